From an optimization exercise on the open Yosys and OpenROAD flow, aimed at small area; shortcuts taken in it are not production practice. Where RTL was checked, it was by simulation tests only, not by an equivalence proof against the original. The runs stand in the order in which they began. Some may have run side by side, so a run need not build on the results above it, and the first need not be the original design. The series may have gaps, and a smaller design here may also do less where the tests do not look. No functional check of the RTL was part of runs 1 to 5. Power and IR drop assume default switching activity.

==> flow/design.v <==
`timescale 1ns / 1ps
module cache_controller (
    input clk,
    input reset,
    input read_en,
    input write_en,
    input [7:0] address,
    input [7:0] write_data,
    output [7:0] read_data,
    output reg hit,
    output reg mem_read_en,
    output reg mem_write_en,
    output reg [7:0] mem_address,
    output [7:0] mem_write_data,
    input      [7:0] mem_read_data
);
    reg [7:0] data0 [0:3];
    reg [7:0] data1 [0:3];
    reg [3:0] tag0  [0:3];
    reg [3:0] tag1  [0:3];
    reg [3:0] lru;    
    reg [3:0] v1;     
    wire [1:0] index = address[3:2];
    wire [3:0] tag   = address[7:4];
    wire active = read_en | write_en;
    wire lru_s = lru[index];
    wire v1_s  = v1[index];
    wire m0 = (lru_s | v1_s) & (tag0[index] == tag);
    wire m1 = v1_s & (tag1[index] == tag);
    wire any_hit = m0 | m1;
    wire way = m1 | (~m0 & lru_s);
    wire data_we = active & ~(read_en & any_hit);
    wire [7:0] wdata = read_en ? mem_read_data : write_data;
    integer s;
    always @(posedge clk) begin
        for (s = 0; s < 4; s = s + 1) begin
            if (reset) begin
                lru[s] <= 1'b0;
                v1[s]  <= 1'b0;
            end else if (active && index == s) begin
                lru[s] <= ~way;
                if (way) v1[s] <= 1'b1;
            end
            if (index == s && data_we) begin
                if (way) begin
                    data1[s] <= wdata;
                    tag1[s]  <= tag;
                end else begin
                    data0[s] <= wdata;
                    tag0[s]  <= tag;
                end
            end
        end
    end
    always @(posedge clk) begin
        hit          <= ~reset & active & any_hit;
        mem_read_en  <= read_en & ~any_hit;
        mem_write_en <= ~read_en & write_en;
        mem_address  <= address;
    end
    wire [1:0] oidx = mem_address[3:2];
    wire oway = ~lru[oidx];
    wire [7:0] line = oway ? data1[oidx] : data0[oidx];
    assign read_data      = line;
    assign mem_write_data = line;
endmodule
==> flow/run.sh <==
#!/bin/bash
# synth_recipe.tcl (not shown) runs the flow's synth.tcl, then flattens the netlist and writes it again
# the make line also repeats each setting of config.mk as NAME=value (left out here)
make -C /OpenROAD-flow-scripts/flow DESIGN_CONFIG=/design/flow/config.mk WORK_HOME=/design/flow/orfs CLKGATE_MAP_FILE= SYNTH_SCRIPT=/design/flow/synth_recipe.tcl finish
==> flow/config.mk <==
export PLATFORM = sky130hd
export DESIGN_NAME = cache_controller
export DESIGN_NICKNAME = cache_controller
export VERILOG_FILES = /design/flow/design.v
export SDC_FILE = /design/flow/constraint.sdc
export NUM_CORES = 4
export LEC_CHECK = 0
export CAP_MARGIN = 20
export CORE_MARGIN = 2
export CORE_UTILIZATION = 40
export SLEW_MARGIN = 20
==> flow/constraint.sdc <==
create_clock -name core_clock -period 5.0 [get_ports {clk}]
set_input_delay 1.0000 -clock core_clock [delete_from_list [all_inputs] [get_ports {clk}]]
set_output_delay 1.0000 -clock core_clock [all_outputs]
set_load 0.01 [all_outputs]
==> flow_summary.yaml, run 1 <==
timing:
  finalCritPeriodShare_pct: 75.9
  fin_worst_skew_ns: 0.00686
  maxSlewViolCount: 0
  setup_tns_ns: 0
  max_slew_margin_pct: 55.9
  setup_violations: 0
  rsz0062_at_grt: "no"
  hold_viol: 0
  fin_ws_ns: 1.20
  min_period_ns: 3.80
  worst_slew_pin_slew_ns: 0.662
  clock.fmax_ghz: 0.263
  worst_hold_slack_ns: 0.483
synthesis:
  avgSynthCellArea_um2: 19.4
  netlist_instances: 236
  yosys-top-cells-area: "edfxtp_1 (63%), mux4_2 (12%), dfxtp_1 (8.3%), mux2_2 (3.9%), xnor2_1 (1.5%)"
  ys_warn_count: 5
  ys_seq_elements: 115
  synth_top_area_cell: "edfxtp_1"
  syn-cell-area_um2: 4570
  synth_top_area_share_pct: 63.1
  synth_cell_types: 31
  ys_seq_area_share_pct: 71.4
place:
  dp_slack_ns: 0.770
  dp_hpwl_mm: 5.58
  place_inst: 428
  port_buffers: 54
  gp_congestion: 0.801
floorplan:
  start_util_pct: 40.6
  core_region_area_um2: 11300
  die_area_um2: 12300
  die_h_um: 111
  io_pins: 55
  num_rows: 39
  die_w_um: 111
global_route:
  grt_pass1_wl_mm: 13.5
  antenna_found_initial: 0
  grt_overflow: 0
  grt_start_max_net_pins: 19
  track_usage_pct: 14.8
  grt_pass1_vias: 2417
clocking:
  root_buffer: "clkbuf_16"
  insertion_delay_ns: 0.40
  cts_made_buffers: 17
  clkSinkCount: 115
  holdBufCountCts: 0
  h-tree-depth: 4
  clk_pin_slew_ns: 0.05
  clock_path_buffers: 2
  postCtsSetupBuffers: 0
  cts_resized: 0
  cts_tree: "yes"
pwr:
  ir_drop_v: 0.000243
  total_leakage_power_uw: 0.00203
  p_total_uw: 2580
  cellPowerDensity_nw_per_um2: 437
worst_setup_path:
  reg2regPathDepth: 7
  cp-start-kind: "input pin"
  crit_type: "in -> reg"
  critPathMaxFanout: 13
  end_kind: "flip-flop"
  cp_data_arrival_time_ns: 3.82
  cp.required_ns: 5.02
final_layout:
  fin_cells: 460
  drive_gt1_share_pct: 28.7
  area_growth_pct: 29.1
  num_antenna_cells: 0
  nNetsFinal: 332
hold_path:
  hold_class: "reg -> reg"
  holdPathStages: 1
routing:
  firstDrtPassIters: 4
  wirelength_mm: 8.47
  vias: 2345
  ant_nets: 0
  viasPerCell: 5.10
  post-route-drc-count: 0
  wl_per_cell_um: 18.4
  drt_iter0_markers: 146
run_status:
  status: "complete, no violations"
flow_run:
  maxCapViolCount: 0
==> critical path, cell delays in order <==
cell	delay, ns
clkdlybuf4s50_1	0.82
mux2i_1	0.33
xnor2_1	0.09
or3_1	0.34
a21oi_1	0.25
a21o_1	0.17
buf_4	0.23
and3b_1	0.59
==> area by class of cell <==
type                       count  area (um2)
fill                         910        5370
tap                          143         179
sequential                   115        3260
timing repair buffer          69         653
clock buffer                  21         450
inverter                       1        3.75
multi-input combinational    100        1170
clock inverter                11         183
==> kinds of logic after synthesis <==
kind of cell | synth area share [%]
AND/OR/NAND/NOR | 4.21
multiplexers | 17.1
flip-flops | 71.4
buffers and inverters | 2.98
XOR/XNOR | 1.92
AO/OA/AOI/OAI | 2.38
==> sequential cells by signal, indices dropped and copies added (netlist names) <==
register and cells:
v1 4, mem_read_en 1, data1 32, data0 32, lru 4, hit 1
mem_address 8, tag0 16, mem_write_en 1, tag1 16
==> power breakdown <==
| group | leakage (uW) | switching, uW | internal, uW |
|---|---|---|---|
| Combinational | 0.000688 | 99.7 | 111 |
| Clock | 0.000311 | 385 | 891 |
| Sequential | 0.00103 | 8.92 | 1080 |
| Total | 0.00203 | 494 | 2090 |
==> stage by stage <==
| stage | util [%] | instance area (um2) |
|---|---|---|
| after global placement | 46.8 | 5270 |
| final | 52.4 | 5900 |
| after floorplan | - | 4570 |
| after detailed placement | 46.8 | 5270 |
| after CTS | 52.4 | 5900 |
| after global routing | 52.4 | 5900 |
==> layout by cell type (no fill, tap or decap), drive strengths merged, types with 5 or more instances in the layout <==
cell           Yosys  routed
buf               17      15
bufinv             0       5
clkbuf             3      21
clkdlybuf4s50      0      54
clkinv             0       5
dfxtp             19      19
edfxtp            96      96
mux2              16      16
mux4              25      25
nand3              6       6
nor2              10      10
nor3               5       5
xnor2              8       8
==> path summary, 6_finish.rpt <==
| kind | startpoint | to | slack, ns |
|---|---|---|---|
| setup / recovery | address[3] | data1[2][7] | 1.20 |
| hold / removal | v1[3] | v1[3] | 0.48 |
| setup reg to reg | tag1[3][0] | data1[2][7] | 2.32 |
| hold reg to reg | v1[3] | v1[3] | 0.48 |
==> layer usage <==
metal  part of all wire [%]  global-route usage (%)
met2                     49                    22.9
met3                    4.2                    4.37
met1                     45                    19.6
met5                      0                       0
met4                    1.3                    6.75
==> synthesized netlist by cell type <==
master    count
nor3_2        4
o31ai_4       1
inv_1         1
buf_2         4
nor2_1       10
o31ai_2       1
a22o_1        4
nor3_1        1
o31ai_1       2
nand4_1       1
buf_4         8
a21o_1        1
dfxtp_1      19
nand2_1       2
and2_1        2
buf_1         2
a21oi_1       1
mux2_2       16
nand3_1       6
xor2_1        2
xnor2_1       8
buf_6         3
mux4_2       25
or3_1         2
edfxtp_1     96
nor2b_1       1
clkbuf_1      3
mux2i_1       4
and3b_1       4
o21ai_0       1
o211ai_1      1
==> run 2, diff against run 1 <==
==> flow/flow/run.sh (new file) <==
#!/bin/bash
# Standard ORFS layout (standard synthesis unchanged) with smaller port
# buffers and a clock tree built from small clock buffers without dummy loads.
set -euo pipefail
bash standard.sh \
  GPL_TIMING_DRIVEN=0 \
  BUFFER_PORTS_ARGS="-buffer_cell sky130_fd_sc_hd__buf_1" \
  CTS_ARGS="-sink_clustering_enable -repair_clock_nets -dont_use_dummy_load -buf_list {sky130_fd_sc_hd__clkbuf_4 sky130_fd_sc_hd__clkbuf_8} -sink_clustering_size 30" \
  finish > flow.log 2>&1
==> flow/standard.sh (new file) <==
#!/bin/bash
# synth_recipe.tcl (not shown) runs the flow's synth.tcl, then flattens the netlist and writes it again
# the make line also repeats each setting of config.mk as NAME=value (left out here)
make -C /OpenROAD-flow-scripts/flow DESIGN_CONFIG=/design/flow/config.mk WORK_HOME=/design/flow/orfs CLKGATE_MAP_FILE= SYNTH_SCRIPT=/design/flow/synth_recipe.tcl "${@:-finish}"
removed: flow/run.sh
==> flow_summary.yaml, run 2 <==
place:
  dp_hpwl_mm: 5.26
  port_buffers: 53
  dp_slack_ns: 1.14
  gp_congestion: 0.747
routing:
  firstDrtPassIters: 4
  ant_nets: 0
  viasPerCell: 5.10
  wirelength_mm: 8.36
  drt_iter0_markers: 113
  post-route-drc-count: 0
  vias: 2291
  wl_per_cell_um: 18.6
synthesis:
  ys_seq_elements: 115
  synth_top_area_share_pct: 63.1
  yosys-top-cells-area: "edfxtp_1 (63%), mux4_2 (12%), dfxtp_1 (8.3%), mux2_2 (3.9%), xnor2_1 (1.5%)"
  synth_common_cells: "edfxtp_1 (96), mux4_2 (25), dfxtp_1 (19), mux2_2 (16), nor2_1 (10)"
  synthFlopType: "edfxtp_1"
  ys_seq_area_share_pct: 71.4
  syn-cell-area_um2: 4570
  netlist_instances: 236
  avgSynthCellArea_um2: 19.4
  synth_cell_types: 31
  synth_top_area_cell: "edfxtp_1"
  ys_warn_count: 5
  synth_edf_count: 96
  yosysMostFrequentCell: "edfxtp_1"
  ys_async_sr_fraction_pct: 0
clocking:
  clock_path_buffers: 2
  postCtsSetupBuffers: 0
  holdBufCountCts: 0
  insertion_delay_ns: 0.43
  clkSinkCount: 115
  h-tree-depth: 4
  cts_resized: 0
  cts_made_buffers: 17
  cts_tree: "yes"
  clk_pin_slew_ns: 0.06
  root_buffer: "clkbuf_8"
worst_setup_path:
  critPathMaxFanout: 10
  cp_data_arrival_time_ns: 2.90
  cp.required_ns: 4.00
  cp-start-kind: "flip-flop"
  end_kind: "output port"
  crit_type: "reg -> out"
pwr:
  ir_drop_v: 0.000167
  total_leakage_power_uw: 0.00169
  cellPowerDensity_nw_per_um2: 357
timing:
  finalCritPeriodShare_pct: 77.9
  setup_violations: 0
  fin_worst_skew_ns: 0.0359
  rsz0062_at_grt: "no"
  maxSlewViolCount: 0
  setup_tns_ns: 0
  max_slew_margin_pct: 47.7
  hold_viol: 0
  fin_ws_ns: 1.10
  clock.fmax_ghz: 0.257
  worst_slew_pin_slew_ns: 0.785
  min_period_ns: 3.90
global_route:
  grt_pass1_wl_mm: 13.0
  grt_pass1_vias: 2363
  antenna_found_initial: 0
  track_usage_pct: 14.5
  grt_start_max_net_pins: 17
  grt_overflow: 0
hold_path:
  hold_class: "reg -> reg"
floorplan:
  die_area_um2: 12300
  io_pins: 55
  num_rows: 39
  start_util_pct: 40.6
  core_region_area_um2: 11300
  die_h_um: 111
  die_w_um: 111
final_layout:
  final_common_cell: "edfxtp_1"
  nNetsFinal: 336
  largest_registers: "data0: 32 flops, data1: 32 flops"
  layout_common_cells: "edfxtp_1 (96), buf_1 (55), mux4_2 (25)"
  nFillCells: 997
  num_antenna_cells: 0
  area_growth_pct: 13.9
  seq_area_um2: 3260
  drive_gt1_share_pct: 25.8
  multi_input_area_um2: 1200
flow_run:
  maxCapViolCount: 0
run_status:
  status: "complete, no violations"
run 2: cell counts after synthesis:
No cell type changed its count.
run 2: path summary, 6_finish.rpt:
path	start	endpoint	slack, ns	cells past startpoint
min reg2reg	v1[3]	v1[3]	0.48	1
max	mem_address[2]	read_data[7]	1.10	6
max reg2reg	tag1[2][0]	data1[0][4]	2.25	6
min	v1[3]	v1[3]	0.48	1
run 2: cells by family (layout without fill, tap and decap cells):
family          Yosys count  after routing  synth area share [%]
flops                   115            115                  71.4
mux                      45             45                  17.1
xor+xnor                 10             10                  1.92
simple gates             33             33                  4.21
buf+inv                  21             91                  2.98
compound gates           12             12                  2.38
run 2: where the power goes:
part | internal (uW) | total [uW] | switching (uW)
clock | 297 | 586 | 289
combinational | 79.2 | 181 | 102
sequential | 1080 | 1090 | 8.47
total | 1460 | 1860 | 400
run 2: routing by layer:
layer	part of all wire, %	GRT usage, %	up-vias	wire [um]
li1	-	-	1066	-
met3	3.7	4.87	6	311
met4	0.59	4.75	0	49
met1	41	16.8	1169	3460
met5	0	0	-	0
met2	54	25.5	50	4540
run 2: metrics by stage:
stage | hold WS, ns | total power, uW | utilization (%) | instance area (um2) | std cells
floorplan | 0.444 | 1230 | - | 4570 | 236
global placement | 0.458 | 1290 | 43.9 | 4950 | 432
detailed placement | 0.463 | 1300 | 44.1 | 4970 | 432
CTS | 0.479 | 1880 | 46.2 | 5210 | 449
global route | 0.485 | 1940 | 46.2 | 5210 | 449
finish | 0.476 | 1860 | 46.2 | 5210 | 449
run 2: cell type report:
cell class / count / share of cell area [%]
tap: 143 / 3.44
inverter: 1 / 0.0721
sequential: 115 / 62.6
clock buffer: 17 / 4.49
multi-input combinational: 100 / 23.0
buffer: 20 / 2.55
timing repair buffer: 53 / 3.82
run 2: worst max-delay path, stage by stage, from the launching register on:
cell and delay (ns):
dfxtp_1 0.32, clkbuf_1 0.55, buf_2 0.49, mux4_2 0.55, mux2_2 0.31, buf_4 0.13
buf_1 0.11
==> run 3, diff against run 2 <==
==> flow/flow/run.sh (replaced) <==
#!/bin/bash
# Standard ORFS layout (standard synthesis unchanged) with: synthesis buffers
# removed and gates downsized at floorplan, smaller port buffers, and a clock
# tree of a few clock buffers without dummy loads.
set -euo pipefail
F=$(pwd)/flow
bash standard.sh \
  REMOVE_ABC_BUFFERS=1 \
  POST_FLOORPLAN_TCL=$F/downsize.tcl \
  GPL_TIMING_DRIVEN=0 \
  BUFFER_PORTS_ARGS="-buffer_cell sky130_fd_sc_hd__buf_1" \
  CTS_ARGS="-sink_clustering_enable -repair_clock_nets -dont_use_dummy_load -buf_list {sky130_fd_sc_hd__clkbuf_8 sky130_fd_sc_hd__clkbuf_16} -sink_clustering_size 30 -sink_clustering_max_diameter 200" \
  finish > flow.log 2>&1
==> flow/flow/downsize.tcl (new file) <==
# Swap every combinational cell for the smallest-area cell with the same
# function (timing is repaired later by the standard repair steps).
sta::make_equiv_cells [lindex [get_libs *] 0]
set n 0
foreach inst [get_cells *] {
  set lc [get_lib_cells -of_objects $inst]
  if {[get_property $lc is_sequential]} { continue }
  set best $lc
  set best_area [get_property $lc area]
  set equiv [sta::find_equiv_cells $lc]
  foreach c $equiv {
    set name [get_name $c]
    if {[string match "*probe*" $name] || [string match "*lpflow*" $name] || [string match "*dly*" $name]} { continue }
    set a [get_property $c area]
    if {$a < $best_area - 1e-6} { set best $c; set best_area $a }
  }
  if {$best ne $lc} {
    replace_cell $inst $best
    incr n
  }
}
puts "downsize: replaced $n cells"
==> flow_summary.yaml, run 3 <==
run_status:
  status: "aborted with a tool error"
  lastStage: "floorplan (2_1_floorplan)"
  error: "Error: floorplan.tcl, 161 liberty_cell objects do not have a is_sequential property."
synthesis:
  avgSynthCellArea_um2: 19.4
  ys_seq_elements: 115
  synthFlopType: "edfxtp_1"
  yosysMostFrequentCell: "edfxtp_1"
  syn-cell-area_um2: 4570
  synth_edf_count: 96
  netlist_instances: 236
  yosys-top-cells-area: "edfxtp_1 (63%), mux4_2 (12%), dfxtp_1 (8.3%), mux2_2 (3.9%), xnor2_1 (1.5%)"
  ys_seq_area_share_pct: 71.4
  synth_top_area_cell: "edfxtp_1"
  synth_cell_types: 31
  synth_top_area_share_pct: 63.1
  ys_async_sr_fraction_pct: 0
  ys_warn_count: 5
  synth_common_cells: "edfxtp_1 (96), mux4_2 (25), dfxtp_1 (19), mux2_2 (16), nor2_1 (10)"
floorplan:
  num_rows: 39
  start_util_pct: 40.6
  die_w_um: 111
  die_h_um: 111
==> run 3: cell families after synthesis <==
group | Yosys count | synth area share [%]
muxes | 45 | 17.1
AOI/OAI and AO/OA | 12 | 2.38
xor gates and xnor gates | 10 | 1.92
DFF | 115 | 71.4
and+or+nand+nor | 33 | 4.21
buffers and inverters | 21 | 2.98
==> run 4, diff against run 3 <==
--- a/flow/flow/downsize.tcl
+++ b/flow/flow/downsize.tcl
@@ -5,5 +5,6 @@
 foreach inst [get_cells *] {
   set lc [get_lib_cells -of_objects $inst]
-  if {[get_property $lc is_sequential]} { continue }
+  set lname [get_name $lc]
+  if {[regexp {__(.*df.*|dl.*|conb.*|tap.*|fill.*|decap.*)$} $lname]} { continue }
   set best $lc
   set best_area [get_property $lc area]
==> flow_summary.yaml, run 4 <==
final_layout:
  stdcell_area_um2: 5260
  nNetsFinal: 321
  fin_cells: 434
  largest_registers: "data0: 32 flops, data1: 32 flops"
  num_antenna_cells: 0
  layout_common_cells: "edfxtp_1 (96), buf_1 (54), mux4_2 (25)"
  drive_gt1_share_pct: 23.0
  final_common_cell: "edfxtp_1"
  area_growth_pct: 15.1
pwr:
  cellPowerDensity_nw_per_um2: 413
  p_total_uw: 2170
  total_leakage_power_uw: 0.00172
  ir_drop_v: 0.000258
global_route:
  grt_start_max_net_pins: 19
  antenna_found_initial: 0
  grt_pass1_wl_mm: 13.5
  track_usage_pct: 15.1
  grt_overflow: 0
  grt_pass1_vias: 2427
routing:
  ant_nets: 0
  viasPerCell: 5.19
  drt_iter0_markers: 154
  wirelength_mm: 8.60
  vias: 2254
  post-route-drc-count: 0
  wl_per_cell_um: 19.8
  firstDrtPassIters: 4
hold_path:
  holdPathStages: 1
  hold_class: "reg -> reg"
place:
  gp_congestion: 0.750
  place_inst: 417
  dpl_cell_area_um2: 4840
  port_buffers: 54
  dp_slack_ns: 0.389
  dp_hpwl_mm: 5.33
clocking:
  cts_resized: 0
  cts_tree: "yes"
  holdBufCountCts: 0
  cts_made_buffers: 17
  clk_pin_slew_ns: 0.04
  insertion_delay_ns: 0.40
  root_buffer: "clkbuf_16"
  clock_path_buffers: 2
  postCtsSetupBuffers: 0
  clkSinkCount: 115
  h-tree-depth: 4
timing:
  setup_violations: 0
  max_slew_margin_pct: 29.3
  finalCritPeriodShare_pct: 82.1
  setup_tns_ns: 0
  fin_worst_skew_ns: 0.0167
  min_period_ns: 4.10
  fin_ws_ns: 0.895
  rsz0062_at_grt: "no"
  worst_slew_pin_slew_ns: 1.06
  maxSlewViolCount: 0
  hold_viol: 0
  clock.fmax_ghz: 0.244
worst_setup_path:
  cp_data_arrival_time_ns: 4.11
  critPathMaxFanout: 16
  cp-start-kind: "input pin"
  crit_type: "in -> reg"
  cp.required_ns: 5.00
  end_kind: "flip-flop"
  reg2regPathDepth: 6
synthesis:
  syn-cell-area_um2: 4570
  netlist_instances: 236
  yosys-top-cells-area: "edfxtp_1 (63%), mux4_2 (12%), dfxtp_1 (8.3%), mux2_2 (3.9%), xnor2_1 (1.5%)"
  ys_seq_elements: 115
  avgSynthCellArea_um2: 19.4
  ys_async_sr_fraction_pct: 0
  synth_top_area_cell: "edfxtp_1"
  synth_edf_count: 96
  synth_common_cells: "edfxtp_1 (96), mux4_2 (25), dfxtp_1 (19), mux2_2 (16), nor2_1 (10)"
  synth_top_area_share_pct: 63.1
  ys_warn_count: 5
  synthFlopType: "edfxtp_1"
  yosysMostFrequentCell: "edfxtp_1"
  ys_seq_area_share_pct: 71.4
  synth_cell_types: 31
run_status:
  status: "complete, no violations"
floorplan:
  core_region_area_um2: 11300
  num_rows: 39
  die_area_um2: 12300
  io_pins: 55
  start_util_pct: 40.6
  die_w_um: 111
  die_h_um: 111
flow_run:
  maxCapViolCount: 0
-- run 4: per-layer routing --
metal	GRT usage, %	part of all wire, %	vias to the layer above
li1	-	-	1034
met1	19.8	44	1137
met2	23.8	50	76
met3	4.87	5.2	7
met4	5.17	1.0	0
met5	0	0	-
-- run 4: cells by family (layout without fill, tap and decap cells) --
| logic type | after synthesis | count (layout) | synth area share [%] |
|---|---|---|---|
| AO/OA/AOI/OAI | 12 | 12 | 2.38 |
| XOR/XNOR | 10 | 10 | 1.92 |
| AND/OR/NAND/NOR | 33 | 33 | 4.21 |
| flip-flops | 115 | 115 | 71.4 |
| buffers and inverters | 21 | 76 | 2.98 |
| multiplexers | 45 | 45 | 17.1 |
-- run 4: stage by stage --
step | utilization [%] | hold slack (ns)
after floorplan | - | 0.444
final | 46.7 | 0.487
after detailed placement | 42.9 | 0.468
after global routing | 46.7 | 0.510
after CTS | 46.7 | 0.482
after global placement | 42.4 | 0.457
-- run 4: worst paths after layout --
path	from	slack, ns	to
worst min-delay path	v1[2]	0.49	v1[2]
worst max-delay path	address[2]	0.90	data1[2][6]
worst max register to register	tag1[3][0]	1.99	data1[2][6]
worst min register to register	v1[2]	0.49	v1[2]
-- run 4: layout make-up --
type                    instances  area, um2
inverters                       1       3.75
multi-input cells             100       1150
well taps                     143        179
clock buffers                  17        425
fillers                       951       6010
flip-flops and latches        115       3260
repair buffers                 58        236
-- run 4: worst max-delay path, stage by stage --
cell     delay [ns]
buf_1          0.71
mux4_2         0.61
xnor2_1        0.20
nand3_1        0.10
a21oi_1        0.22
a21o_1         0.45
and3b_1        0.80
-- run 4: power by group --
| group | switching, uW | total, uW | internal (uW) |
|---|---|---|---|
| sequential | 16.0 | 1100 | 1080 |
| combinational | 89.9 | 157 | 66.8 |
| clock | 331 | 914 | 583 |
==> run 5, diff against run 4 <==
==> flow/flow/run.sh (replaced) <==
#!/bin/bash
# Standard ORFS layout (standard synthesis unchanged) with: synthesis buffers
# removed and gates downsized at floorplan, smaller port buffers, and a clock
# tree of small clock buffers without dummy loads.
set -euo pipefail
F=$(pwd)/flow
bash standard.sh \
  REMOVE_ABC_BUFFERS=1 \
  POST_FLOORPLAN_TCL=$F/downsize.tcl \
  GPL_TIMING_DRIVEN=0 \
  BUFFER_PORTS_ARGS="-buffer_cell sky130_fd_sc_hd__buf_1" \
  CTS_ARGS="-sink_clustering_enable -repair_clock_nets -dont_use_dummy_load -buf_list {sky130_fd_sc_hd__clkbuf_2 sky130_fd_sc_hd__clkbuf_4}" \
  finish > flow.log 2>&1
--- a/flow/config.mk
+++ b/flow/config.mk
@@ -6,6 +6,7 @@
 export NUM_CORES = 4
 export LEC_CHECK = 0
-export CAP_MARGIN = 20
+export CAP_MARGIN = 0
 export CORE_MARGIN = 2
-export CORE_UTILIZATION = 40
-export SLEW_MARGIN = 20
+export CORE_UTILIZATION = 65
+export PLACE_DENSITY = 0.75
+export SLEW_MARGIN = 0
==> flow_summary.yaml, run 5 <==
synthesis:
  synth_cell_types: 31
  synth_top_area_share_pct: 63.1
  yosys-top-cells-area: "edfxtp_1 (63%), mux4_2 (12%), dfxtp_1 (8.3%), mux2_2 (3.9%), xnor2_1 (1.5%)"
  synth_edf_count: 96
  ys_warn_count: 5
  syn-cell-area_um2: 4570
  netlist_instances: 236
  ys_async_sr_fraction_pct: 0
  synthFlopType: "edfxtp_1"
  ys_seq_elements: 115
  synth_top_area_cell: "edfxtp_1"
  ys_seq_area_share_pct: 71.4
  synth_common_cells: "edfxtp_1 (96), mux4_2 (25), dfxtp_1 (19), mux2_2 (16), nor2_1 (10)"
  yosysMostFrequentCell: "edfxtp_1"
  avgSynthCellArea_um2: 19.4
worst_setup_path:
  end_kind: "flip-flop"
  cp_num_buf_inv: 1
  slowest_stage: "and3b_1"
  crit_type: "in -> reg"
  cp_data_arrival_time_ns: 4.06
  r2r-end: "data1[1][5]"
  r2r-start: "tag1[3][0]"
  critPathMaxFanout: 16
  critical_path.top_delay_family: "simple AND/OR/NAND/NOR gates"
  crit_chain: "buf_1 > mux4_2 > xnor2_1 > nand3_1 > a21oi_1 > a21o_1 > and3b_1"
  cp.required_ns: 5.09
  reg2regPathDepth: 6
  cp-start-kind: "input pin"
  slowest_delay_ns: 0.79
  r2r_setup_slack_ns: 2.03
pwr:
  switching_share_pct: 21.9
  total_leakage_power_uw: 0.00160
  p_total_uw: 1670
  p_switching_uw: 364
  internal_power_uw: 1300
  cellPowerDensity_nw_per_um2: 339
  comb_power_share_pct: 9.4
  ir_drop_v: 0.000199
  seqPwrFrac_pct: 65.7
  p_clk_share_pct: 24.9
place:
  gp_congestion: 0.786
  place_inst: 370
  port_buffers: 54
  dp_hpwl_mm: 4.88
routing:
  wl_met3_um: 394
  wl_met1_mm: 3.20
  wl_per_cell_um: 20.1
  firstDrtPassIters: 4
  vias: 2248
  ant_nets: 0
  wl_met2_mm: 4.09
  top_layer: "met4"
  wirelength_mm: 7.77
  drt_iter0_markers: 137
  viasPerCell: 5.81
  post-route-drc-count: 0
floorplan:
  die_h_um: 87.9
  die_area_um2: 7720
  core_region_area_um2: 6790
  io_pins: 55
  die_w_um: 87.9
  start_util_pct: 67.3
  num_rows: 30
timing:
  worst_hold_slack_ns: 0.485
  rsz0062_at_grt: "no"
  worst_slew_pin_slew_ns: 1.17
  setup_violations: 0
  finalCritPeriodShare_pct: 79.6
  clock.fmax_ghz: 0.251
  hold_viol: 0
  max_slew_margin_pct: 21.7
  min_period_ns: 3.98
  maxSlewViolCount: 0
  fin_worst_skew_ns: 0.0388
  setup_tns_ns: 0
final_layout:
  nFillCells: 420
  num_antenna_cells: 0
  fin_cells: 387
  area_growth_pct: 7.53
  multi_input_area_um2: 1150
  layout_common_cells: "edfxtp_1 (96), buf_1 (54), mux4_2 (25)"
  seq_area_um2: 3260
  largest_registers: "data0: 32 flops, data1: 32 flops"
  drive_gt1_share_pct: 22.7
  final_common_cell: "edfxtp_1"
  nNetsFinal: 321
global_route:
  antenna_found_initial: 0
  grt_start_max_net_pins: 19
  grt_pass1_wl_mm: 11.8
  grt_pass1_vias: 2180
  track_usage_pct: 22.3
  grt_overflow: 0
clocking:
  root_buffer: "clkbuf_4"
  postCtsSetupBuffers: 0
  insertion_delay_ns: 0.49
  cts_tree: "yes"
  clock_path_buffers: 2
  cts_resized: 0
  clkSinkCount: 115
  h-tree-depth: 4
  holdBufCountCts: 0
  clk_pin_slew_ns: 0.08
  cts_made_buffers: 17
hold_path:
  hold_class: "reg -> reg"
  holdPathStages: 1
  hp-start: "v1[2]"
  hold_end: "v1[2]"
run_status:
  status: "complete, no violations"
flow_run:
  maxCapViolCount: 0
## run 5: layout make-up
class,instances,area share [%]
sequential,115,66.4
timing repair buffer,58,5.04
multi-input combinational,100,23.5
tap,96,2.44
clock buffer,17,2.60
inverter,1,0.0764
## run 5: worst max-delay path by stage
stage / from / to / slack, ns / cells past startpoint
floorplan: address[2] / data1[2][0] / 1.88 / 6
global placement: address[2] / data0[1][3] / -0.20 / 6
detailed placement: address[2] / data1[1][3] / 0.48 / 7
global route: address[2] / data1[1][5] / 0.77 / 7
finish: address[2] / data1[1][5] / 1.02 / 7
CTS: address[2] / data1[1][5] / 0.98 / 7
## run 5: power by group through the flow
stage	Combinational, uW	Sequential (uW)	Clock, uW
6_report	157	1090	415
5_1_grt	171	1100	473
4_1_cts	158	1100	428
3_5_place_dp	158	1120	0
3_3_place_gp	148	1120	0
2_1_floorplan	96.2	1110	0
## run 5: kinds of logic (layout without fill, tap and decap cells)
logic type	count (synthesis)	count (layout)	synth area share (%)
flops	115	115	71.4
mux	45	45	17.1
simple gates	33	33	4.21
buf+inv	21	76	2.98
compound gates	12	12	2.38
xor+xnor	10	10	1.92
## run 5: layer usage
layer,global-route usage [%],vias up
li1,-,1038
met1,28.4,1123
met2,37.1,80
met3,7.26,7
met4,7.13,0
met5,0,-
## run 5: stage by stage
step | util (%) | worst slack [ns] | instance area, um2
finish | 72.4 | 1.02 | 4920
global route | 72.4 | 0.770 | 4920
CTS | 72.4 | 0.984 | 4920
detailed placement | 70.5 | 0.478 | 4790
global placement | 69.5 | -0.196 | 4720
floorplan | - | 1.88 | 4440
==> run 6, diff against run 5 <==
--- a/flow/design.v
+++ b/flow/design.v
@@ -23,9 +23,17 @@
     wire [1:0] index = address[3:2];
     wire [3:0] tag   = address[7:4];
+    wire [3:0] dec   = 4'b0001 << index;
     wire active = read_en | write_en;
-    wire lru_s = lru[index];
-    wire v1_s  = v1[index];
-    wire m0 = (lru_s | v1_s) & (tag0[index] == tag);
-    wire m1 = v1_s & (tag1[index] == tag);
+    wire [3:0] t0, t1;
+    wire lru_s, v1_s;
+    cache_sel4 #(.W(10)) u_look (
+        .sel (dec),
+        .d0  ({tag1[0], tag0[0], v1[0], lru[0]}),
+        .d1  ({tag1[1], tag0[1], v1[1], lru[1]}),
+        .d2  ({tag1[2], tag0[2], v1[2], lru[2]}),
+        .d3  ({tag1[3], tag0[3], v1[3], lru[3]}),
+        .q   ({t1, t0, v1_s, lru_s}));
+    wire m0 = (lru_s | v1_s) & (t0 == tag);
+    wire m1 = v1_s & (t1 == tag);
     wire any_hit = m0 | m1;
     wire way = m1 | (~m0 & lru_s);
@@ -38,9 +46,9 @@
                 lru[s] <= 1'b0;
                 v1[s]  <= 1'b0;
-            end else if (active && index == s) begin
+            end else if (active && dec[s]) begin
                 lru[s] <= ~way;
                 if (way) v1[s] <= 1'b1;
             end
-            if (index == s && data_we) begin
+            if (dec[s] && data_we) begin
                 if (way) begin
                     data1[s] <= wdata;
@@ -59,8 +67,29 @@
         mem_address  <= address;
     end
-    wire [1:0] oidx = mem_address[3:2];
-    wire oway = ~lru[oidx];
-    wire [7:0] line = oway ? data1[oidx] : data0[oidx];
+    wire [3:0] odec  = 4'b0001 << mem_address[3:2];
+    wire [3:0] osel0 = odec & lru;      
+    wire [3:0] osel1 = odec & ~lru;
+    wire [7:0] line;
+    cache_sel8 u_out (
+        .sel ({osel1, osel0}),
+        .d0  (data0[0]), .d1 (data0[1]), .d2 (data0[2]), .d3 (data0[3]),
+        .d4  (data1[0]), .d5 (data1[1]), .d6 (data1[2]), .d7 (data1[3]),
+        .q   (line));
     assign read_data      = line;
     assign mem_write_data = line;
 endmodule
+module cache_sel4 #(parameter W = 8) (
+    input  [3:0]   sel,
+    input  [W-1:0] d0, d1, d2, d3,
+    output [W-1:0] q
+);
+    assign q = ({W{sel[0]}} & d0) | ({W{sel[1]}} & d1) | ({W{sel[2]}} & d2) | ({W{sel[3]}} & d3);
+endmodule
+module cache_sel8 (
+    input  [7:0] sel,
+    input  [7:0] d0, d1, d2, d3, d4, d5, d6, d7,
+    output [7:0] q
+);
+    assign q = ({8{sel[0]}} & d0) | ({8{sel[1]}} & d1) | ({8{sel[2]}} & d2) | ({8{sel[3]}} & d3)
+             | ({8{sel[4]}} & d4) | ({8{sel[5]}} & d5) | ({8{sel[6]}} & d6) | ({8{sel[7]}} & d7);
+endmodule
--- a/flow/flow/run.sh
+++ b/flow/flow/run.sh
@@ -10,4 +10,4 @@
   GPL_TIMING_DRIVEN=0 \
   BUFFER_PORTS_ARGS="-buffer_cell sky130_fd_sc_hd__buf_1" \
-  CTS_ARGS="-sink_clustering_enable -repair_clock_nets -dont_use_dummy_load -buf_list {sky130_fd_sc_hd__clkbuf_2 sky130_fd_sc_hd__clkbuf_4}" \
+  CTS_ARGS="-sink_clustering_enable -repair_clock_nets -dont_use_dummy_load -buf_list {sky130_fd_sc_hd__clkbuf_4}" \
   finish > flow.log 2>&1
--- a/flow/config.mk
+++ b/flow/config.mk
@@ -11,2 +11,4 @@
 export PLACE_DENSITY = 0.75
 export SLEW_MARGIN = 0
+export SYNTH_HIERARCHICAL = 1
+export SYNTH_MINIMUM_KEEP_SIZE = 0
==> flow_summary.yaml, run 6 <==
timing:
  hold_viol: 0
  finalCritPeriodShare_pct: 84.5
  setup_violations: 0
  min_period_ns: 4.23
  max_slew_margin_pct: 11.6
  clock.fmax_ghz: 0.237
  maxSlewViolCount: 0
  fin_worst_skew_ns: 0.0449
  rsz0062_at_grt: "no"
  worst_hold_slack_ns: 0.497
  setup_tns_ns: 0
  fin_ws_ns: 0.774
  worst_slew_pin_slew_ns: 1.32
worst_setup_path:
  cp-start-kind: "input pin"
  crit_type: "in -> reg"
  cp.required_ns: 5.16
  reg2regPathDepth: 7
  r2r_setup_slack_ns: 1.74
  r2r-start: "tag0[0][3]"
  cp_data_arrival_time_ns: 4.38
  critPathMaxFanout: 12
  end_kind: "flip-flop"
  r2r-end: "data0[2][0]"
  cp-startpoint: "address[3]"
final_layout:
  nNetsFinal: 371
  largest_registers: "data0: 32 flops, data1: 32 flops"
  layout_common_cells: "edfxtp_1 (96), buf_1 (54), a22oi_1 (52)"
  drive_gt1_share_pct: 10.9
  fin_cells: 421
  final_common_cell: "edfxtp_1"
  area_growth_pct: 6.36
  num_antenna_cells: 0
pwr:
  cellPowerDensity_nw_per_um2: 347
  ir_drop_v: 0.000224
  p_total_uw: 1660
  total_leakage_power_uw: 0.00155
synthesis:
  netlist_instances: 287
  synth_edf_count: 96
  ys_warn_count: 15
  ys_async_sr_fraction_pct: 0
  synthFlopType: "edfxtp_1"
  syn-cell-area_um2: 4500
  synth_cell_types: 35
  ys_seq_area_share_pct: 72.5
  synth_top_area_cell: "edfxtp_1"
  ys_seq_elements: 115
  synth_common_cells: "edfxtp_1 (96), a22oi_1 (47), dfxtp_1 (19), nand2_1 (14), nor2_1 (11)"
  yosysMostFrequentCell: "edfxtp_1"
  yosys-top-cells-area: "edfxtp_1 (64%), dfxtp_1 (8.4%), a22oi_1 (7.8%), buf_6 (2.3%), mux2_2 (2.0%)"
  avgSynthCellArea_um2: 15.7
  synth_top_area_share_pct: 64.0
clocking:
  cts_tree: "yes"
  insertion_delay_ns: 0.48
  cts_resized: 0
  root_buffer: "clkbuf_4"
  clk_pin_slew_ns: 0.08
  clkSinkCount: 115
  postCtsSetupBuffers: 0
  clock_path_buffers: 2
  cts_made_buffers: 17
  h-tree-depth: 4
  holdBufCountCts: 0
global_route:
  antenna_found_initial: 0
  grt_overflow: 0
  grt_busiest_layer: "met2"
  met3_usage_pct: 9.00
  grt_util_met2_pct: 37.9
  grt_start_max_net_pins: 17
  track_usage_pct: 25.1
  grt_pass1_wl_mm: 13.5
  use_met1_pct: 34.6
  grt_pass1_vias: 2511
hold_path:
  hold_class: "reg -> reg"
  hp-start: "v1[2]"
  holdPathStages: 1
  hold_end: "v1[2]"
routing:
  ant_nets: 0
  wl_per_cell_um: 20.9
  viasPerCell: 6.32
  drt_iter0_markers: 194
  wirelength_mm: 8.80
  post-route-drc-count: 0
  vias: 2661
  firstDrtPassIters: 5
place:
  gp_congestion: 0.777
  dp_hpwl_mm: 5.70
  place_inst: 404
  dp_slack_ns: 0.330
  port_buffers: 54
floorplan:
  num_rows: 30
  start_util_pct: 66.6
  io_pins: 55
  die_w_um: 87.2
  die_area_um2: 7610
  core_region_area_um2: 6760
  die_h_um: 87.2
flow_run:
  maxCapViolCount: 0
run_status:
  status: "complete, no violations"
-- run 6: per-module statistics from Yosys (local to each module, per instance), a selection --
module	copies in the design	area (um2)	cells
cache_controller	1	3880	205
cache_sel8	1	379	48
-- run 6: layout make-up --
cell class / instances / area (um2)
clock buffer: 17 / 128
fill: 462 / 1970
inverter: 4 / 15.0
multi-input combinational: 146 / 1030
sequential: 115 / 3260
tap: 80 / 100
timing repair buffer: 59 / 248
-- run 6: routing by layer --
metal,vias to the layer above,part of all wire (%)
li1,1234,-
met1,1301,42
met2,118,50
met3,8,7.4
met4,0,1.1
met5,-,0
-- run 6: cell families after synthesis --
family                 Yosys count  share of synthesized area [%]
flip-flops                     115                           72.5
AO/OA/AOI/OAI                   71                           12.6
multiplexers                     8                           2.00
buffers and inverters           26                           4.50
AND/OR/NAND/NOR                 59                           6.89
XOR/XNOR                         8                           1.56
-- run 6: metrics by stage --
step	utilization (%)	instance area, um2
after CTS	70.8	4780
after detailed placement	68.9	4660
after floorplan	-	4310
final	70.9	4790
after global placement	67.8	4580
after global routing	70.9	4790
-- run 6: power by group --
part,internal (uW),leakage [uW],switching (uW)
combinational,51.2,0.000435,105
sequential,1080,0.00103,12.4
clock,155,0.0000782,260
-- run 6: worst max-delay path, cell delays in order --
cell     delay (ns)
buf_1          0.12
nor2_1         0.74
a22oi_1        0.23
nand2_1        0.13
xnor2_1        0.17
a41o_1         0.26
o21ai_0        0.43
nor4_2         0.97
buf_4          0.32
-- run 6: worst max-delay path by stage --
stage,to,slack [ns]
floorplan,data0[1][0],1.16
global placement,data0[2][7],-0.83
detailed placement,data0[2][5],0.33
CTS,data0[2][0],0.82
global route,data0[2][0],0.52
finish,data0[2][0],0.77
==> run 7, diff against run 6 <==
--- a/flow/config.mk
+++ b/flow/config.mk
@@ -8,6 +8,6 @@
 export CAP_MARGIN = 0
 export CORE_MARGIN = 2
-export CORE_UTILIZATION = 65
-export PLACE_DENSITY = 0.75
+export CORE_UTILIZATION = 72
+export PLACE_DENSITY = 0.85
 export SLEW_MARGIN = 0
 export SYNTH_HIERARCHICAL = 1
==> flow_summary.yaml, run 7 <==
run_status:
  status: "complete, no violations"
worst_setup_path:
  cp-startpoint: "address[3]"
  r2r-start: "tag0[0][3]"
  crit_chain: "buf_1 > nor2_1 > a22oi_1 > nand2_1 > xnor2_1 > a41o_1 > o21ai_0 > nor4_2 > buf_6"
  slowest_delay_ns: 0.91
  reg2regPathDepth: 7
  cp-start-kind: "input pin"
  crit_type: "in -> reg"
  critical_path.top_delay_family: "simple AND/OR/NAND/NOR gates"
  slowest_stage: "nor4_2"
  cp.depth: 9
  critPathMaxFanout: 12
  cp_num_buf_inv: 2
  end_kind: "flip-flop"
  cp.required_ns: 5.18
  cp_data_arrival_time_ns: 4.33
  r2r-end: "data0[2][4]"
  crit_end: "data0[2][4]"
  r2r_setup_slack_ns: 1.82
clocking:
  clkSinkCount: 115
  clock_path_buffers: 2
  root_buffer: "clkbuf_4"
  postCtsSetupBuffers: 0
  holdBufCountCts: 0
  cts_made_buffers: 17
  clk_pin_slew_ns: 0.07
  cts_resized: 0
  cts_tree: "yes"
  insertion_delay_ns: 0.51
  h-tree-depth: 4
final_layout:
  nFillCells: 342
  fin_cells: 417
  layout_common_cells: "edfxtp_1 (96), buf_1 (54), a22oi_1 (52)"
  num_antenna_cells: 0
  drive_gt1_share_pct: 11.4
  final_util_pct: 80.2
  largest_registers: "data0: 32 flops, data1: 32 flops"
  final_common_cell: "edfxtp_1"
  area_growth_pct: 6.70
  nNetsFinal: 372
timing:
  hold_viol: 0
  finalCritPeriodShare_pct: 83.1
  worst_slew_pin_slew_ns: 1.36
  clock.fmax_ghz: 0.241
  min_period_ns: 4.16
  fin_worst_skew_ns: 0.0485
  setup_violations: 0
  rsz0062_at_grt: "no"
  fin_ws_ns: 0.843
  maxSlewViolCount: 0
  max_slew_margin_pct: 9.23
global_route:
  antenna_found_initial: 0
  grt_pass1_vias: 2746
  grt_pass1_wl_mm: 14.4
  grt_start_max_net_pins: 17
  grt_overflow: 0
  track_usage_pct: 28.2
routing:
  wirelength_mm: 9.23
  post-route-drc-count: 0
  vias: 2785
  wl_per_cell_um: 22.1
  ant_nets: 0
  viasPerCell: 6.68
  drt_iter0_markers: 339
  firstDrtPassIters: 6
floorplan:
  die_w_um: 83.1
  start_util_pct: 75.1
  die_h_um: 83.1
  io_pins: 55
  core_region_area_um2: 5990
  die_area_um2: 6900
  num_rows: 28
synthesis:
  synth_top_area_cell: "edfxtp_1"
  synth_edf_count: 96
  yosysMostFrequentCell: "edfxtp_1"
  ys_warn_count: 15
  synth_cell_types: 35
  ys_seq_elements: 115
  synth_top_area_share_pct: 64.0
  ys_seq_area_share_pct: 72.5
  synthFlopType: "edfxtp_1"
  ys_async_sr_fraction_pct: 0
  avgSynthCellArea_um2: 15.7
  yosys-top-cells-area: "edfxtp_1 (64%), dfxtp_1 (8.4%), a22oi_1 (7.8%), buf_6 (2.3%), mux2_2 (2.0%)"
  synth_common_cells: "edfxtp_1 (96), a22oi_1 (47), dfxtp_1 (19), nand2_1 (14), nor2_1 (11)"
  netlist_instances: 287
  syn-cell-area_um2: 4500
pwr:
  p_clk_share_pct: 24.9
  seqPwrFrac_pct: 65.5
  internal_power_uw: 1290
  ir_drop_v: 0.000234
  cellPowerDensity_nw_per_um2: 347
  p_switching_uw: 381
  switching_share_pct: 22.9
  comb_power_share_pct: 9.6
  total_leakage_power_uw: 0.00156
place:
  dp_slack_ns: 0.495
  port_buffers: 54
  dp_hpwl_mm: 5.81
  place_inst: 399
  gp_congestion: 0.814
flow_run:
  maxCapViolCount: 0
hold_path:
  hold_class: "reg -> reg"
## run 7: cell counts after synthesis
No cell type changed its count.
## run 7: per-stage QoR
stage / hold WS, ns / total power (uW) / TNS (ns) / cell area, um2
2_1_floorplan: 0.450 / 1200 / 0 / 4310
3_5_place_dp: 0.469 / 1270 / 0 / 4650
5_1_grt: 0.534 / 1730 / 0 / 4800
4_1_cts: 0.487 / 1670 / 0 / 4780
6_report: 0.487 / 1670 / 0 / 4800
3_3_place_gp: 0.467 / 1250 / -17.62 / 4580
## run 7: modules after synthesis, one instance, submodules excluded, a selection
module            cells  copies in the design  flip-flops and latches
cache_controller    205                     1                     115
cache_sel8           48                     1                       0
## run 7: kinds of logic (layout without fill, tap and decap cells)
kind of cell    count (synthesis)  count (layout)  synth area share (%)
mux                             8               8                  2.00
buf+inv                        26              81                  4.50
simple gates                   59              59                  6.89
xor+xnor                        8               8                  1.56
compound gates                 71              71                  12.6
flops                         115             115                  72.5
## run 7: cell type report
cell class              instances  area, um2  area share [%]
repair buffers                 60        263            5.47
inverters                       4       15.0           0.313
multi-input cells             146       1040            21.7
clock buffers                  17        128            2.66
flip-flops and latches        115       3260            67.9
well taps                      75       93.8            1.95
## run 7: power groups by stage
stage / logic (uW) / clock network, uW / registers [uW]
floorplan: 90.1 / 0 / 1110
global placement: 143 / 0 / 1110
detailed placement: 157 / 0 / 1110
CTS: 158 / 419 / 1090
global route: 174 / 457 / 1090
finish: 160 / 414 / 1090
## run 7: worst min path at each step
stage | cells past startpoint | startpoint | end
after floorplan | 1 | v1[1] | v1[1]
after global placement | 1 | v1[2] | v1[2]
after detailed placement | 1 | v1[3] | v1[3]
after CTS | 1 | v1[3] | v1[3]
after global routing | 1 | v1[3] | v1[3]
final | 1 | v1[3] | v1[3]
## run 7: per-layer routing
| metal | share of wire (%) | track usage, % |
|---|---|---|
| met1 | 39 | 38.6 |
| met2 | 48 | 43.0 |
| met3 | 10 | 7.75 |
| met4 | 2.5 | 12.7 |
| met5 | 0 | 0 |
==> run 8, diff against run 7 <==
--- a/flow/config.mk
+++ b/flow/config.mk
@@ -8,6 +8,6 @@
 export CAP_MARGIN = 0
 export CORE_MARGIN = 2
-export CORE_UTILIZATION = 72
-export PLACE_DENSITY = 0.85
+export CORE_UTILIZATION = 80
+export PLACE_DENSITY = 0.9
 export SLEW_MARGIN = 0
 export SYNTH_HIERARCHICAL = 1
==> flow_summary.yaml, run 8 <==
timing:
  fin_ws_ns: 0.856
  hold_viol: 0
  min_period_ns: 4.14
  max_slew_margin_pct: 8.08
  clock.fmax_ghz: 0.241
  worst_slew_pin_slew_ns: 1.38
  fin_worst_skew_ns: 0.0473
  setup_violations: 0
  finalCritPeriodShare_pct: 82.9
  worst_hold_slack_ns: 0.493
  maxSlewViolCount: 0
  rsz0062_at_grt: "no"
routing:
  post-route-drc-count: 0
  viasPerCell: 6.91
  vias: 2853
  drt_iter0_markers: 416
  ant_nets: 0
  wirelength_mm: 9.54
  wl_per_cell_um: 23.1
  firstDrtPassIters: 6
synthesis:
  synth_top_family_by_area: "compound AO/OA/AOI/OAI gates"
  yosys-top-cells-area: "edfxtp_1 (64%), dfxtp_1 (8.4%), a22oi_1 (7.8%), buf_6 (2.3%), mux2_2 (2.0%)"
  syn-cell-area_um2: 4500
  synth_cell_types: 35
  ys_async_sr_fraction_pct: 0
  synth.mux.area_fraction_pct: 2.00
  ys_seq_area_share_pct: 72.5
  synth_edf_count: 96
  synth_compound_area_share_pct: 12.6
  synthXorXnorAreaFrac_pct: 1.56
  ys_seq_elements: 115
  netlist_instances: 287
  yosysMostFrequentCell: "edfxtp_1"
  synth-simple-area-share_pct: 6.89
  synthAdderAreaFrac_pct: 0
  synth_top_area_cell: "edfxtp_1"
  ys_warn_count: 15
  avgSynthCellArea_um2: 15.7
  synth_common_cells: "edfxtp_1 (96), a22oi_1 (47), dfxtp_1 (19), nand2_1 (14), nor2_1 (11)"
  synth_top_area_share_pct: 64.0
  synthFlopType: "edfxtp_1"
floorplan:
  die_area_um2: 6240
  io_pins: 55
  die_w_um: 79.0
  core_region_area_um2: 5470
  num_rows: 27
  start_util_pct: 82.3
  die_h_um: 79.0
global_route:
  grt_pass1_vias: 2588
  grt_start_max_net_pins: 17
  track_usage_pct: 31.5
  antenna_found_initial: 0
  grt_overflow: 0
  grt_pass1_wl_mm: 13.6
worst_setup_path:
  cp-start-kind: "input pin"
  crit_type: "in -> reg"
  critPathMaxFanout: 12
  end_kind: "flip-flop"
  cp_data_arrival_time_ns: 4.31
  cp.required_ns: 5.17
pwr:
  total_leakage_power_uw: 0.00155
  switching_share_pct: 22.8
  p_clk_share_pct: 24.8
  comb_power_share_pct: 9.6
  internal_power_uw: 1290
  cellPowerDensity_nw_per_um2: 349
  seqPwrFrac_pct: 65.6
  p_switching_uw: 380
  ir_drop_v: 0.000269
final_layout:
  multi_input_area_um2: 1030
  seq_area_um2: 3260
  area_growth_pct: 6.09
  largest_registers: "data0: 32 flops, data1: 32 flops"
  num_antenna_cells: 0
  stdcell_area_um2: 4780
  nFillCells: 249
  nNetsFinal: 371
  layout_common_cells: "edfxtp_1 (96), buf_1 (54), a22oi_1 (52)"
  drive_gt1_share_pct: 10.6
  final_common_cell: "edfxtp_1"
hold_path:
  hold_class: "reg -> reg"
run_status:
  status: "complete, no violations"
clocking:
  h-tree-depth: 4
  clock_path_buffers: 2
  postCtsSetupBuffers: 0
  cts_tree: "yes"
  clkSinkCount: 115
  insertion_delay_ns: 0.49
  holdBufCountCts: 0
  root_buffer: "clkbuf_4"
  cts_resized: 0
  clk_pin_slew_ns: 0.08
  cts_made_buffers: 17
place:
  dpl_cell_area_um2: 4640
  dp_hpwl_mm: 5.82
  dp_slack_ns: 0.484
  port_buffers: 54
  gp_congestion: 0.852
flow_run:
  maxCapViolCount: 0
[run 8: power groups by stage]
stage	Sequential, uW	Combinational (uW)	Clock (uW)
finish	1090	161	412
CTS	1090	157	414
global placement	1110	142	0
floorplan	1110	90.1	0
global route	1090	171	456
detailed placement	1110	154	0
[run 8: metrics by stage]
stage / total power (uW) / cells / utilization (%) / TNS (ns)
3_3_place_gp: 1250 / 391 / 83.5 / -16.81
2_1_floorplan: 1200 / 265 / - / 0
6_report: 1670 / 413 / 87.3 / 0
3_5_place_dp: 1270 / 396 / 84.8 / 0
5_1_grt: 1720 / 413 / 87.3 / 0
4_1_cts: 1660 / 413 / 87.1 / 0
[run 8: per-module statistics from Yosys (local to each module, per instance), excerpt]
| module | copies in the design | area (um2) | cells inside |
|---|---|---|---|
| cache_controller | 1 | 3880 | 205 |
| cache_sel8 | 1 | 379 | 48 |
[run 8: worst paths after layout]
path / from / to / slack [ns] / cells after the start
worst max-delay path: address[3] / data0[1][4] / 0.86 / 9
worst min-delay path: v1[2] / v1[2] / 0.49 / 1
worst max register to register: tag0[2][2] / data0[1][4] / 1.82 / 7
worst min register to register: v1[2] / v1[2] / 0.49 / 1
[run 8: cells by family (layout without fill, tap and decap cells)]
group | after synthesis | after routing
mux | 8 | 8
buf+inv | 26 | 80
simple gates | 59 | 59
compound gates | 71 | 71
flops | 115 | 115
xor+xnor | 8 | 8
[run 8: per-layer routing]
| layer | GRT usage, % | vias up | wire length [um] |
|---|---|---|---|
| met5 | 0 | - | 0 |
| met4 | 13.8 | 0 | 358 |
| met3 | 8.52 | 36 | 1190 |
| met2 | 49.7 | 248 | 4710 |
| met1 | 42.0 | 1337 | 3290 |
| li1 | - | 1232 | - |
[run 8: area by class of cell]
| cell class | count | area share, % |
|---|---|---|
| Clock buffer | 17 | 2.67 |
| Inverter | 4 | 0.314 |
| Multi-Input combinational cell | 146 | 21.6 |
| Sequential cell | 115 | 68.3 |
| Tap cell | 72 | 1.89 |
| Timing Repair Buffer | 59 | 5.19 |
[run 8: critical path, stage by stage]
cell and delay, ns:
buf_1 0.12, nor2_1 0.72, a22oi_1 0.23, nand2_1 0.14, xnor2_1 0.16, a41o_1 0.26, o21ai_0 0.43, nor4_2 0.92
buf_4 0.33
==> run 9, diff against run 8 <==
--- a/flow/flow/run.sh
+++ b/flow/flow/run.sh
@@ -2,5 +2,7 @@
 # Standard ORFS layout (standard synthesis unchanged) with: synthesis buffers
 # removed and gates downsized at floorplan, smaller port buffers, and a clock
-# tree of small clock buffers without dummy loads.
+# tree of small clock buffers without dummy loads; after the placement
+# repair, cells are shrunk again where slew, capacitance and timing allow
+# (recover.tcl).
 set -euo pipefail
 F=$(pwd)/flow
@@ -8,4 +10,5 @@
   REMOVE_ABC_BUFFERS=1 \
   POST_FLOORPLAN_TCL=$F/downsize.tcl \
+  POST_RESIZE_TCL=$F/recover.tcl \
   GPL_TIMING_DRIVEN=0 \
   BUFFER_PORTS_ARGS="-buffer_cell sky130_fd_sc_hd__buf_1" \
==> flow/flow/recover.tcl (new file) <==
# Area recovery: try each combinational cell in the smallest equivalent
# cell that keeps the design free of max-slew/max-capacitance violations
# and keeps setup and hold slack above a margin; otherwise leave it.
proc recover_ok {setup_min hold_min} {
  if {[sta::max_slew_violation_count] > 0} { return 0 }
  if {[sta::max_capacitance_violation_count] > 0} { return 0 }
  if {[sta::worst_slack_cmd max] < $setup_min * 1e-9} { return 0 }
  if {[sta::worst_slack_cmd min] < $hold_min * 1e-9} { return 0 }
  return 1
}
proc area_recover {setup_min hold_min} {
  sta::make_equiv_cells [lindex [get_libs *] 0]
  set saved 0.0
  set n 0
  set insts {}
  foreach inst [get_cells *] {
    set lc [get_lib_cells -of_objects $inst]
    if {$lc eq "" || $lc eq "NULL"} { continue }
    set lname [get_name $lc]
    if {[regexp {__(.*df.*|dl.*|conb.*|tap.*|fill.*|decap.*|clk.*)$} $lname]} { continue }
    lappend insts [list $inst [get_property $lc area]]
  }
  foreach e [lsort -real -decreasing -index 1 $insts] {
    lassign $e inst area
    set lc [get_lib_cells -of_objects $inst]
    set cands {}
    foreach c [sta::find_equiv_cells $lc] {
      set name [get_name $c]
      if {[string match "*probe*" $name] || [string match "*lpflow*" $name] || [string match "*dly*" $name]} { continue }
      set a [get_property $c area]
      if {$a < $area - 1e-6} { lappend cands [list $c $a] }
    }
    foreach ca [lsort -real -index 1 $cands] {
      lassign $ca c a
      replace_cell $inst $c
      if {[recover_ok $setup_min $hold_min]} {
        set saved [expr {$saved + $area - $a}]
        incr n
        break
      }
      replace_cell $inst $lc
    }
  }
  puts [format "area_recover: %d cells smaller, %.1f um2 saved" $n $saved]
}

area_recover 0.2 0.05
--- a/flow/config.mk
+++ b/flow/config.mk
@@ -8,6 +8,6 @@
 export CAP_MARGIN = 0
 export CORE_MARGIN = 2
-export CORE_UTILIZATION = 80
-export PLACE_DENSITY = 0.9
+export CORE_UTILIZATION = 65
+export PLACE_DENSITY = 0.75
 export SLEW_MARGIN = 0
 export SYNTH_HIERARCHICAL = 1
==> flow_summary.yaml, run 9 <==
run_status:
  status: "complete, no violations"
worst_setup_path:
  cp_data_arrival_time_ns: 4.78
  crit_top_cell: "clkbuf_1"
  slowest_delay_ns: 1.11
  slowest_stage: "nor4_1"
  crit_chain: "buf_1 > nor2_1 > a22oi_1 > nand2_1 > xnor2_1 > a41o_1 > o21ai_0 > nor4_1 > clkbuf_1 > clkbuf_1"
  cp.required_ns: 5.16
  r2r_setup_slack_ns: 1.34
  critPathMaxFanout: 12
  critical_path.top_delay_family: "simple AND/OR/NAND/NOR gates"
  cp-start-kind: "input pin"
  end_kind: "flip-flop"
  cp_num_buf_inv: 3
  crit_type: "in -> reg"
routing:
  wl_per_cell_um: 20.8
  post-route-drc-count: 0
  firstDrtPassIters: 5
  ant_nets: 0
  vias: 2675
  wirelength_mm: 8.77
  drt_iter0_markers: 222
  viasPerCell: 6.35
synthesis:
  synth_common_cells: "edfxtp_1 (96), a22oi_1 (47), dfxtp_1 (19), nand2_1 (14), nor2_1 (11)"
  ys_seq_elements: 115
  synth_cell_types: 35
  ys_warn_count: 15
  avgSynthCellArea_um2: 15.7
  synth_top_area_cell: "edfxtp_1"
  ys_seq_area_share_pct: 72.5
  syn-cell-area_um2: 4500
  yosys-top-cells-area: "edfxtp_1 (64%), dfxtp_1 (8.4%), a22oi_1 (7.8%), buf_6 (2.3%), mux2_2 (2.0%)"
  ys_async_sr_fraction_pct: 0
  yosysMostFrequentCell: "edfxtp_1"
  synth_edf_count: 96
  synth_top_area_share_pct: 64.0
  netlist_instances: 287
  synthFlopType: "edfxtp_1"
global_route:
  grt_pass1_wl_mm: 13.5
  antenna_found_initial: 0
  grt_overflow: 0
  track_usage_pct: 24.8
  grt_pass1_vias: 2522
  grt_start_max_net_pins: 17
pwr:
  cellPowerDensity_nw_per_um2: 350
  total_leakage_power_uw: 0.00152
  ir_drop_v: 0.000292
final_layout:
  nNetsFinal: 371
  fin_cells: 421
  num_antenna_cells: 0
  area_growth_pct: 5.42
  final_common_cell: "edfxtp_1"
  final_util_pct: 70.2
  nFillCells: 461
  drive_gt1_share_pct: 8.50
  layout_common_cells: "edfxtp_1 (96), buf_1 (54), a22oi_1 (52)"
  stdcell_area_um2: 4750
  largest_registers: "data0: 32 flops, data1: 32 flops"
place:
  dp_slack_ns: -0.0875
  place_inst: 404
  dp_hpwl_mm: 5.63
  dpl_cell_area_um2: 4610
  gp_congestion: 0.777
  port_buffers: 54
clocking:
  clk_pin_slew_ns: 0.10
  postCtsSetupBuffers: 0
  insertion_delay_ns: 0.48
  holdBufCountCts: 0
  cts_resized: 0
  clock_path_buffers: 2
  clkSinkCount: 115
  h-tree-depth: 4
  cts_tree: "yes"
  cts_made_buffers: 17
  root_buffer: "clkbuf_4"
floorplan:
  die_w_um: 87.2
  die_h_um: 87.2
  num_rows: 30
  die_area_um2: 7610
  start_util_pct: 66.6
  io_pins: 55
  core_region_area_um2: 6760
timing:
  hold_viol: 0
  fin_worst_skew_ns: 0.0427
  finalCritPeriodShare_pct: 92.4
  setup_violations: 0
  fin_ws_ns: 0.382
  rsz0062_at_grt: "no"
  min_period_ns: 4.62
  clock.fmax_ghz: 0.217
  max_slew_margin_pct: 10.1
  maxSlewViolCount: 0
  worst_slew_pin_slew_ns: 1.35
flow_run:
  maxCapViolCount: 0
hold_path:
  hold_class: "reg -> reg"
## run 9: cell counts after synthesis
Identical to the previous run, type by type.
## run 9: path summary, 6_finish.rpt
| kind | endpoint | start | depth (start not counted) |
|---|---|---|---|
| max | tag0[1][3] | address[3] | 10 |
| min | v1[2] | v1[2] | 1 |
| max reg2reg | tag0[1][3] | tag0[0][3] | 8 |
| min reg2reg | v1[2] | v1[2] | 1 |
## run 9: kinds of logic after synthesis
kind of cell | after synthesis | share of synthesized area [%]
buf+inv | 26 | 4.50
compound gates | 71 | 12.6
mux | 8 | 2.00
simple gates | 59 | 6.89
xor+xnor | 8 | 1.56
flops | 115 | 72.5
## run 9: where the power goes
part | total [uW] | switching, uW | internal (uW)
Combinational | 152 | 104 | 48.0
Sequential | 1090 | 12.3 | 1080
Clock | 417 | 262 | 155
Total | 1660 | 378 | 1280
## run 9: metrics by stage
stage | total power [uW] | hold slack [ns] | setup TNS, ns
6_report | 1660 | 0.490 | 0
5_1_grt | 1720 | 0.513 | 0
4_1_cts | 1670 | 0.499 | 0
3_5_place_dp | 1260 | 0.477 | -0.437
3_3_place_gp | 1260 | 0.466 | -20.90
2_1_floorplan | 1200 | 0.450 | 0
## run 9: cell type report
| cell class | count | area (um2) | share of cell area (%) |
|---|---|---|---|
| Inverter | 4 | 15.0 | 0.316 |
| Sequential cell | 115 | 3260 | 68.8 |
| Tap cell | 80 | 100 | 2.11 |
| Multi-Input combinational cell | 146 | 1020 | 21.5 |
| Clock buffer | 17 | 128 | 2.69 |
| Timing Repair Buffer | 59 | 221 | 4.67 |
## run 9: layer usage
layer  global-route usage (%)  up-vias  share of wire (%)
li1                         -     1230                  -
met1                     34.4     1308                 41
met2                     38.7      128                 51
met3                     7.49        9                7.7
met4                     7.27        0               0.99
met5                        0        -                  0
## run 9: Yosys stat by module, one instance, submodules excluded, a selection
module	cells	flip-flops and latches	times used
cache_controller	205	115	1
cache_sel8	48	0	1
==> run 10, diff against run 9 <==
==> flow/design.v (replaced) <==
`timescale 1ns / 1ps
module cache_controller (
    input clk,
    input reset,
    input read_en,
    input write_en,
    input [7:0] address,
    input [7:0] write_data,
    output [7:0] read_data,
    output reg hit,
    output reg mem_read_en,
    output reg mem_write_en,
    output reg [7:0] mem_address,
    output [7:0] mem_write_data,
    input      [7:0] mem_read_data
);
    reg [7:0] data0 [0:3];
    reg [7:0] data1 [0:3];
    reg [3:0] tag0  [0:3];
    reg [3:0] tag1  [0:3];
    reg [3:0] lru;    
    reg [3:0] v1;     
    wire [3:0] tag = address[7:4];
    wire [3:0] dec;
    cc_nor2  u_dec0 (.a(address[3]), .b(address[2]), .y(dec[0]));
    cc_andn2 u_dec1 (.a(address[2]), .bn(address[3]), .y(dec[1]));
    cc_andn2 u_dec2 (.a(address[3]), .bn(address[2]), .y(dec[2]));
    cc_and2  u_dec3 (.a(address[3]), .b(address[2]), .y(dec[3]));
    wire [3:0] t0, t1;
    wire lru_s, v1_s;
    genvar b;
    generate
        for (b = 0; b < 4; b = b + 1) begin : g_look
            cc_sel4 u_t0 (.s(dec), .d({tag0[3][b], tag0[2][b], tag0[1][b], tag0[0][b]}), .y(t0[b]));
            cc_sel4 u_t1 (.s(dec), .d({tag1[3][b], tag1[2][b], tag1[1][b], tag1[0][b]}), .y(t1[b]));
        end
    endgenerate
    cc_sel4 u_lru (.s(dec), .d(lru), .y(lru_s));
    cc_sel4 u_v1  (.s(dec), .d(v1),  .y(v1_s));
    wire [3:0] e0, e1;
    generate
        for (b = 0; b < 4; b = b + 1) begin : g_cmp
            cc_xnor2 u_e0 (.a(t0[b]), .b(tag[b]), .y(e0[b]));
            cc_xnor2 u_e1 (.a(t1[b]), .b(tag[b]), .y(e1[b]));
        end
    endgenerate
    wire ne0, ne1, nv0, m0, m1;
    cc_nand4 u_ne0 (.a(e0[0]), .b(e0[1]), .c(e0[2]), .d(e0[3]), .y(ne0));
    cc_nand4 u_ne1 (.a(e1[0]), .b(e1[1]), .c(e1[2]), .d(e1[3]), .y(ne1));
    cc_nor2  u_nv0 (.a(lru_s), .b(v1_s), .y(nv0));            
    cc_nor2  u_m0  (.a(ne0), .b(nv0), .y(m0));                
    cc_andn2 u_m1  (.a(v1_s), .bn(ne1), .y(m1));              
    wire m1_or_lru_n, way, nway;
    cc_nor2 u_w1 (.a(m1), .b(lru_s), .y(m1_or_lru_n));
    cc_nor2 u_w2 (.a(m0), .b(m1_or_lru_n), .y(way));
    cc_inv  u_w3 (.a(way), .y(nway));
    wire nany, nact, active, rd_miss, wr_only, hit_d, data_we, nreset;
    cc_nor2  u_nany (.a(m0), .b(m1), .y(nany));
    cc_nor2  u_nact (.a(read_en), .b(write_en), .y(nact));
    cc_inv   u_act  (.a(nact), .y(active));
    cc_and2  u_rmis (.a(read_en), .b(nany), .y(rd_miss));
    cc_andn2 u_wro  (.a(write_en), .bn(read_en), .y(wr_only));
    cc_nor3  u_hitd (.a(reset), .b(nact), .c(nany), .y(hit_d));
    cc_or2   u_dwe  (.a(rd_miss), .b(wr_only), .y(data_we));   
    cc_inv   u_nrst (.a(reset), .y(nreset));
    wire [3:0] we0, we1;
    generate
        for (b = 0; b < 4; b = b + 1) begin : g_we
            cc_and3 u_we0 (.a(dec[b]), .b(data_we), .c(nway), .y(we0[b]));
            cc_and3 u_we1 (.a(dec[b]), .b(data_we), .c(way), .y(we1[b]));
        end
    endgenerate
    wire act_nway, act_way;
    cc_nor3 u_anw (.a(nact), .b(reset), .c(way), .y(act_nway));    
    cc_nor3 u_aw  (.a(nact), .b(reset), .c(nway), .y(act_way));    
    wire [3:0] keep, lru_d, v1_d;
    generate
        for (b = 0; b < 4; b = b + 1) begin : g_state
            cc_a21oi u_keep (.a1(dec[b]), .a2(active), .b1(reset), .y(keep[b]));
            cc_a22o  u_lru  (.a1(lru[b]), .a2(keep[b]), .b1(dec[b]), .b2(act_nway), .y(lru_d[b]));
            cc_a22o  u_v1   (.a1(v1[b]), .a2(nreset), .b1(dec[b]), .b2(act_way), .y(v1_d[b]));
        end
    endgenerate
    wire [7:0] wdata;
    generate
        for (b = 0; b < 8; b = b + 1) begin : g_wd
            cc_mux2 u_wd (.a0(write_data[b]), .a1(mem_read_data[b]), .s(read_en), .y(wdata[b]));
        end
    endgenerate
    integer s;
    always @(posedge clk) begin
        lru <= lru_d;
        v1  <= v1_d;
        for (s = 0; s < 4; s = s + 1) begin
            if (we0[s]) begin
                data0[s] <= wdata;
                tag0[s]  <= tag;
            end
            if (we1[s]) begin
                data1[s] <= wdata;
                tag1[s]  <= tag;
            end
        end
        hit          <= hit_d;
        mem_read_en  <= rd_miss;
        mem_write_en <= wr_only;
        mem_address  <= address;
    end
    wire [3:0] odec  = 4'b0001 << mem_address[3:2];
    wire [3:0] osel0 = odec & lru;      
    wire [3:0] osel1 = odec & ~lru;
    wire [7:0] line;
    generate
        for (b = 0; b < 8; b = b + 1) begin : g_out
            wire ya, yb, yc;
            cc_aoi222 u_a (.a1(osel0[0]), .a2(data0[0][b]), .b1(osel0[1]), .b2(data0[1][b]),
                           .c1(osel0[2]), .c2(data0[2][b]), .y(ya));
            cc_aoi222 u_b (.a1(osel0[3]), .a2(data0[3][b]), .b1(osel1[0]), .b2(data1[0][b]),
                           .c1(osel1[1]), .c2(data1[1][b]), .y(yb));
            cc_aoi22  u_c (.a1(osel1[2]), .a2(data1[2][b]), .b1(osel1[3]), .b2(data1[3][b]), .y(yc));
            cc_nand3  u_q (.a(ya), .b(yb), .c(yc), .y(line[b]));
        end
    endgenerate
    assign read_data      = line;
    assign mem_write_data = line;
endmodule
module cc_inv   (input a, output y);                 assign y = ~a;              endmodule
module cc_and2  (input a, b, output y);              assign y = a & b;           endmodule
module cc_andn2 (input a, bn, output y);             assign y = a & ~bn;         endmodule
module cc_or2   (input a, b, output y);              assign y = a | b;           endmodule
module cc_nor2  (input a, b, output y);              assign y = ~(a | b);        endmodule
module cc_and3  (input a, b, c, output y);           assign y = a & b & c;       endmodule
module cc_nor3  (input a, b, c, output y);           assign y = ~(a | b | c);    endmodule
module cc_nand3 (input a, b, c, output y);           assign y = ~(a & b & c);    endmodule
module cc_nand4 (input a, b, c, d, output y);        assign y = ~(a & b & c & d); endmodule
module cc_xnor2 (input a, b, output y);              assign y = ~(a ^ b);        endmodule
module cc_mux2  (input a0, a1, s, output y);         assign y = s ? a1 : a0;     endmodule
module cc_a21oi (input a1, a2, b1, output y);        assign y = ~((a1 & a2) | b1); endmodule
module cc_a22o  (input a1, a2, b1, b2, output y);    assign y = (a1 & a2) | (b1 & b2); endmodule
module cc_aoi22 (input a1, a2, b1, b2, output y);    assign y = ~((a1 & a2) | (b1 & b2)); endmodule
module cc_aoi222 (input a1, a2, b1, b2, c1, c2, output y);
    assign y = ~((a1 & a2) | (b1 & b2) | (c1 & c2));
endmodule
module cc_sel4 (input [3:0] s, input [3:0] d, output y);
    wire y1, y2;
    cc_aoi22 u1 (.a1(s[0]), .a2(d[0]), .b1(s[1]), .b2(d[1]), .y(y1));
    cc_aoi22 u2 (.a1(s[2]), .a2(d[2]), .b1(s[3]), .b2(d[3]), .y(y2));
    assign y = ~(y1 & y2);
endmodule
==> flow_summary.yaml, run 10 <==
run_status:
  status: "complete, no violations"
global_route:
  grt_pass1_wl_mm: 12.3
  grt_pass1_vias: 2287
  antenna_found_initial: 0
  grt_start_max_net_pins: 17
  track_usage_pct: 23.5
  grt_overflow: 0
timing:
  hold_viol: 0
  worst_slew_pin_slew_ns: 1.26
  setup_violations: 0
  finalCritPeriodShare_pct: 76.9
  maxSlewViolCount: 0
  max_slew_margin_pct: 16.0
  setup_tns_ns: 0
  min_period_ns: 3.85
  rsz0062_at_grt: "no"
  fin_worst_skew_ns: 0.0500
  clock.fmax_ghz: 0.260
worst_setup_path:
  crit_chain: "buf_1 > nor2b_1 > a22oi_1 > nand2_1 > xnor2_1 > nand4_1 > nor2b_1 > nor2_1 > and2_1 > or2_1 > and3_1"
  cp_data_arrival_time_ns: 3.93
  slowest_delay_ns: 0.91
  crit_type: "in -> reg"
  critical_path.top_delay_family: "simple AND/OR/NAND/NOR gates"
  slowest_stage: "nor2b_1"
  cp.required_ns: 5.09
  cp-start-kind: "input pin"
  reg2regPathDepth: 9
  end_kind: "flip-flop"
  crit_top_cell: "nor2b_1"
  critPathMaxFanout: 15
  cp.depth: 11
  cp_num_buf_inv: 1
final_layout:
  area_growth_pct: 3.13
  multi_input_area_um2: 911
  final_util_pct: 68.7
  nNetsFinal: 344
  final_common_cell: "edfxtp_1"
  seq_area_um2: 3260
  nFillCells: 462
  num_antenna_cells: 0
  layout_common_cells: "edfxtp_1 (96), buf_1 (54), a22oi_1 (28)"
  largest_registers: "data0: 32 flops, data1: 32 flops"
  drive_gt1_share_pct: 5.73
synthesis:
  ys_async_sr_fraction_pct: 0
  avgSynthCellArea_um2: 17.8
  ys_warn_count: 15
  synth_top_area_cell: "edfxtp_1"
  synthFlopType: "edfxtp_1"
  synth_cell_types: 23
  ys_seq_area_share_pct: 72.9
  yosysMostFrequentCell: "edfxtp_1"
  netlist_instances: 251
  yosys-top-cells-area: "edfxtp_1 (64%), dfxtp_1 (8.5%), a22oi_2 (7.8%), a222oi_1 (3.6%), mux2_4 (2.7%)"
  synth_top_area_share_pct: 64.4
  syn-cell-area_um2: 4480
  synth_edf_count: 96
  ys_seq_elements: 115
  synth_common_cells: "edfxtp_1 (96), a22oi_2 (28), dfxtp_1 (19), a222oi_1 (16), nand2_1 (10)"
flow_run:
  maxCapViolCount: 0
clocking:
  clock_path_buffers: 2
  holdBufCountCts: 0
  postCtsSetupBuffers: 0
  clkSinkCount: 115
  cts_made_buffers: 17
  clk_pin_slew_ns: 0.07
  cts_resized: 0
  cts_tree: "yes"
  root_buffer: "clkbuf_4"
  insertion_delay_ns: 0.50
  h-tree-depth: 4
place:
  dp_hpwl_mm: 4.86
  port_buffers: 54
  gp_congestion: 0.746
hold_path:
  holdPathStages: 1
  hold_class: "reg -> reg"
floorplan:
  io_pins: 55
  die_w_um: 87.0
  num_rows: 30
  core_region_area_um2: 6720
  die_area_um2: 7570
  die_h_um: 87.0
  start_util_pct: 66.6
routing:
  vias: 2490
  viasPerCell: 6.32
  drt_iter0_markers: 323
  post-route-drc-count: 0
  wirelength_mm: 8.03
  firstDrtPassIters: 5
  ant_nets: 0
  wl_per_cell_um: 20.4
pwr:
  ir_drop_v: 0.000208
  total_leakage_power_uw: 0.00153
  cellPowerDensity_nw_per_um2: 354
==> run 10: power breakdown <==
part	internal, uW	switching, uW	total (uW)
registers	1080	10.7	1090
clock network	155	254	409
logic	44.2	92.0	136
==> run 10: layout make-up <==
cell class | count | share of cell area (%)
clock buffers | 17 | 2.76
inverters | 3 | 0.244
multi-input cells | 125 | 19.7
flip-flops and latches | 115 | 70.7
well taps | 80 | 2.17
repair buffers | 54 | 4.39
==> run 10: modules after synthesis (local to each module, per instance), excerpt <==
module     area, um2  cells inside  times used  flops+latches
cc_mux2         15.0             1           8              0
cc_inv          3.75             1           3              0
cc_nand3        5.00             1           8              0
cc_aoi22        12.5             1          28              0
cc_or2          6.26             1           1              0
cc_xnor2        8.76             1           8              0
cc_aoi222       10.0             1          16              0
cc_and3         6.26             1           8              0
cc_nor2         3.75             1           7              0
==> run 10: final timing paths <==
| path | start | end | slack (ns) |
|---|---|---|---|
| max | address[3] | data1[2][5] | 1.15 |
| min | v1[2] | v1[2] | 0.49 |
| max reg2reg | tag1[2][3] | data1[2][5] | 2.34 |
| min reg2reg | v1[2] | v1[2] | 0.49 |
==> run 10: kinds of logic after synthesis <==
group,Yosys count,synth area share [%]
flip-flops,115,72.9
buffers and inverters,11,1.59
XOR/XNOR,8,1.57
AND/OR/NAND/NOR,53,7.49
multiplexers,8,2.68
AO/OA/AOI/OAI,56,13.8
==> run 10: layer usage <==
layer | part of all wire [%] | global-route usage (%)
met2 | 46 | 33.1
met3 | 8.9 | 7.77
met5 | 0 | 0
met4 | 1.1 | 8.10
met1 | 44 | 34.7
==> run 10: stage by stage <==
stage          cells  worst slack [ns]  instance area, um2  total power [uW]  hold slack, ns
6_report         394              1.15                4620              1630           0.493
5_1_grt          394             0.934                4620              1700           0.502
4_1_cts          394              1.23                4610              1650           0.491
3_5_place_dp     377             0.713                4480              1240           0.471
3_3_place_gp     377             0.832                4480              1240           0.468
2_1_floorplan    243              1.50                4420              1210           0.474

separate check: timing with driven ports:
How much do the figures lean on ideal ports? The routed layouts below were timed once more, with nothing changed but the port constraints. Step 1 assumes that a clkbuf_16 drives the clock port and a buf_2 every other input. Step 2, shift: input delay + t, output delay - t, t = (earliest + latest rising clock arrival at the registers) / 2. This alone moves slack from input paths to output paths. Slacks: ideal ports / drivers / drivers and shift; pairs: ideal ports / drivers.
| run | shift t [ns] | slack for setup (ns) | hold slack, ns | worst slew at a driven data input, ns |
|---|---|---|---|---|
| run 1 | 0.430 | 1.205 / 1.214 / 0.784 | 0.483 / 0.483 / 0.483 | 0.04 |
| run 2 | 0.440 | 1.104 / 1.071 / 1.185 | 0.476 / 0.476 / 0.476 | 0.04 |
| run 4 | 0.421 | 0.895 / 0.902 / 0.481 | 0.487 / 0.487 / 0.487 | 0.04 |
| run 5 | 0.500 | 1.021 / 1.020 / 0.520 | 0.485 / 0.485 / 0.485 | 0.03 |
| run 6 | 0.487 | 0.774 / 0.779 / 0.292 | 0.497 / 0.497 / 0.497 | 0.03 |
| run 7 | 0.516 | 0.843 / 0.851 / 0.336 | 0.487 / 0.487 / 0.487 | 0.03 |
| run 8 | 0.497 | 0.856 / 0.861 / 0.363 | 0.493 / 0.493 / 0.493 | 0.05 |
| run 9 | 0.491 | 0.382 / 0.389 / -0.102 | 0.490 / 0.490 / 0.490 | 0.03 |
| run 10 | 0.506 | 1.153 / 1.156 / 0.650 | 0.493 / 0.493 / 0.493 | 0.03 |
With both steps, setup timing fails in run 9, where it was met with ideal ports. For run 7, which loses most, drivers alone change the setup slack by +0.008 ns; drivers and shift together by -0.507 ns.
